What follows belongs to an exercise in optimizing a design on an open flow for small area and a short achievable clock period; a production flow would make more cautious choices. The RTL was checked by simulation tests, not by an equivalence proof against the original design. Runs are listed by start time; runs that overlapped did not see each other's results, and the first one shown may already differ from the original design. Not every run is shown, and edits may drop behaviour that the tests do not exercise. Power is estimated from default activity; no workload was simulated.

### design.v
`timescale 1ns / 1ps
module iq (
 input clk,
 input reset,
 input logic [3:0] inserted,
 input logic [6:0] robIdx0,
 input logic [7:0] srcReg0_1,
 input logic [7:0] srcReg0_2,
 input logic [6:0] robIdx1,
 input logic [7:0] srcReg1_1,
 input logic [7:0] srcReg1_2,
 input logic [6:0] robIdx2,
 input logic [7:0] srcReg2_1,
 input logic [7:0] srcReg2_2,
 input logic [6:0] robIdx3,
 input logic [7:0] srcReg3_1,
 input logic [7:0] srcReg3_2,
 input logic executed,
 input logic [7:0] executedReg,
 output logic [2:0] numIssued,
 output logic [6:0] issued0,
 output logic [6:0] issued1,
 output logic [6:0] issued2,
 output logic [6:0] issued3,
 output logic full
);
localparam int N = 32;
logic [N-1:0] vld_q;
logic [N-1:0] r1_q;
logic [N-1:0] r2_q;
logic [6:0]   rob_q [N];
logic [7:0]   t1_q  [N];
logic [7:0]   t2_q  [N];
logic [4:0]   cnt_q;
function automatic logic [3:0] tadd(input logic [3:0] a, input logic [3:0] b);
    tadd[0] = a[0] | b[0];
    tadd[1] = a[1] | b[1] | (a[0] & b[0]);
    tadd[2] = a[2] | b[2] | (a[1] & b[0]) | (a[0] & b[1]);
    tadd[3] = a[3] | b[3] | (a[2] & b[0]) | (a[1] & b[1]) | (a[0] & b[2]);
endfunction
logic [N-1:0] rdy, fre;
always_comb begin
    rdy = vld_q & r1_q & r2_q;
    fre = ~vld_q;
end
logic [3:0] pr [6][N];
logic [3:0] pf [6][N];
always_comb begin
    for (int i = 0; i < N; i++) begin
        pr[0][i] = {3'b0, rdy[i]};
        pf[0][i] = {3'b0, fre[i]};
    end
    for (int l = 0; l < 5; l++) begin
        for (int i = 0; i < N; i++) begin
            if (((i >> l) & 1) == 1) begin
                pr[l+1][i] = tadd(pr[l][((i >> l) << l) - 1], pr[l][i]);
                pf[l+1][i] = tadd(pf[l][((i >> l) << l) - 1], pf[l][i]);
            end else begin
                pr[l+1][i] = pr[l][i];
                pf[l+1][i] = pf[l][i];
            end
        end
    end
end
logic [N-1:0] isel [4];    
logic [N-1:0] fsel [4];    
logic [N-1:0] iss;         
always_comb begin
    for (int i = 0; i < N; i++) begin
        logic [3:0] er, ef;
        er = (i == 0) ? 4'b0 : pr[5][(i == 0) ? 0 : i-1];
        ef = (i == 0) ? 4'b0 : pf[5][(i == 0) ? 0 : i-1];
        isel[0][i] = rdy[i] & ~er[0];
        isel[1][i] = rdy[i] & er[0] & ~er[1];
        isel[2][i] = rdy[i] & er[1] & ~er[2];
        isel[3][i] = rdy[i] & er[2] & ~er[3];
        iss[i]     = rdy[i] & ~er[3];
        fsel[0][i] = fre[i] & ~ef[0];
        fsel[1][i] = fre[i] & ef[0] & ~ef[1];
        fsel[2][i] = fre[i] & ef[1] & ~ef[2];
        fsel[3][i] = fre[i] & ef[2] & ~ef[3];
    end
end
logic [3:0] tot;
assign tot = pr[5][N-1];
assign numIssued = {tot[3], tot[1] & ~tot[3], (tot[0] & ~tot[1]) | (tot[2] & ~tot[3])};
assign full = (cnt_q > 5'd27);
always_comb begin
    issued0 = '0; issued1 = '0; issued2 = '0; issued3 = '0;
    for (int i = 0; i < N; i++) begin
        issued0 |= {7{isel[0][i]}} & rob_q[i];
        issued1 |= {7{isel[1][i]}} & rob_q[i];
        issued2 |= {7{isel[2][i]}} & rob_q[i];
        issued3 |= {7{isel[3][i]}} & rob_q[i];
    end
end
logic [3:0] ins;
assign ins = inserted & {4{~full}};
logic [2:0] ins_amt;
assign ins_amt = {2'b0, ins[0]} + {2'b0, ins[1]} + {2'b0, ins[2]} + {2'b0, ins[3]};
logic [6:0] p_rob [4];
logic [7:0] p_t1  [4];
logic [7:0] p_t2  [4];
assign p_rob[0] = robIdx0; assign p_t1[0] = srcReg0_1; assign p_t2[0] = srcReg0_2;
assign p_rob[1] = robIdx1; assign p_t1[1] = srcReg1_1; assign p_t2[1] = srcReg1_2;
assign p_rob[2] = robIdx2; assign p_t1[2] = srcReg2_1; assign p_t2[2] = srcReg2_2;
assign p_rob[3] = robIdx3; assign p_t1[3] = srcReg3_1; assign p_t2[3] = srcReg3_2;
logic [N-1:0] vld_n, r1_n, r2_n;
logic [6:0] rob_n [N];
logic [7:0] t1_n  [N];
logic [7:0] t2_n  [N];
always_comb begin
    for (int i = 0; i < N; i++) begin
        vld_n[i] = (vld_q[i] & ~iss[i]) |
                   (fsel[0][i] & ins[0]) | (fsel[1][i] & ins[1]) |
                   (fsel[2][i] & ins[2]) | (fsel[3][i] & ins[3]);
        r1_n[i] = vld_q[i] & (r1_q[i] | (executed && t1_q[i] == executedReg));
        r2_n[i] = vld_q[i] & (r2_q[i] | (executed && t2_q[i] == executedReg));
        rob_n[i] = ({7{vld_q[i]}} & rob_q[i]) |
                   ({7{fsel[0][i]}} & p_rob[0]) | ({7{fsel[1][i]}} & p_rob[1]) |
                   ({7{fsel[2][i]}} & p_rob[2]) | ({7{fsel[3][i]}} & p_rob[3]);
        t1_n[i]  = ({8{vld_q[i]}} & t1_q[i]) |
                   ({8{fsel[0][i]}} & p_t1[0]) | ({8{fsel[1][i]}} & p_t1[1]) |
                   ({8{fsel[2][i]}} & p_t1[2]) | ({8{fsel[3][i]}} & p_t1[3]);
        t2_n[i]  = ({8{vld_q[i]}} & t2_q[i]) |
                   ({8{fsel[0][i]}} & p_t2[0]) | ({8{fsel[1][i]}} & p_t2[1]) |
                   ({8{fsel[2][i]}} & p_t2[2]) | ({8{fsel[3][i]}} & p_t2[3]);
    end
end
always_ff @(posedge clk) begin
    if (~reset) begin
        vld_q <= '0;
        cnt_q <= '0;
    end else begin
        vld_q <= vld_n;
        cnt_q <= cnt_q + {2'b0, ins_amt} - {2'b0, numIssued};
    end
    r1_q <= r1_n;
    r2_q <= r2_n;
    for (int i = 0; i < N; i++) begin
        rob_q[i] <= rob_n[i];
        t1_q[i]  <= t1_n[i];
        t2_q[i]  <= t2_n[i];
    end
end
endmodule
### run.sh
#!/bin/bash
# synth_recipe.tcl (not shown) runs the flow's synth.tcl, then flattens the netlist and writes it again
# the make line also repeats each setting of config.mk as NAME=value (left out here)
make -C /OpenROAD-flow-scripts/flow DESIGN_CONFIG=/design/flow/config.mk WORK_HOME=/design/flow/orfs CLKGATE_MAP_FILE= SYNTH_SCRIPT=/design/flow/synth_recipe.tcl finish
### config.mk
export PLATFORM = sky130hd
export DESIGN_NAME = iq
export DESIGN_NICKNAME = iq
export VERILOG_FILES = /design/flow/design.v
export SDC_FILE = /design/flow/constraint.sdc
export NUM_CORES = 8
export LEC_CHECK = 0
export CAP_MARGIN = 40
export CORE_MARGIN = 2
export CORE_UTILIZATION = 40
export SETUP_SLACK_MARGIN = 0.5
export SLEW_MARGIN = 40
### constraint.sdc
create_clock -name core_clock -period 18.0 [get_ports {clk}]
set_input_delay 3.6000 -clock core_clock [delete_from_list [all_inputs] [get_ports {clk}]]
set_output_delay 3.6000 -clock core_clock [all_outputs]
set_load 0.01 [all_outputs]
==> impl.org, run 1 <==
** Die
- From bottom edge to top edge, the die measures 388 um.
- Std-Cell Core Area :: 147000 sq um
- Width of the die :: 388 um
- Once the floorplan was initialized, standard cells occupied 40.1% of the core.
- The die covers between 150000 and 200000 sq um.
- For this design the top-level I/O count stands at approximately 140.
- FP Rows :: around 140

** Global routing
- Global-route wire length before repair :: 491 mm
- Maximum number of pins on one net before global-route repair :: 83
- GRT Util Overall :: ~44%
- Antenna violations before repair :: 14
- Via count of the first global-routing pass :: 64100
- The total overflow left after global routing is 0.

** Detailed routing
- After detailed routing, the number of remaining DRC violations is 0.
- In the final routed layout, each cell accounts on average for 37.3 um.
- Once detail routing completed, the nets flagged for antenna violations numbered 0.
- For this run, the detailed router's first-pass iteration total came to 14.
- Total wirelength of the detailed-routed design :: 354 mm
- Count of vias placed by the detailed router :: 71000
- Per-cell via count in the routed design :: 7.48
- Drt initial violations :: 14100

** Logic synthesis
- Among all flip-flop cells after synthesis, the most frequent one is sky130_fd_sc_hd__dfxtp_1.
- Number of warnings issued by yosys :: 14
- In this run the mean area of a mapped cell was 7.52 sq um.
- Portion of the post-synthesis area used by sequential elements :: about 29%
- Count leader, synth :: sky130_fd_sc_hd__nand2_1
- By count the netlist is led by 1451 x sky130_fd_sc_hd__nand2_1, 814 x sky130_fd_sc_hd__dfxtp_1, 795 x sky130_fd_sc_hd__clkbuf_1.
- Summed instance area of the synthesized netlist :: 59100 sq um
- Cells after synthesis :: 7856
- Top cell type's share of synthesized area :: 27.6%
- Library cell with the largest summed area after synthesis :: sky130_fd_sc_hd__dfxtp_1
- Number of enable-type register cells in the synthesized netlist :: 23
- Sorting the synthesized cells by area gives the leading types as sky130_fd_sc_hd__dfxtp_1 28%, sky130_fd_sc_hd__nand2_1 9.2%, sky130_fd_sc_hd__a22oi_1 8.4%.
- Proportion of synthesized flip-flops having asynchronous set or reset :: 0%
- Number of library cell types mapped by synthesis :: 97
- Seq cells post-synth :: 837

** Clock network
- Once the clock tree was built, the setup fixing pass inserted 0 buffers.
- Post-cts gate resize count :: 0
- Post-CTS Hold Fix Bufs :: 0
- Clock slew seen by the registers of the worst setup and hold paths :: 0.06 ns
- CTS sink cnt :: about 840
- CTS built an H-tree with a depth of 3.
- Worst-Skew Late Latency :: approximately 0.75 ns
- Counting the buffers created by CTS gives 94.
- Buffers from clock root to sink, at most :: 3
- TritonCTS built the clock tree.
- Clock tree root driver cell :: sky130_fd_sc_hd__clkbuf_16

** Critical path
- The critical path contains buffers and inverters numbering 2 combined.
- Along the worst path, the maximum fanout reaches 39.
- Setup slack on the worst reg-to-reg path comes out at about 10 ns.
- Critical Path Source Type :: flop
- At the worst endpoint, the arrival time is 7.06 ns.
- The number of cells on the worst reg-to-reg path is 20.
- Type of destination of the critical path :: output port
- The setup path with the least slack is of type flop to output port.
- Among all stages on the critical path, the largest delay is contributed by sky130_fd_sc_hd__a2111o_1.
- Grouping stages by cell kind, the critical path spends the most delay in simple AND/OR/NAND/NOR gates.
- Critical path data required time :: 14.40 ns
- Delay contributed by the slowest stage of the critical path :: 0.73 ns
- Walking the worst path, the cells encountered are buf_4 -> and3_1 -> nor4_4 -> a211oi_1 -> a2111o_1 -> a221oi_2 -> nand3_1 -> a2111oi_0 -> nand2_1 -> nor2_1 -> a222oi_1 -> nand4_1 -> clkdlybuf4s50_1.
- The critical path crosses 13 cells after its start point.

** Placement
- Once detailed placement completed, the half-perimeter wirelength came to 220 mm.
- Routability-driven placement finished with a final weighted congestion of 1.04.
- Port buffer count :: between 100 and 150

** Layout
- Area growth, synth to finish :: 11.1%
- At the end of the flow, the number of nets in the layout was 7603.
- For this run, the share of the core covered by cells in the final layout is 44.6%.
- The post-route netlist has 10.5% of its cells at a drive strength greater than 1.
- The filler cells instantiated in the layout total 14700.
- Summing all flip-flop and latch instances after layout gives 17000 sq um.
- Footprint of the multi-input gates :: around 39000 sq um

** STA
- Final Max Slew Viols :: 0
- The worst pin sits at a relative slew slack of between 20% and 30%.
- Setup repair after global routing left no endpoint under its margin.
- The clock period could shrink to 10.66 ns.
- Worst clock skew on the final layout :: 0.0575 ns
- The total count of hold-check failures in the final report came to 0.
- Worst Tran Pin Value :: 1.09 ns
- Setup total negative slack on the finished layout was measured at 0 ns.
- Setup violations remaining at the end of the flow were counted as 0.
- Part of the cycle the worst path needs :: 59.2%
- FMAX :: ~0.094 GHz

** Worst hold path
- Worst min path class :: flop to flop
- Number of cells on the worst hold path :: 2

** Power and ir drop
- For this design the ratio of total power to cell area is 73.8 nW/um^2.
- IR analysis of the VDD net gives a maximum drop of 67.3 uV.
- Leak Pwr :: roughly 25 nW
- After layout, the design draws a total of 4.85 mW.

** Run
- Max-capacitance violation count :: 0

** Outcome
- The flow ran to the end and the layout has no timing, DRC or antenna violations.
## logic make-up after synthesis
family	count (synthesis)	synth area share, %
AOI/OAI and AO/OA	2697	34.4
and+or+nand+nor	2694	20.7
buffers and inverters	1002	6.56
DFF	837	28.8
xor gates and xnor gates	550	8.16
adders and majority gates	50	0.941
muxes	26	0.443
## through the flow
step | hold WS (ns) | cell area [sq um] | instances | setup slack, ns
3_5_place_dp | 0.467 | 62400 | 9315 | 8.36
6_report | 0.479 | 65600 | 9493 | 7.34
4_1_cts | 0.481 | 65400 | 9480 | 7.59
2_1_floorplan | 0.447 | 59100 | 7856 | 10.88
5_1_grt | 0.499 | 65600 | 9482 | 7.24
3_3_place_gp | 0.459 | 61900 | 9306 | 8.14
## worst reg2reg max path, stage by stage (launching register included)
cell and delay [ns]:
sky130_fd_sc_hd__dfxtp_2 0.35, sky130_fd_sc_hd__buf_4 0.30, sky130_fd_sc_hd__nand3_1 0.39, sky130_fd_sc_hd__nand2_1 0.25, sky130_fd_sc_hd__a21oi_1 0.61, sky130_fd_sc_hd__o221ai_1 0.44, sky130_fd_sc_hd__or3_1 0.61, sky130_fd_sc_hd__nor2_1 0.80
sky130_fd_sc_hd__nand3_1 0.32, sky130_fd_sc_hd__a21oi_1 0.28, sky130_fd_sc_hd__nand4_1 0.24, sky130_fd_sc_hd__o22ai_1 0.48, sky130_fd_sc_hd__ha_1 0.34, sky130_fd_sc_hd__fa_1 0.48, sky130_fd_sc_hd__inv_1 0.05, sky130_fd_sc_hd__fa_1 0.41
sky130_fd_sc_hd__fa_1 0.48, sky130_fd_sc_hd__a21o_1 0.17, sky130_fd_sc_hd__a21oi_1 0.18, sky130_fd_sc_hd__xnor2_1 0.14, sky130_fd_sc_hd__nor2_1 0.05
## path summary, 6_finish.rpt
check                  start         end
hold / removal    t1_q[4][1]  t1_q[4][1]
setup / recovery    vld_q[7]  issued3[4]
setup reg to reg    vld_q[2]    cnt_q[4]
hold reg to reg   t1_q[4][1]  t1_q[4][1]
## sequential cells by signal (all words and copies together), names as in the netlist, named ones only
register / count
t1_q: 248
r2_q: 32
vld_q: 32
r1_q: 32
rob_q: 217
t2_q: 248
cnt_q: 5
## layout by cell type (no fill, tap or decap), types with 32 or more instances in the layout
master                            count
sky130_fd_sc_hd__a211oi_1            43
sky130_fd_sc_hd__a21oi_1            405
sky130_fd_sc_hd__a221o_1            272
sky130_fd_sc_hd__a221oi_1           265
sky130_fd_sc_hd__a222oi_1           162
sky130_fd_sc_hd__a22o_1             226
sky130_fd_sc_hd__a22oi_1            664
sky130_fd_sc_hd__a31oi_1             42
sky130_fd_sc_hd__and3_1              60
sky130_fd_sc_hd__buf_2               55
sky130_fd_sc_hd__buf_4              354
sky130_fd_sc_hd__clkbuf_1            32
sky130_fd_sc_hd__clkbuf_16           97
sky130_fd_sc_hd__clkdlybuf4s50_1     65
sky130_fd_sc_hd__dfxtp_1            794
sky130_fd_sc_hd__inv_1               49
sky130_fd_sc_hd__maj3_1              37
sky130_fd_sc_hd__nand2_1           1451
sky130_fd_sc_hd__nand3_1            426
sky130_fd_sc_hd__nand4_1             77
sky130_fd_sc_hd__nor2_1             238
sky130_fd_sc_hd__nor3_1              53
sky130_fd_sc_hd__nor3_2              71
sky130_fd_sc_hd__nor4_1             112
sky130_fd_sc_hd__nor4_2              39
sky130_fd_sc_hd__o211ai_1            36
sky130_fd_sc_hd__o21a_1              60
sky130_fd_sc_hd__o21ai_0            294
sky130_fd_sc_hd__o22ai_1             37
sky130_fd_sc_hd__xnor2_1            154
sky130_fd_sc_hd__xor2_1             396
## cell type report
class	count	share of cell area, %
repair buffers	481	5.56
clock buffers	144	4.20
multi-input cells	6017	59.9
clock inverters	21	0.366
diodes	11	0.0419
flip-flops and latches	837	25.9
inverters	52	0.297
well taps	1930	3.68
## report_power, final
group,internal (mW),leakage [nW],total [mW],switching [mW]
Sequential,1.97,6.84,2.11,0.144
Clock,1.08,1.45,1.96,0.879
Combinational,0.226,16.4,0.770,0.544
Total,3.28,24.7,4.85,1.57
## metal layers
| layer | share of wire, % | vias up | global-route usage [%] |
|---|---|---|---|
| li1 | - | 29000 | - |
| met1 | 38 | 34000 | 58.8 |
| met2 | 40 | 6474 | 62.0 |
| met3 | 15 | 1537 | 14.4 |
| met4 | 7.2 | 6 | 27.0 |
| met5 | 0.011 | - | 0 |
==> inputs of run 2 (changes only) <==
==> design.v (replaced) <==
`timescale 1ns / 1ps
module iq (
 input clk,
 input reset,
 input logic [3:0] inserted,
 input logic [6:0] robIdx0,
 input logic [7:0] srcReg0_1,
 input logic [7:0] srcReg0_2,
 input logic [6:0] robIdx1,
 input logic [7:0] srcReg1_1,
 input logic [7:0] srcReg1_2,
 input logic [6:0] robIdx2,
 input logic [7:0] srcReg2_1,
 input logic [7:0] srcReg2_2,
 input logic [6:0] robIdx3,
 input logic [7:0] srcReg3_1,
 input logic [7:0] srcReg3_2,
 input logic executed,
 input logic [7:0] executedReg,
 output logic [2:0] numIssued,
 output logic [6:0] issued0,
 output logic [6:0] issued1,
 output logic [6:0] issued2,
 output logic [6:0] issued3,
 output logic full
);
localparam int N = 32;
localparam int NG = 8;
logic [N-1:0] vld_q;
logic [N-1:0] r1_q;
logic [N-1:0] r2_q;
logic [6:0]   rob_q [N];
logic [7:0]   t1_q  [N];
logic [7:0]   t2_q  [N];
logic [4:0]   cnt_q;
logic [3:0]   isel_q [N];
logic [2:0]   nis_q;       
function automatic logic [3:0] tadd(input logic [3:0] a, input logic [3:0] b);
    tadd[0] = a[0] | b[0];
    tadd[1] = a[1] | b[1] | (a[0] & b[0]);
    tadd[2] = a[2] | b[2] | (a[1] & b[0]) | (a[0] & b[1]);
    tadd[3] = a[3] | b[3] | (a[2] & b[0]) | (a[1] & b[1]) | (a[0] & b[2]);
endfunction
function automatic logic [3:0] tcnt4(input logic [3:0] x);
    tcnt4 = tadd({2'b0, x[1] & x[0], x[1] | x[0]}, {2'b0, x[3] & x[2], x[3] | x[2]});
endfunction
function automatic logic [3:0] t2oh(input logic [3:0] t);
    t2oh = {t[2] & ~t[3], t[1] & ~t[2], t[0] & ~t[1], ~t[0]};
endfunction
logic [N-1:0] iss;
always_comb for (int i = 0; i < N; i++) iss[i] = |isel_q[i];
logic [6:0] issued [4];
for (genvar k = 0; k < 4; k++) begin : g_out
    for (genvar b = 0; b < 7; b++) begin : g_bit
        logic [N-1:0] s, d;
        for (genvar i = 0; i < N; i++) begin : g_i
            assign s[i] = isel_q[i][k];
            assign d[i] = rob_q[i][b];
        end
        iq_ao32 u_mux (.s(s), .d(d), .o(issued[k][b]));
    end
end
assign issued0 = issued[0];
assign issued1 = issued[1];
assign issued2 = issued[2];
assign issued3 = issued[3];
assign numIssued = nis_q;
assign full = (cnt_q > 5'd27);
logic [N-1:0] fre;
assign fre = ~vld_q;
logic [3:0] fgo [NG];
always_comb begin
    logic [3:0] c;
    c = 4'b0;
    for (int g = 0; g < NG; g++) begin
        fgo[g] = t2oh(c);
        c = tadd(c, tcnt4(fre[4*g +: 4]));
    end
end
logic [3:0] fsel [N];      
for (genvar g = 0; g < NG; g++) begin : g_fsel
    iq_grpsel_c u_sel (.m(fre[4*g +: 4]), .go(fgo[g]),
                     .s0(fsel[4*g]), .s1(fsel[4*g+1]), .s2(fsel[4*g+2]), .s3(fsel[4*g+3]));
end
logic [3:0] ins;
assign ins = inserted & {4{~full}};
logic [2:0] ins_amt;
assign ins_amt = {2'b0, ins[0]} + {2'b0, ins[1]} + {2'b0, ins[2]} + {2'b0, ins[3]};
logic [6:0] p_rob [4];
logic [7:0] p_t1  [4];
logic [7:0] p_t2  [4];
assign p_rob[0] = robIdx0; assign p_t1[0] = srcReg0_1; assign p_t2[0] = srcReg0_2;
assign p_rob[1] = robIdx1; assign p_t1[1] = srcReg1_1; assign p_t2[1] = srcReg1_2;
assign p_rob[2] = robIdx2; assign p_t1[2] = srcReg2_1; assign p_t2[2] = srcReg2_2;
assign p_rob[3] = robIdx3; assign p_t1[3] = srcReg3_1; assign p_t2[3] = srcReg3_2;
logic [N-1:0] vld_n, r1_n, r2_n, keep;
logic [6:0] rob_n [N];
logic [7:0] t1_n  [N];
logic [7:0] t2_n  [N];
always_comb begin
    for (int i = 0; i < N; i++) begin
        keep[i]  = vld_q[i] & ~iss[i];
        vld_n[i] = keep[i] | (|(fsel[i] & ins));
    end
end
for (genvar i = 0; i < N; i++) begin : g_slot
    iq_rdy u_r1 (.keep(keep[i]), .r(r1_q[i]), .ex(executed), .t(t1_q[i]), .e(executedReg), .rn(r1_n[i]));
    iq_rdy u_r2 (.keep(keep[i]), .r(r2_q[i]), .ex(executed), .t(t2_q[i]), .e(executedReg), .rn(r2_n[i]));
    for (genvar b = 0; b < 7; b++) begin : g_rob
        iq_dbit u_d (.hold(vld_q[i]), .q(rob_q[i][b]), .sel(fsel[i]),
                     .p({p_rob[3][b], p_rob[2][b], p_rob[1][b], p_rob[0][b]}), .d(rob_n[i][b]));
    end
    for (genvar b = 0; b < 8; b++) begin : g_tag
        iq_dbit u_d1 (.hold(vld_q[i]), .q(t1_q[i][b]), .sel(fsel[i]),
                      .p({p_t1[3][b], p_t1[2][b], p_t1[1][b], p_t1[0][b]}), .d(t1_n[i][b]));
        iq_dbit u_d2 (.hold(vld_q[i]), .q(t2_q[i][b]), .sel(fsel[i]),
                      .p({p_t2[3][b], p_t2[2][b], p_t2[1][b], p_t2[0][b]}), .d(t2_n[i][b]));
    end
end
logic [N-1:0] rn;
assign rn = r1_n & r2_n;
logic [3:0] gp  [4][NG];    
logic [3:0] go_n [NG];
logic [3:0] isel_n [N];
logic [2:0] nis_n;
always_comb begin
    logic [3:0] t;
    for (int g = 0; g < NG; g++) gp[0][g] = tcnt4(rn[4*g +: 4]);
    for (int l = 0; l < 3; l++) begin
        for (int g = 0; g < NG; g++) begin
            if (((g >> l) & 1) == 1) gp[l+1][g] = tadd(gp[l][((g >> l) << l) - 1], gp[l][g]);
            else                     gp[l+1][g] = gp[l][g];
        end
    end
    go_n[0] = 4'b0001;
    for (int g = 1; g < NG; g++) go_n[g] = t2oh(gp[3][g-1]);
    t = gp[3][NG-1];
    nis_n = {t[3], t[1] & ~t[3], (t[0] & ~t[1]) | (t[2] & ~t[3])};
end
for (genvar g = 0; g < NG; g++) begin : g_isel
    iq_grpsel u_sel (.m(rn[4*g +: 4]), .go(go_n[g]),
                     .s0(isel_n[4*g]), .s1(isel_n[4*g+1]), .s2(isel_n[4*g+2]), .s3(isel_n[4*g+3]));
end
always_ff @(posedge clk) begin
    if (~reset) begin
        vld_q <= '0;
        cnt_q <= '0;
        nis_q <= '0;
        for (int i = 0; i < N; i++) isel_q[i] <= '0;
    end else begin
        vld_q <= vld_n;
        cnt_q <= cnt_q + {2'b0, ins_amt} - {2'b0, numIssued};
        nis_q <= nis_n;
        for (int i = 0; i < N; i++) isel_q[i] <= isel_n[i];
    end
    r1_q <= r1_n;
    r2_q <= r2_n;
    for (int i = 0; i < N; i++) begin
        rob_q[i] <= rob_n[i];
        t1_q[i]  <= t1_n[i];
        t2_q[i]  <= t2_n[i];
    end
end
endmodule
module iq_grpsel (
 input  logic [3:0] m,
 input  logic [3:0] go,
 output logic [3:0] s0,
 output logic [3:0] s1,
 output logic [3:0] s2,
 output logic [3:0] s3
);
logic [3:0] l1, l2, l3;    
assign l1 = {2'b0, m[0], ~m[0]};
assign l2 = {1'b0, m[0] & m[1], m[0] ^ m[1], ~m[0] & ~m[1]};
assign l3 = {m[0] & m[1] & m[2],
             (m[0] & m[1] & ~m[2]) | (m[0] & ~m[1] & m[2]) | (~m[0] & m[1] & m[2]),
             (m[0] & ~m[1] & ~m[2]) | (~m[0] & m[1] & ~m[2]) | (~m[0] & ~m[1] & m[2]),
             ~m[0] & ~m[1] & ~m[2]};
always_comb begin
    for (int k = 0; k < 4; k++) begin
        s0[k] = m[0] & go[k];
        s1[k] = 1'b0;
        s2[k] = 1'b0;
        s3[k] = 1'b0;
        for (int a = 0; a <= k; a++) begin
            s1[k] |= go[a] & l1[k-a];
            s2[k] |= go[a] & l2[k-a];
            s3[k] |= go[a] & l3[k-a];
        end
        s1[k] &= m[1];
        s2[k] &= m[2];
        s3[k] &= m[3];
    end
end
endmodule
module iq_grpsel_c (
 input  logic [3:0] m,
 input  logic [3:0] go,
 output logic [3:0] s0,
 output logic [3:0] s1,
 output logic [3:0] s2,
 output logic [3:0] s3
);
logic [3:0] v1, v2, v3;
assign v1 = m[0] ? {go[2:0], 1'b0} : go;
assign v2 = m[1] ? {v1[2:0], 1'b0} : v1;
assign v3 = m[2] ? {v2[2:0], 1'b0} : v2;
assign s0 = {4{m[0]}} & go;
assign s1 = {4{m[1]}} & v1;
assign s2 = {4{m[2]}} & v2;
assign s3 = {4{m[3]}} & v3;
endmodule
module iq_ao32 (
 input  logic [31:0] s,
 input  logic [31:0] d,
 output logic        o
);
assign o = |(s & d);
endmodule
module iq_dbit (
 input  logic       hold,
 input  logic       q,
 input  logic [3:0] sel,
 input  logic [3:0] p,
 output logic       d
);
assign d = (hold & q) | (sel[0] & p[0]) | (sel[1] & p[1]) | (sel[2] & p[2]) | (sel[3] & p[3]);
endmodule
module iq_rdy (
 input  logic       keep,
 input  logic       r,
 input  logic       ex,
 input  logic [7:0] t,
 input  logic [7:0] e,
 output logic       rn
);
assign rn = keep & (r | (ex & (t == e)));
endmodule
==> flow/run.sh (new file) <==
#!/bin/bash
# Standard ORFS layout (standard.sh, standard synthesis unchanged), with
# timing repair aimed at a tighter setup margin than the design's clock period needs.
set -euo pipefail
bash standard.sh SETUP_SLACK_MARGIN=12 finish > standard_flow.log 2>&1
==> standard.sh (new file) <==
#!/bin/bash
# synth_recipe.tcl (not shown) runs the flow's synth.tcl, then flattens the netlist and writes it again
# the make line also repeats each setting of config.mk as NAME=value (left out here)
make -C /OpenROAD-flow-scripts/flow DESIGN_CONFIG=/design/flow/config.mk WORK_HOME=/design/flow/orfs CLKGATE_MAP_FILE= SYNTH_SCRIPT=/design/flow/synth_recipe.tcl "${@:-finish}"
--- a/config.mk
+++ b/config.mk
@@ -7,6 +7,7 @@
 export LEC_CHECK = 0
 export CAP_MARGIN = 40
 export CORE_MARGIN = 2
-export CORE_UTILIZATION = 40
-export SETUP_SLACK_MARGIN = 0.5
+export CORE_UTILIZATION = 50
 export SLEW_MARGIN = 40
+export SYNTH_HIERARCHICAL = 1
+export SYNTH_MINIMUM_KEEP_SIZE = 0
removed: run.sh
==> impl.org, run 2 <==
** STA
- The maximum clock rate was 0.149 GHz (+59%).
- The actual transition at the worst max-transition pin came to 2.57 ns (+1.48 ns).
- The setup TNS was 0 ns (unchanged).
- Worst clock skew on the final layout :: 0.0394 ns (-0.0181 ns)
- Final-report setup violation count :: 0 (unchanged)
- The tightest hold margin was 0.463 ns (-0.0163 ns).
- The final period demand of the worst path is 6.70 ns (-3.96 ns).
- Setup repair after global routing could not meet its margin everywhere.
- The final number of max-transition violations is 76 (+76).
- Worst Setup Slack, final :: 11.30 ns (+3.96 ns)
- The total count of hold-check failures in the final report came to 0 (unchanged).
- The post-route fraction of the period consumed by the critical path is 37.2% (-22 points).
- Worst slew margin :: -72.0% (-99 points)

** Global routing
- The overall overflow remaining after global route is 0 (unchanged).
- Via count of the first global-routing pass :: 64900 (+1.3%)
- The largest net degree at the start of global routing is 99 (+19%).
- The number of antenna violations at the first check in global routing was 22 (+8).
- The overall fraction of global-route tracks in use is 57.8% (+13 points).
- The global-route wire length before repair was 485 mm (-1.3%).

** Detailed routing
- The number of vias after detailed routing was 70500 (-0.63%).
- Number of design rule violations left after detail routing :: 0 (unchanged)
- The count of routing violations after the opening detailed-route iteration was 17000 (+21%).
- The remaining number of nets flagged by the antenna check after routing came to 0 (unchanged).
- Per-cell via count in the routed design :: 8.29 (+11%)
- The detailed-router iteration count before antenna repair is 17 (+3).
- Wire length per cell :: 41.8 um (+12%)
- The aggregate routed wire length was 356 mm (+0.36%).

** Critical path
- Maximum fanout encountered on the critical timing path :: 7 (-82%)
- By startpoint and endpoint, the worst setup path is classified as input port to flop.
- Reg-to-reg setup timing slack :: 12.17 ns (+1.68 ns)
- The worst setup path is captured at a flop.
- Critical Path Source Type :: input port
- Number of cells traversed by the worst register-to-register path :: 17 (-15%)
- The critical path arrival is 7.31 ns (+0.25 ns).
- The worst path required time was 18.61 ns (+4.21 ns).
- The endpoint identified for the worst register-to-register timing path is vld_q[30].
- The startpoint identified for the worst register-to-register timing path is vld_q[2].

** Power and ir drop
- Fraction of power consumed by sequential logic :: 40.7% (-2.9 points)
- Portion of total power attributed to the clock network :: 39.8% (-0.7 points)
- The reported leakage power was 26.8 nW (+8.4%).
- The power per cell area came to 85.6 nW/um^2 (+16%).
- The combinational fraction of design power came to 19.4% (+3.5 points).
- Design internal power :: 4.08 mW (+24%)
- The switching power as a share of total power was 32.8% (+0.50 points).
- Peak ir drop on the vdd network :: 109 uV (+63%)
- The overall power is 6.07 mW (+25%).
- The power spent charging and discharging nets is 1.99 mW (+27%).

** Die
- The chip height was 340 um (-12%).
- The row count came to 123 (-13%).
- Std-Cell Core Area :: 112000 sq um (-24%)
- The floorplan die area came to 116000 sq um (-23%).
- The die outline width was 340 um (-12%).
- IO Count :: 139 (unchanged)
- The initial standard-cell utilization of the core is 50.3% (+10 points).

** Logic synthesis
- Cells after synthesis :: 6245 (-21%)
- The number of register bits inferred by synthesis came to 968 (+16%).
- The proportion of netlist area held by the largest area contributor came to 34.3% (+6.7 points).
- Main area contributors after synthesis :: sky130_fd_sc_hd__dfxtp_1 34%, sky130_fd_sc_hd__a22oi_1 16%, sky130_fd_sc_hd__a222oi_1 14%
- Portion of the post-synthesis area used by sequential elements :: 34.3% (+5.6 points)
- Number of library cell types mapped by synthesis :: 94 (-3.1%)
- The average size of a mapped cell came to 9.04 sq um (+20%).
- The Yosys warning count came to 34 (+20).
- The biggest area contributor in the post-synthesis netlist is sky130_fd_sc_hd__dfxtp_1.
- Proportion of synthesized flip-flops having asynchronous set or reset :: 0% (unchanged)
- The most used flip-flop cell after synthesis is sky130_fd_sc_hd__dfxtp_1.
- Among all cell types in the netlist, the one instantiated most often is sky130_fd_sc_hd__a22oi_1.
- Number of enable-type register cells in the synthesized netlist :: 0 (-100%)
- Summed instance area of the synthesized netlist :: 56500 sq um (-4.4%)
- Leading post-synthesis cells by instance count :: 1181 x sky130_fd_sc_hd__a22oi_1, 968 x sky130_fd_sc_hd__dfxtp_1, 922 x sky130_fd_sc_hd__nand2_1

** Worst hold path
- For hold timing, the worst endpoint is r1_q[30].
- Number of cells on the worst hold path :: 2 (unchanged)
- The worst hold path begins at r1_q[30].
- The path class of the tightest hold or removal check is flop to flop.

** Placement
- The placement-stage worst setup slack came to 8.17 ns (-0.190 ns).
- Port buffer count :: 138 (unchanged)
- The sum of net half-perimeters after detailed placement came to 204 mm (-7.5%).
- The global placement routability congestion came to 1.07 (+2.0%).

** Layout
- Area growth, synth to finish :: 25.8%
- Leaving out fill and tap cells, the most frequent cell in the layout is sky130_fd_sc_hd__a22oi_1.
- Number of nets in the final layout :: 7066 (-7.1%)
- Total of fill cells in the finished design :: 9336 (-37%)
- The largest registers in the layout are t1_q (256), t2_q (256), rob_q (224).
- Share of layout cells above drive strength 1 :: 21.2% (+11 points)
- The top cell types in the final layout, fill and taps aside, are 1082 x sky130_fd_sc_hd__a22oi_1, 896 x sky130_fd_sc_hd__nand2_1, 850 x sky130_fd_sc_hd__dfxtp_1.

** Clock network
- The number of hold-repair buffers added at the cts stage is 0 (unchanged).
- TritonCTS Buffers :: 109 (+16%)
- The clock latency at the later pin of the worst-skew pair came to 0.76 ns (about the same).
- CTS tree :: built
- The clock-pin slew reported for the worst setup and hold paths after clock tree synthesis came to 0.06 ns (about the same).
- CTS sink cnt :: 968 (+16%)
- The maximum level of the CTS H-tree was 3 (unchanged).
- Buffers from clock root to sink, at most :: 3 (unchanged)
- Clock tree root driver cell :: sky130_fd_sc_hd__clkbuf_16

** Outcome
- The flow ran to the end, but the layout failed its checks.
- Checks that blocked a clean result :: slew limit

** Run
- Max-capacitance violation count :: 0 (unchanged)
==> run 2: layer usage <==
metal  GRT usage, %  vias to the layer above  routed length (um)
met5           2.33                        -                 916
met4           41.6                       20               34100
met3           33.7                     2291               70500
met2           76.6                     7616              133000
met1           68.3                    33200              117000
li1               -                    27400                   -
==> run 2: Yosys stat by module (local to each module, per instance) <==
module	flip-flops and latches	cell area (sq um)
iq	968	25200
iq_ao32	0	158
iq_dbit	0	21.3
iq_grpsel	0	325
iq_grpsel_c	0	251
iq_rdy	0	103
==> run 2: area by class of cell <==
class	instances	area (sq um)	area share (%)
clock buffers	163	3270	4.61
diodes	9	22.5	0.0317
inverters	107	449	0.633
multi-input cells	5090	38700	54.5
flip-flops and latches	968	19600	27.6
repair inverters	1	7.51	0.0106
well taps	1500	1880	2.64
clock inverters	37	526	0.740
repair buffers	637	6530	9.20
==> run 2: power by group through the flow <==
stage | registers [mW] | logic [mW] | clock network [mW]
6_report | 2.48 | 1.18 | 2.42
5_1_grt | 2.48 | 1.18 | 2.47
3_3_place_gp | 2.50 | 0.967 | 0
3_5_place_dp | 2.50 | 0.989 | 0
4_1_cts | 2.46 | 1.07 | 2.39
2_1_floorplan | 2.45 | 0.520 | 0
==> run 2: how the worst max path moves through the flow <==
stage                               from            end
after floorplan           executedReg[6]  isel_q[31][2]
after global placement    executedReg[3]  isel_q[31][2]
after detailed placement  executedReg[5]  isel_q[31][2]
after CTS                 executedReg[4]  isel_q[27][3]
after global routing      executedReg[4]  isel_q[31][3]
final                     executedReg[4]  isel_q[31][3]
==> run 2: timing repair <==
item / CTS / global route
gates resized for setup: 712 / 170
cloned: 31 / 1
buffers inserted: 207 / 74
setup endpoints to repair: 150 / 133
pin swaps: 218 / 170
==> run 2: worst max-delay path, cell delays in order <==
cell,delay (ns)
sky130_fd_sc_hd__buf_16,0.16
sky130_fd_sc_hd__buf_16,0.18
sky130_fd_sc_hd__xnor2_2,0.17
sky130_fd_sc_hd__nand4_1,0.23
sky130_fd_sc_hd__o31ai_4,0.37
sky130_fd_sc_hd__nand2_2,0.17
sky130_fd_sc_hd__maj3_2,0.36
sky130_fd_sc_hd__and2_4,0.20
sky130_fd_sc_hd__o2111ai_4,0.32
sky130_fd_sc_hd__a2111o_2,0.41
sky130_fd_sc_hd__nand2_2,0.11
sky130_fd_sc_hd__a21oi_2,0.16
sky130_fd_sc_hd__nor2_2,0.06
sky130_fd_sc_hd__and3_4,0.16
sky130_fd_sc_hd__a21oi_1,0.15
sky130_fd_sc_hd__a21oi_1,0.06
sky130_fd_sc_hd__o31a_1,0.24
sky130_fd_sc_hd__and2_1,0.17
==> run 2: logic make-up after synthesis <==
family,share of synthesized area (%)
XOR/XNOR,8.13
buffers and inverters,1.93
other,0.0133
flip-flops,34.3
AO/OA/AOI/OAI,37.4
adder cells (fa/ha/maj),1.21
AND/OR/NAND/NOR,16.2
multiplexers,0.816
==> run 2: per-stage QoR <==
| stage | instance area (sq um) | utilization, % | cells |
|---|---|---|---|
| 3_5_place_dp | 60700 | 54.1 | 7988 |
| 3_3_place_gp | 60400 | 53.8 | 7981 |
| 4_1_cts | 69600 | 62.0 | 8426 |
| 6_report | 71000 | 63.3 | 8512 |
| 5_1_grt | 71000 | 63.3 | 8508 |
| 2_1_floorplan | 56800 | - | 6273 |
==> inputs of run 3 (changes only) <==
==> design.v (replaced) <==
`timescale 1ns / 1ps
module iq (
 input clk,
 input reset,
 input logic [3:0] inserted,
 input logic [6:0] robIdx0,
 input logic [7:0] srcReg0_1,
 input logic [7:0] srcReg0_2,
 input logic [6:0] robIdx1,
 input logic [7:0] srcReg1_1,
 input logic [7:0] srcReg1_2,
 input logic [6:0] robIdx2,
 input logic [7:0] srcReg2_1,
 input logic [7:0] srcReg2_2,
 input logic [6:0] robIdx3,
 input logic [7:0] srcReg3_1,
 input logic [7:0] srcReg3_2,
 input logic executed,
 input logic [7:0] executedReg,
 output logic [2:0] numIssued,
 output logic [6:0] issued0,
 output logic [6:0] issued1,
 output logic [6:0] issued2,
 output logic [6:0] issued3,
 output logic full
);
localparam int N = 32;
logic [N-1:0] vld_q;
logic [N-1:0] r1_q;
logic [N-1:0] r2_q;
logic [6:0]   rob_q [N];
logic [7:0]   t1_q  [N];
logic [7:0]   t2_q  [N];
logic [4:0]   cnt_q;       
logic [3:0]   isel_q [N];
logic [2:0]   nis_q;       
logic [6:0] issued [4];
for (genvar k = 0; k < 4; k++) begin : g_out
    for (genvar b = 0; b < 7; b++) begin : g_bit
        logic [N-1:0] s, d;
        logic [3:0] o8;
        logic [1:0] n16;
        for (genvar i = 0; i < N; i++) begin : g_i
            assign s[i] = isel_q[i][k];
            assign d[i] = rob_q[i][b];
        end
        for (genvar q = 0; q < 4; q++) begin : g_q
            iq_ao8 u_ao (.s(s[8*q +: 8]), .d(d[8*q +: 8]), .o(o8[q]));
        end
        iq_nor2  u_n0 (.a(o8[0]), .b(o8[1]), .y(n16[0]));
        iq_nor2  u_n1 (.a(o8[2]), .b(o8[3]), .y(n16[1]));
        iq_nand2 u_o  (.a(n16[0]), .b(n16[1]), .y(issued[k][b]));
    end
end
assign issued0 = issued[0];
assign issued1 = issued[1];
assign issued2 = issued[2];
assign issued3 = issued[3];
assign numIssued = nis_q;
assign full = (cnt_q > 5'd27);
logic [N-1:0] fre;
assign fre = ~vld_q;
logic [3:0] fsel [N];      
logic [4*N-1:0] fsel_w;
iq_pick u_fpick (.m(fre), .sel(fsel_w), .tot());
always_comb for (int i = 0; i < N; i++) fsel[i] = fsel_w[4*i +: 4];
logic [3:0] ins;
assign ins = inserted & {4{~full}};
logic [2:0] ins_amt;
assign ins_amt = {2'b0, ins[0]} + {2'b0, ins[1]} + {2'b0, ins[2]} + {2'b0, ins[3]};
logic [6:0] p_rob [4];
logic [7:0] p_t1  [4];
logic [7:0] p_t2  [4];
assign p_rob[0] = robIdx0; assign p_t1[0] = srcReg0_1; assign p_t2[0] = srcReg0_2;
assign p_rob[1] = robIdx1; assign p_t1[1] = srcReg1_1; assign p_t2[1] = srcReg1_2;
assign p_rob[2] = robIdx2; assign p_t1[2] = srcReg2_1; assign p_t2[2] = srcReg2_2;
assign p_rob[3] = robIdx3; assign p_t1[3] = srcReg3_1; assign p_t2[3] = srcReg3_2;
logic [N-1:0] iss, keep, vld_n, r1_n, r2_n;
logic [6:0] rob_n [N];
logic [7:0] t1_n  [N];
logic [7:0] t2_n  [N];
always_comb begin
    for (int i = 0; i < N; i++) begin
        iss[i]   = |isel_q[i];
        keep[i]  = vld_q[i] & ~iss[i] & reset;
        vld_n[i] = keep[i] | (|(fsel[i] & ins));
    end
end
logic exn;
assign exn = ~executed;
for (genvar i = 0; i < N; i++) begin : g_slot
    iq_rdy u_r1 (.keep(keep[i]), .r(r1_q[i]), .exn(exn), .t(t1_q[i]), .e(executedReg), .rn(r1_n[i]));
    iq_rdy u_r2 (.keep(keep[i]), .r(r2_q[i]), .exn(exn), .t(t2_q[i]), .e(executedReg), .rn(r2_n[i]));
    for (genvar b = 0; b < 7; b++) begin : g_rob
        iq_dbit u_d (.hold(vld_q[i]), .q(rob_q[i][b]), .sel(fsel[i]),
                     .p({p_rob[3][b], p_rob[2][b], p_rob[1][b], p_rob[0][b]}), .d(rob_n[i][b]));
    end
    for (genvar b = 0; b < 8; b++) begin : g_tag
        iq_dbit u_d1 (.hold(vld_q[i]), .q(t1_q[i][b]), .sel(fsel[i]),
                      .p({p_t1[3][b], p_t1[2][b], p_t1[1][b], p_t1[0][b]}), .d(t1_n[i][b]));
        iq_dbit u_d2 (.hold(vld_q[i]), .q(t2_q[i][b]), .sel(fsel[i]),
                      .p({p_t2[3][b], p_t2[2][b], p_t2[1][b], p_t2[0][b]}), .d(t2_n[i][b]));
    end
end
logic [N-1:0] rn;
assign rn = r1_n & r2_n;
logic [3:0] isel_n [N];
logic [3:0] tot;
logic [2:0] nis_n;
logic [4*N-1:0] isel_w;
iq_pick u_ipick (.m(rn), .sel(isel_w), .tot(tot));
always_comb for (int i = 0; i < N; i++) isel_n[i] = isel_w[4*i +: 4];
assign nis_n = {~(|tot), tot[3] | tot[2], tot[3] | tot[1]};
always_ff @(posedge clk) begin
    if (~reset) begin
        vld_q <= '0;
        cnt_q <= '0;
    end else begin
        vld_q <= vld_n;
        cnt_q <= cnt_q + {2'b0, ins_amt} - {2'b0, numIssued};
    end
    nis_q <= nis_n;
    for (int i = 0; i < N; i++) isel_q[i] <= isel_n[i];
    r1_q <= r1_n;
    r2_q <= r2_n;
    for (int i = 0; i < N; i++) begin
        rob_q[i] <= rob_n[i];
        t1_q[i]  <= t1_n[i];
        t2_q[i]  <= t2_n[i];
    end
end
endmodule
module iq_pick (
 input  logic [31:0]  m,
 output logic [127:0] sel,
 output logic [3:0]   tot
);
logic [3:0] gc [8];         
logic [3:0] go [8];         
logic [3:0] c01, c23, c45, c46, c67, c47;
logic [1:0] l1  [8];        
logic [2:0] l2  [8];
logic [3:0] l3  [8];
iq_grp u_g0 (.m(m[3:0]), .c(gc[0]), .l1(sel[5:4]), .l2(sel[10:8]), .l3(sel[15:12]));
iq_buf u_g0s (.a(m[0]), .y(sel[0]));
assign sel[3:1] = 3'b0;
assign sel[7:6] = 2'b0;
assign sel[11]  = 1'b0;
for (genvar g = 1; g < 8; g++) begin : g_grp
    iq_grp u_g (.m(m[4*g +: 4]), .c(gc[g]), .l1(l1[g]), .l2(l2[g]), .l3(l3[g]));
end
iq_cadd u_p01 (.a(gc[0]), .b(gc[1]), .c(c01));
iq_cadd u_p23 (.a(gc[2]), .b(gc[3]), .c(c23));
iq_cadd u_p45 (.a(gc[4]), .b(gc[5]), .c(c45));
iq_cadd u_p46 (.a(c45),   .b(gc[6]), .c(c46));
iq_cadd u_p02 (.a(c01),   .b(gc[2]), .c(go[3]));
iq_cadd u_p03 (.a(c01),   .b(c23),   .c(go[4]));
iq_cadd u_p04 (.a(go[4]), .b(gc[4]), .c(go[5]));
iq_cadd u_p05 (.a(go[4]), .b(c45),   .c(go[6]));
iq_cadd u_p06 (.a(go[4]), .b(c46),   .c(go[7]));
iq_cadd u_p67 (.a(gc[6]), .b(gc[7]), .c(c67));
iq_cadd u_p47 (.a(c45),   .b(c67),   .c(c47));
iq_cadd u_p07 (.a(go[4]), .b(c47),   .c(tot));
assign go[0] = 4'b0001;
assign go[1] = gc[0];
assign go[2] = c01;
for (genvar g = 1; g < 8; g++) begin : g_sel
    iq_sel0 u_s0 (.go(go[g]), .l(m[4*g]), .s(sel[16*g    +: 4]));
    iq_sel1 u_s1 (.go(go[g]), .l(l1[g]), .s(sel[16*g+4  +: 4]));
    iq_sel2 u_s2 (.go(go[g]), .l(l2[g]), .s(sel[16*g+8  +: 4]));
    iq_cadd u_s3 (.a(go[g]),  .b(l3[g]), .c(sel[16*g+12 +: 4]));
end
endmodule
module iq_grp (
 input  logic [3:0] m,
 output logic [3:0] c,
 output logic [1:0] l1,
 output logic [2:0] l2,
 output logic [3:0] l3
);
logic [2:0] h01, h23;       
logic [3:0] c3;             
logic       m0n;
iq_ha3   u_h01 (.a(m[0]), .b(m[1]), .h(h01));
iq_ha3   u_h23 (.a(m[2]), .b(m[3]), .h(h23));
iq_cadd3 u_c   (.a(h01), .b(h23), .c(c));
iq_cinc  u_c3  (.a(h01), .b(m[2]), .c(c3));
iq_inv  u_m0n (.a(m[0]), .y(m0n));
iq_and2 u_l10 (.a(m0n), .b(m[1]), .y(l1[0]));
iq_and2 u_l11 (.a(m[0]), .b(m[1]), .y(l1[1]));
for (genvar k = 0; k < 3; k++) begin : g_l2
    iq_and2 u_l2 (.a(h01[k]), .b(m[2]), .y(l2[k]));
end
for (genvar k = 0; k < 4; k++) begin : g_l3
    iq_and2 u_l3 (.a(c3[k]), .b(m[3]), .y(l3[k]));
end
endmodule
module iq_ha3 (
 input  logic       a,
 input  logic       b,
 output logic [2:0] h
);
iq_nor2 u_0 (.a(a), .b(b), .y(h[0]));
iq_xor2 u_1 (.a(a), .b(b), .y(h[1]));
iq_and2 u_2 (.a(a), .b(b), .y(h[2]));
endmodule
module iq_cinc (
 input  logic [2:0] a,
 input  logic       b,
 output logic [3:0] c
);
logic bn;
iq_inv   u_bn (.a(b), .y(bn));
iq_and2  u_0  (.a(bn), .b(a[0]), .y(c[0]));
iq_ao2   u_1  (.a(b), .b(a[0]), .c(bn), .d(a[1]), .y(c[1]));
iq_ao2   u_2  (.a(b), .b(a[1]), .c(bn), .d(a[2]), .y(c[2]));
iq_and2  u_3  (.a(b), .b(a[2]), .y(c[3]));
endmodule
module iq_cadd3 (
 input  logic [2:0] a,
 input  logic [2:0] b,
 output logic [3:0] c
);
iq_and2 u_0 (.a(a[0]), .b(b[0]), .y(c[0]));
iq_ao2  u_1 (.a(a[0]), .b(b[1]), .c(a[1]), .d(b[0]), .y(c[1]));
iq_ao3  u_2 (.a(a[0]), .b(b[2]), .c(a[1]), .d(b[1]), .e(a[2]), .f(b[0]), .y(c[2]));
iq_ao2  u_3 (.a(a[1]), .b(b[2]), .c(a[2]), .d(b[1]), .y(c[3]));
endmodule
module iq_cadd (
 input  logic [3:0] a,
 input  logic [3:0] b,
 output logic [3:0] c
);
iq_and2 u_0 (.a(a[0]), .b(b[0]), .y(c[0]));
iq_ao2  u_1 (.a(a[0]), .b(b[1]), .c(a[1]), .d(b[0]), .y(c[1]));
iq_ao3  u_2 (.a(a[0]), .b(b[2]), .c(a[1]), .d(b[1]), .e(a[2]), .f(b[0]), .y(c[2]));
iq_ao4  u_3 (.a(a[0]), .b(b[3]), .c(a[1]), .d(b[2]), .e(a[2]), .f(b[1]), .g(a[3]), .h(b[0]), .y(c[3]));
endmodule
module iq_sel0 (
 input  logic [3:0] go,
 input  logic       l,
 output logic [3:0] s
);
for (genvar k = 0; k < 4; k++) begin : g_k
    iq_and2 u_s (.a(go[k]), .b(l), .y(s[k]));
end
endmodule
module iq_sel1 (
 input  logic [3:0] go,
 input  logic [1:0] l,
 output logic [3:0] s
);
iq_and2 u_0 (.a(go[0]), .b(l[0]), .y(s[0]));
iq_ao2  u_1 (.a(go[0]), .b(l[1]), .c(go[1]), .d(l[0]), .y(s[1]));
iq_ao2  u_2 (.a(go[1]), .b(l[1]), .c(go[2]), .d(l[0]), .y(s[2]));
iq_ao2  u_3 (.a(go[2]), .b(l[1]), .c(go[3]), .d(l[0]), .y(s[3]));
endmodule
module iq_sel2 (
 input  logic [3:0] go,
 input  logic [2:0] l,
 output logic [3:0] s
);
iq_and2 u_0 (.a(go[0]), .b(l[0]), .y(s[0]));
iq_ao2  u_1 (.a(go[0]), .b(l[1]), .c(go[1]), .d(l[0]), .y(s[1]));
iq_ao3  u_2 (.a(go[0]), .b(l[2]), .c(go[1]), .d(l[1]), .e(go[2]), .f(l[0]), .y(s[2]));
iq_ao3  u_3 (.a(go[1]), .b(l[2]), .c(go[2]), .d(l[1]), .e(go[3]), .f(l[0]), .y(s[3]));
endmodule
module iq_ao2 (input logic a, input logic b, input logic c, input logic d, output logic y);
logic x0, x1;
iq_nand2 u_0 (.a(a), .b(b), .y(x0));
iq_nand2 u_1 (.a(c), .b(d), .y(x1));
iq_nand2 u_y (.a(x0), .b(x1), .y(y));
endmodule
module iq_ao3 (input logic a, input logic b, input logic c, input logic d,
               input logic e, input logic f, output logic y);
logic x0, x1, x2;
iq_nand2 u_0 (.a(a), .b(b), .y(x0));
iq_nand2 u_1 (.a(c), .b(d), .y(x1));
iq_nand2 u_2 (.a(e), .b(f), .y(x2));
iq_nand3 u_y (.a(x0), .b(x1), .c(x2), .y(y));
endmodule
module iq_ao4 (input logic a, input logic b, input logic c, input logic d,
               input logic e, input logic f, input logic g, input logic h, output logic y);
logic x0, x1, x2, x3;
iq_nand2 u_0 (.a(a), .b(b), .y(x0));
iq_nand2 u_1 (.a(c), .b(d), .y(x1));
iq_nand2 u_2 (.a(e), .b(f), .y(x2));
iq_nand2 u_3 (.a(g), .b(h), .y(x3));
iq_nand4 u_y (.a(x0), .b(x1), .c(x2), .d(x3), .y(y));
endmodule
module iq_buf (input logic a, output logic y);
assign y = a;
endmodule
module iq_inv (input logic a, output logic y);
assign y = ~a;
endmodule
module iq_and2 (input logic a, input logic b, output logic y);
assign y = a & b;
endmodule
module iq_xor2 (input logic a, input logic b, output logic y);
assign y = a ^ b;
endmodule
module iq_nand3 (input logic a, input logic b, input logic c, output logic y);
assign y = ~(a & b & c);
endmodule
module iq_nand4 (input logic a, input logic b, input logic c, input logic d, output logic y);
assign y = ~(a & b & c & d);
endmodule
module iq_ao8 (
 input  logic [7:0] s,
 input  logic [7:0] d,
 output logic       o
);
assign o = |(s & d);
endmodule
module iq_nor2 (input logic a, input logic b, output logic y);
assign y = ~(a | b);
endmodule
module iq_nand2 (input logic a, input logic b, output logic y);
assign y = ~(a & b);
endmodule
module iq_dbit (
 input  logic       hold,
 input  logic       q,
 input  logic [3:0] sel,
 input  logic [3:0] p,
 output logic       d
);
assign d = (hold & q) | (sel[0] & p[0]) | (sel[1] & p[1]) | (sel[2] & p[2]) | (sel[3] & p[3]);
endmodule
module iq_rdy (
 input  logic       keep,
 input  logic       r,
 input  logic       exn,
 input  logic [7:0] t,
 input  logic [7:0] e,
 output logic       rn
);
assign rn = keep & (r | ~(exn | (|(t ^ e))));
endmodule
==> flow/run.sh (replaced) <==
#!/bin/bash
# The standard layout (standard.sh, standard synthesis unchanged), with
# timing repair aimed at a setup margin of 12 ns (a period near 6 ns) instead
# of the design's 18 ns, and a repair_design pass after global route's timing
# repair (post_grt.tcl) so that no max-slew or max-cap violation is left.
set -euo pipefail
F="$(pwd)/flow"
bash standard.sh SETUP_SLACK_MARGIN=12 POST_GLOBAL_ROUTE_TCL="$F/post_grt.tcl" finish > standard_flow.log 2>&1
==> flow/post_grt.tcl (new file) <==
# Timing repair in global_route.tcl can leave max-slew or max-capacitance
# violations behind it; repair them and re-route the nets that changed.
global_route -start_incremental
repair_design_helper
detailed_placement
global_route -end_incremental
estimate_parasitics -global_routing
write_guides $::env(RESULTS_DIR)/route.guide
==> impl.org, run 3 <==
** Outcome
- The run finished with no timing, DRC or antenna violations.

** Layout
- The largest registers in the layout are t1_q (256), t2_q (256), rob_q (224).
- From synthesis to final layout, the design area changed by 19.3%.
- Most frequent cells in the layout :: 1525 x sky130_fd_sc_hd__nand2_1, 1204 x sky130_fd_sc_hd__a22oi_1, 878 x sky130_fd_sc_hd__dfxtp_1
- The share of post-route cells with drive strength above 1 was 13.4% (-7.8 points).
- The library cell used most frequently in the layout, excluding fill and tap cells, is sky130_fd_sc_hd__nand2_1.
- Number of nets in the final layout :: 6949 (-1.7%)
- Final non-filler cell total :: 8340 (-2.0%)

** Detailed routing
- Number of design rule violations left after detail routing :: 0 (unchanged)
- Met1 layer wirelength in the final routing :: 104 mm (-11%)
- Pre-Repair DR Iteration Count :: 14 (-3)
- The remaining number of nets flagged by the antenna check after routing came to 0 (unchanged).
- The met3 layer wire length in the routed design came to 51.0 mm (-28%).
- The via density per instance was 7.88 (-4.9%).
- The detail-routed net length per standard cell was 36.8 um (-12%).
- The aggregate routed wire length is 307 mm (-14%).
- The number of vias after detailed routing was 65700 (-6.8%).
- In this run the top signal layer used is met5.
- The count of routing violations after the opening detailed-route iteration came to 14800 (-13%).
- The total length of routed met2 wires was 123 mm (-7.7%).

** Die
- Initial standard-cell utilization of the core :: 50.4% (+0.11 points)
- The chip height is 335 um (-1.4%).
- FP Rows :: 121 (-1.6%)
- Std-Cell Core Area :: 109000 sq um (-3.0%)
- Width of the die :: 335 um (-1.4%)
- IO Count :: 139 (unchanged)
- Area of the die :: 112000 sq um (-2.7%)

** Clock network
- Number of buffers inserted by post-CTS setup repair :: 37 (-82%)
- Worst-Skew Late Latency :: 0.74 ns (-0.02 ns)
- The clock-pin slew reported for the worst setup and hold paths after clock tree synthesis came to 0.06 ns (about the same).
- Post-cts gate resize count :: 346 (-51%)
- The number of hold-repair buffers added at the cts stage came to 0 (unchanged).
- CTS placed an instance of sky130_fd_sc_hd__clkbuf_16 at the clock tree root.
- TritonCTS Buffers :: 111 (+1.8%)
- TritonCTS built the clock tree.
- Buffers from clock root to sink, at most :: 3 (unchanged)
- CTS sink cnt :: 968 (unchanged)
- The maximum level of the CTS H-tree was 3 (unchanged).

** STA
- The final period demand of the worst path was 6.19 ns (-0.504 ns).
- Worst Tran Pin Value :: 0.898 ns (-1.67 ns)
- The relative max-transition margin came to 40.1% (+110 points).
- FMAX :: 0.161 GHz (+8.1%)
- The final count of negative-setup-slack endpoints came to 0 (unchanged).
- The final setup slack of the worst path came to 11.81 ns (+0.504 ns).
- The setup TNS was 0 ns (unchanged).
- The worst-case clock skew was 0.0254 ns (-0.0140 ns).
- The post-route fraction of the period consumed by the critical path is 34.4% (-2.8 points).
- Final Max Slew Viols :: 0 (-100%)
- The total count of hold-check failures in the final report was 0 (unchanged).

** Placement
- The global placement routability congestion is 1.05 (-1.7%).
- The sum of net half-perimeters after detailed placement came to 175 mm (-14%).
- Port buffer count :: 138 (unchanged)
- # placed instances :: 8044 (+0.70%)
- The placement-stage worst setup slack was 9.73 ns (+1.55 ns).

** Power and ir drop
- Design internal power :: 4.04 mW (-0.98%)
- Reported net switching power :: 1.94 mW (-2.9%)
- Fraction of power consumed by sequential logic :: 40.8% (about the same)
- Leak Pwr :: 27.3 nW (+1.8%)
- Power density over the cells :: 91.2 nW/um^2 (+6.6%)
- Portion of total power attributed to the clock network :: 40.3% (+0.5 points)
- The switching power as a share of total power was 32.4% (-0.43 points).
- The combinational fraction of design power is 18.8% (-0.6 points).
- The overall power came to 5.98 mW (-1.6%).
- The maximum vdd drop is 128 uV (+17%).

** Critical path
- Type of destination of the critical path :: flop
- Type of the worst setup path :: input port to flop
- The maximum fanout along the worst path came to 29 (+22).
- The worst path required time came to 18.65 ns (+0.04 ns).
- Arrival @ worst endpoint :: 6.85 ns (-0.46 ns)
- Critical Path Source Type :: input port

** Logic synthesis
- Cells after synthesis :: 6364 (+1.9%)
- The cell area after technology mapping was 54900 sq um (-2.8%).
- Mean Syn Cell Area :: 8.63 sq um (-4.6%)
- Number of warnings issued by yosys :: 36 (+5.9%)

** Global routing
- Global-route wire length before repair :: 430 mm (-11%)
- The number of antenna violations at the first check in global routing came to 8 (-64%).
- Via count of the first global-routing pass :: 61400 (-5.5%)
- GRT Util Overall :: 51.6% (-6.2 points)
- The overall overflow remaining after global route was 0 (unchanged).
- Maximum number of pins on one net before global-route repair :: 35 (-65%)

** Run
- Max-capacitance violation count :: 0 (unchanged)

** Worst hold path
- Worst min path class :: flop to flop
-- run 3: through the flow --
stage / cell area (sq um) / hold WS [ns] / util (%)
after floorplan: 55200 / 0.435 / -
after global placement: 58900 / 0.441 / 54.1
after detailed placement: 59200 / 0.447 / 54.4
after CTS: 64700 / 0.464 / 59.4
final: 65500 / 0.466 / 60.2
-- run 3: path summary, 6_finish.rpt --
kind	start	to	slack (ns)	cells past startpoint
worst min register to register	r1_q[23]	r1_q[23]	0.47	1
worst min-delay path	r1_q[23]	r1_q[23]	0.47	1
worst max-delay path	executedReg[7]	nis_q[2]	11.81	19
worst max register to register	vld_q[2]	vld_q[30]	12.62	17
-- run 3: area by class of cell --
class	instances	area (sq um)
diodes	3	7.51
clock inverters	46	553
fillers	9714	43300
clock buffers	161	3290
multi-input cells	5292	36500
repair buffers	382	3580
flip-flops and latches	968	19500
well taps	1414	1770
inverters	74	294
-- run 3: critical path, stage by stage --
cell and delay (ns):
sky130_fd_sc_hd__buf_6 0.25, sky130_fd_sc_hd__buf_16 0.30, sky130_fd_sc_hd__xor2_1 0.13, sky130_fd_sc_hd__nor3_2 0.48
sky130_fd_sc_hd__a32o_1 0.27, sky130_fd_sc_hd__and2_4 0.23, sky130_fd_sc_hd__xor2_4 0.11, sky130_fd_sc_hd__nand2_2 0.10
sky130_fd_sc_hd__nand3_4 0.10, sky130_fd_sc_hd__nand2_2 0.07, sky130_fd_sc_hd__nand4_1 0.11, sky130_fd_sc_hd__buf_6 0.15
sky130_fd_sc_hd__nand2_2 0.06, sky130_fd_sc_hd__nand4_1 0.11, sky130_fd_sc_hd__buf_6 0.18, sky130_fd_sc_hd__nand2_2 0.06
sky130_fd_sc_hd__nand4_1 0.11, sky130_fd_sc_hd__or2_4 0.25, sky130_fd_sc_hd__nor3_2 0.09
-- run 3: power by group through the flow --
stage / clock, mW / combinational (mW) / sequential (mW)
6_report: 2.41 / 1.13 / 2.44
4_1_cts: 2.40 / 1.05 / 2.43
3_5_place_dp: 0 / 0.999 / 2.47
3_3_place_gp: 0 / 0.983 / 2.47
2_1_floorplan: 0 / 0.516 / 2.44
-- run 3: metal layers --
layer  vias up  track usage (%)
met5         -            0.478
li1      26700                -
met1     31000             63.1
met2      6298             72.6
met4        12             39.1
met3      1650             20.1
==> inputs of run 4 (changes only) <==
--- a/design.v
+++ b/design.v
@@ -62,7 +62,7 @@
 assign fre = ~vld_q;
 logic [3:0] fsel [N];      
 logic [4*N-1:0] fsel_w;
-iq_pick u_fpick (.m(fre), .sel(fsel_w), .tot());
+iq_pick #(.TOT(0)) u_fpick (.m(fre), .sel(fsel_w), .tot());
 always_comb for (int i = 0; i < N; i++) fsel[i] = fsel_w[4*i +: 4];
 logic [3:0] ins;
 assign ins = inserted & {4{~full}};
@@ -120,7 +120,8 @@
         cnt_q <= cnt_q + {2'b0, ins_amt} - {2'b0, numIssued};
     end
     nis_q <= nis_n;
-    for (int i = 0; i < N; i++) isel_q[i] <= isel_n[i];
+    for (int i = 0; i < N; i++)
+        for (int k = 0; k < 4; k++) isel_q[i][k] <= (k <= i) ? isel_n[i][k] : 1'b0;
     r1_q <= r1_n;
     r2_q <= r2_n;
     for (int i = 0; i < N; i++) begin
@@ -130,7 +131,9 @@
     end
 end
 endmodule
-module iq_pick (
+module iq_pick #(
+ parameter bit TOT = 1      
+) (
  input  logic [31:0]  m,
  output logic [127:0] sel,
  output logic [3:0]   tot
@@ -158,9 +161,13 @@
 iq_cadd u_p04 (.a(go[4]), .b(gc[4]), .c(go[5]));
 iq_cadd u_p05 (.a(go[4]), .b(c45),   .c(go[6]));
 iq_cadd u_p06 (.a(go[4]), .b(c46),   .c(go[7]));
-iq_cadd u_p67 (.a(gc[6]), .b(gc[7]), .c(c67));
-iq_cadd u_p47 (.a(c45),   .b(c67),   .c(c47));
-iq_cadd u_p07 (.a(go[4]), .b(c47),   .c(tot));
+if (TOT) begin : g_tot
+    iq_cadd u_p67 (.a(gc[6]), .b(gc[7]), .c(c67));
+    iq_cadd u_p47 (.a(c45),   .b(c67),   .c(c47));
+    iq_cadd u_p07 (.a(go[4]), .b(c47),   .c(tot));
+end else begin : g_nt
+    assign tot = 4'b0;
+end
 assign go[0] = 4'b0001;
 assign go[1] = gc[0];
 assign go[2] = c01;
==> flow/run.sh (replaced) <==
#!/bin/bash
# The standard layout (standard.sh, standard synthesis unchanged) with:
#  - timing repair aimed at a setup margin of 12 ns (a period near 6 ns)
#    instead of the design's 18 ns;
#  - a repair_design pass after global route's timing repair (post_grt.tcl),
#    so that no max-slew or max-cap violation is left;
#  - CTS sink clusters of up to 20 flip-flops within 80 um and no dummy loads,
#    which needs about half the clock buffers.
set -euo pipefail
F="$(pwd)/flow"
bash standard.sh \
  SETUP_SLACK_MARGIN=12 \
  POST_GLOBAL_ROUTE_TCL="$F/post_grt.tcl" \
  "CTS_ARGS=-sink_clustering_enable -repair_clock_nets -dont_use_dummy_load -sink_clustering_size 20 -sink_clustering_max_diameter 80" \
  finish > standard_flow.log 2>&1
--- a/config.mk
+++ b/config.mk
@@ -7,7 +7,7 @@
 export LEC_CHECK = 0
 export CAP_MARGIN = 40
 export CORE_MARGIN = 2
-export CORE_UTILIZATION = 50
+export CORE_UTILIZATION = 56
 export SLEW_MARGIN = 40
 export SYNTH_HIERARCHICAL = 1
 export SYNTH_MINIMUM_KEEP_SIZE = 0
==> impl.org, run 4 <==
** Worst hold path
- Hold Startpoint :: r2_q[8]
- Worst min path class :: flop to flop

** Layout
- Number of nets in the final layout :: 6859 (-1.3%)
- Final non-filler cell total :: 8016 (-3.9%)
- Area growth, synth to finish :: 16.1%
- Final standard cell area without fillers :: 63100 sq um (-3.7%)
- Most frequent cells in the layout :: 1551 x sky130_fd_sc_hd__nand2_1, 1162 x sky130_fd_sc_hd__a22oi_1, 849 x sky130_fd_sc_hd__dfxtp_1
- Most common library cell in the layout ignoring fill and taps :: sky130_fd_sc_hd__nand2_1
- Total of fill cells in the finished design :: 8306 (-14%)
- The largest registers in the layout are t1_q (256), t2_q (256), rob_q (224).
- Final core utilization :: 65.4% (+5.2 points)
- The share of post-route cells with drive strength above 1 came to 12.6% (-0.77 points).

** Detailed routing
- The aggregate routed wire length was 303 mm (-1.2%).
- Wire length per cell :: 37.8 um (+2.8%)
- The count of routing violations after the opening detailed-route iteration came to 17600 (+19%).
- The detailed-router iteration count before antenna repair is 15 (+1).
- The via density per instance is 8.25 (+4.7%).
- The remaining routing DRC violations was 0 (unchanged).
- Count of vias placed by the detailed router :: 66100 (+0.61%)
- Number of nets with antenna violations after detailed routing :: 0 (unchanged)

** STA
- The final period demand of the worst path is 6.12 ns (-0.0761 ns).
- Worst clock skew on the final layout :: 0.147 ns (+0.122 ns)
- The setup TNS was 0 ns (unchanged).
- The post-route fraction of the period consumed by the critical path came to 34.0% (-0.42 points).
- Worst slew margin :: 31.5% (-8.6 points)
- The final number of max-transition violations was 0 (unchanged).
- The total count of hold-check failures in the final report is 0 (unchanged).
- The tightest hold margin was 0.478 ns (+0.0124 ns).
- FMAX :: 0.163 GHz (+1.2%)
- Worst Tran Pin Value :: 1.02 ns (+0.120 ns)
- Final-report setup violation count :: 0 (unchanged)

** Die
- Initial standard-cell utilization of the core :: 56.3% (+5.9 points)
- Area of the die :: 99500 sq um (-12%)
- The die outline width was 315 um (-5.9%).
- The chip height is 315 um (-5.9%).
- The I/O pin total came to 139 (unchanged).
- The core box area is 96400 sq um (-11%).
- FP Rows :: 114 (-5.8%)

** Placement
- Routability cong. :: 1.07 (+1.9%)
- # placed instances :: 7859 (-2.3%)
- The quantity of I/O buffers inserted on ports was 138 (unchanged).
- Final HPWL from detailed placement :: 171 mm (-2.6%)
- Area of placed instances :: 58600 sq um (-1.0%)

** Clock network
- The maximum level of the CTS H-tree came to 2 (-1).
- The number of buffers between clock root and the deepest sink is 3 (unchanged).
- CTS sink cnt :: 962 (-0.62%)
- Clock tree root driver cell :: sky130_fd_sc_hd__clkbuf_16
- TritonCTS Buffers :: 57 (-49%)
- The number of hold-repair buffers added at the cts stage was 0 (unchanged).
- Clock slew seen by the registers of the worst setup and hold paths :: 0.09 ns (+0.03 ns)
- TritonCTS built the clock tree.
- The number of post-CTS setup repair buffers is 37 (unchanged).
- The number of gates resized after cts is 355 (+2.6%).
- The clock latency at the later pin of the worst-skew pair was 0.78 ns (+0.04 ns).

** Run
- The count of max-cap constraint violations came to 0 (unchanged).

** Global routing
- Via count of the first global-routing pass :: 60500 (-1.4%)
- The global-route wire length before repair is 419 mm (-2.7%).
- The largest net degree at the start of global routing was 39 (+11%).
- Antenna violations before repair :: 5 (-3)
- Residual overflow from global routing :: 0 (unchanged)
- GRT Util Overall :: 56.9% (+5.3 points)

** Critical path
- The most critical setup path has its endpoint at nis_q[2].
- The critical path arrival is 6.70 ns (-0.15 ns).
- Startpoint of the most critical register-to-register path :: vld_q[0]
- Critical path data required time :: 18.59 ns (-0.06 ns)
- Type of the worst setup path :: input port to flop
- The worst setup path is launched from an input port.
- Reg-to-reg setup timing slack :: 12.35 ns (-0.27 ns)
- Critical Path Source :: executedReg[5]
- STA classifies the critical path endpoint as a flop.
- The number of cells on the worst reg-to-reg path came to 16 (-1).
- Maximum fanout encountered on the critical timing path :: 34 (+17%)
- The endpoint identified for the worst register-to-register timing path is t2_q[27][1].

** Logic synthesis
- The instance count of the mapped netlist came to 6297 (-1.1%).
- The average size of a mapped cell came to 8.63 sq um (about the same).
- The Yosys warning count came to 43 (+19%).
- Summed instance area of the synthesized netlist :: 54300 sq um (-1.0%)

** Power and ir drop
- The maximum vdd drop was 90.8 uV (-29%).
- The power per cell area came to 76.1 nW/um^2 (-17%).
- Leak Pwr :: 26.2 nW (-3.9%)

** Outcome
- Run status :: timing/DRC/antenna clean
[run 4: layout make-up]
cell class / instances / area [sq um] / area share (%)
Multi-Input combinational cell: 5278 / 36500 / 57.9
Sequential cell: 962 / 19400 / 30.8
Timing Repair Buffer: 364 / 3750 / 5.95
Tap cell: 1276 / 1600 / 2.53
Clock buffer: 57 / 1430 / 2.26
Inverter: 73 / 304 / 0.482
Timing Repair inverter: 3 / 42.5 / 0.0674
Antenna cell: 3 / 7.51 / 0.0119
[run 4: metal layers]
layer | up-vias | wire length (um) | GRT usage, %
met5 | - | 147 | 0.852
met2 | 7098 | 115000 | 76.8
met4 | 8 | 31900 | 45.8
met1 | 30700 | 97700 | 68.2
met3 | 1997 | 58300 | 27.1
li1 | 26300 | - | -
[run 4: how the worst min path moves through the flow]
stage | slack, ns | to | cells after the start
finish | 0.48 | r2_q[8] | 1
CTS | 0.47 | r1_q[10] | 1
detailed placement | 0.45 | r2_q[12] | 1
global placement | 0.44 | r1_q[21] | 1
floorplan | 0.44 | r2_q[10] | 1
[run 4: through the flow]
stage,setup WS (ns),power (mW)
after floorplan,11.54,2.86
after global placement,9.88,3.31
after detailed placement,9.78,3.34
after CTS,11.95,4.63
final,11.88,4.80
[run 4: critical path: stages]
cell                        delay [ns]
sky130_fd_sc_hd__buf_12           0.27
sky130_fd_sc_hd__clkbuf_16        0.33
sky130_fd_sc_hd__xor2_1           0.10
sky130_fd_sc_hd__nor3_1           0.31
sky130_fd_sc_hd__a32o_1           0.26
sky130_fd_sc_hd__and2_4           0.25
sky130_fd_sc_hd__xor2_2           0.14
sky130_fd_sc_hd__nand2_1          0.09
sky130_fd_sc_hd__nand3_1          0.09
sky130_fd_sc_hd__nand2_1          0.09
sky130_fd_sc_hd__nand3_2          0.12
sky130_fd_sc_hd__nand2_4          0.15
sky130_fd_sc_hd__nand3_4          0.17
sky130_fd_sc_hd__nand2_1          0.12
sky130_fd_sc_hd__nand4_1          0.14
sky130_fd_sc_hd__or2_4            0.27
sky130_fd_sc_hd__nor3_1           0.12
[run 4: report_power, final]
part           switching [mW]  internal (mW)  total (mW)
clock network           0.784          0.559        1.34
registers               0.134           2.25        2.39
logic                   0.733          0.336        1.07
==> inputs of run 5 (changes only) <==
--- a/design.v
+++ b/design.v
@@ -33,7 +33,7 @@
 logic [7:0]   t2_q  [N];
 logic [4:0]   cnt_q;       
 logic [3:0]   isel_q [N];
-logic [2:0]   nis_q;       
+logic [3:0]   tot_q;       
 logic [6:0] issued [4];
 for (genvar k = 0; k < 4; k++) begin : g_out
     for (genvar b = 0; b < 7; b++) begin : g_bit
@@ -56,7 +56,7 @@
 assign issued1 = issued[1];
 assign issued2 = issued[2];
 assign issued3 = issued[3];
-assign numIssued = nis_q;
+assign numIssued = {~(|tot_q), tot_q[3] | tot_q[2], tot_q[3] | tot_q[1]};
 assign full = (cnt_q > 5'd27);
 logic [N-1:0] fre;
 assign fre = ~vld_q;
@@ -106,11 +106,9 @@
 assign rn = r1_n & r2_n;
 logic [3:0] isel_n [N];
 logic [3:0] tot;
-logic [2:0] nis_n;
 logic [4*N-1:0] isel_w;
 iq_pick u_ipick (.m(rn), .sel(isel_w), .tot(tot));
 always_comb for (int i = 0; i < N; i++) isel_n[i] = isel_w[4*i +: 4];
-assign nis_n = {~(|tot), tot[3] | tot[2], tot[3] | tot[1]};
 always_ff @(posedge clk) begin
     if (~reset) begin
         vld_q <= '0;
@@ -119,7 +117,7 @@
         vld_q <= vld_n;
         cnt_q <= cnt_q + {2'b0, ins_amt} - {2'b0, numIssued};
     end
-    nis_q <= nis_n;
+    tot_q <= tot;
     for (int i = 0; i < N; i++)
         for (int k = 0; k < 4; k++) isel_q[i][k] <= (k <= i) ? isel_n[i][k] : 1'b0;
     r1_q <= r1_n;
--- a/flow/run.sh
+++ b/flow/run.sh
@@ -5,11 +5,16 @@
 #  - a repair_design pass after global route's timing repair (post_grt.tcl),
 #    so that no max-slew or max-cap violation is left;
 #  - CTS sink clusters of up to 20 flip-flops within 80 um and no dummy loads,
-#    which needs about half the clock buffers.
+#    which needs about half the clock buffers;
+#  - buf_4 as the port buffer (the default pick is a slow delay cell, which
+#    timing repair cannot swap as it keeps cell footprints).
+# The whole make output goes to standard_flow.log; ORFS keeps each step's log
+# under orfs/logs.
 set -euo pipefail
 F="$(pwd)/flow"
 bash standard.sh \
   SETUP_SLACK_MARGIN=12 \
   POST_GLOBAL_ROUTE_TCL="$F/post_grt.tcl" \
   "CTS_ARGS=-sink_clustering_enable -repair_clock_nets -dont_use_dummy_load -sink_clustering_size 20 -sink_clustering_max_diameter 80" \
+  "BUFFER_PORTS_ARGS=-buffer_cell sky130_fd_sc_hd__buf_4" \
   finish > standard_flow.log 2>&1
==> impl.org, run 5 <==
** Clock network
- The number of gates resized after cts is 121 (-66%).
- Post-CTS Hold Fix Bufs :: 0 (unchanged)
- CTS tree :: built
- Clock tree root driver cell :: sky130_fd_sc_hd__clkbuf_16
- The CTS sink count came to 963 (+0.10%).
- Worst-Skew Late Latency :: 0.75 ns (-0.03 ns)
- Buffers from clock root to sink, at most :: 3 (unchanged)
- The total clock buffers created by CTS is 58 (+1.8%).
- Number of buffers inserted by post-CTS setup repair :: 8 (-78%)
- H-Tree Depth :: 2 (unchanged)
- Clock slew seen by the registers of the worst setup and hold paths :: 0.09 ns (about the same)

** Critical path
- Critical path data required time :: 18.57 ns (-0.02 ns)
- The critical path arrival came to 6.67 ns (-0.03 ns).
- Endpoint of the worst register-to-register path :: vld_q[27]
- Reg-to-reg setup timing slack :: 12.84 ns (+0.49 ns)
- Maximum fanout encountered on the critical timing path :: 26 (-24%)
- The setup path with the least slack is of type input port to flop.
- Number of cells traversed by the worst register-to-register path :: 18 (+2)
- Startpoint of the most critical register-to-register path :: vld_q[2]
- STA classifies the critical path endpoint as a flop.
- Critical Path Source Type :: input port

** Detailed routing
- Number of design rule violations left after detail routing :: 0 (unchanged)
- Pre-Repair DR Iteration Count :: 17 (+2)
- Per-cell via count in the routed design :: 8.20 (-0.56%)
- The aggregate routed wire length came to 295 mm (-2.7%).
- The remaining number of nets flagged by the antenna check after routing came to 0 (unchanged).
- Drt initial violations :: 16500 (-6.3%)
- The number of vias after detailed routing is 65800 (-0.43%).
- The detail-routed net length per standard cell was 36.7 um (-2.8%).

** Layout
- The share of post-route cells with drive strength above 1 came to 9.31% (-3.3 points).
- The top cell types in the final layout, fill and taps aside, are 1573 x sky130_fd_sc_hd__nand2_1, 1213 x sky130_fd_sc_hd__a22oi_1, 947 x sky130_fd_sc_hd__dfxtp_1.
- Registers with the most flip-flops :: t1_q (256), t2_q (256), rob_q (224)
- The number of standard cells in the final layout excluding fillers came to 8027 (+0.14%).
- The area growth from synthesis to layout is 12.6%.
- The utilization after layout was 63.8% (-1.6 points).
- The final layout net count came to 6869 (+0.15%).
- Leaving out fill and tap cells, the most frequent cell in the layout is sky130_fd_sc_hd__nand2_1.

** Power and ir drop
- Combinational share of power :: 22.6% (+0.3 points)
- Power density over the cells :: 78.5 nW/um^2 (+3.2%)
- The maximum vdd drop was 113 uV (+24%).
- Leak Pwr :: 25.5 nW (-2.6%)
- Design internal power :: 3.17 mW (+0.72%)
- Net switching fraction of the power :: 34.8% (+0.36 points)
- Fraction of power consumed by sequential logic :: 49.4% (-0.4 points)
- The overall power was 4.86 mW (+1.3%).
- Portion of total power attributed to the clock network :: 27.9% (about the same)
- The power spent charging and discharging nets is 1.69 mW (+2.3%).

** STA
- The relative max-transition margin was 35.1% (+3.6 points).
- Worst Tran Pin Value :: 0.973 ns (-0.0449 ns)
- The final number of max-transition violations came to 0 (unchanged).
- FMAX :: 0.164 GHz (+0.21%)
- Part of the cycle the worst path needs :: 33.9% (-0.071 points)
- Hold Fails Final Rpt :: 0 (unchanged)
- The setup TNS was 0 ns (unchanged).
- The final count of negative-setup-slack endpoints came to 0 (unchanged).
- Minimum period implied by the final worst setup slack :: 6.10 ns (-0.0127 ns)
- Worst clock skew on the final layout :: 0.0968 ns (-0.0505 ns)
- The final setup slack of the worst path came to 11.90 ns (+0.0127 ns).

** Placement
- Final HPWL from detailed placement :: 168 mm (-1.5%)
- The global placement routability congestion came to 1.06 (-0.84%).
- Placement-stage worst setup slack :: 9.94 ns (+0.168 ns)
- The quantity of I/O buffers inserted on ports was 138 (unchanged).
- The number of placed cells counting well taps is 7896 (+0.47%).

** Die
- IO Count :: 139 (unchanged)
- Width of the die :: 317 um (+0.60%)
- The initial standard-cell utilization of the core came to 56.7% (+0.35 points).
- Vert. Die Dim :: 317 um (+0.60%)
- Area of the die :: 101000 sq um (+1.2%)
- The row count was 114 (unchanged).
- The core box area was 97000 sq um (+0.59%).

** Global routing
- The number of antenna violations at the first check in global routing was 10 (+5).
- GRT Util Overall :: 54.7% (-2.2 points)
- The overall overflow remaining after global route came to 0 (unchanged).
- The global-route wire length before repair is 408 mm (-2.6%).
- The via count of the first global-routing pass is 59600 (-1.4%).
- The largest net degree at the start of global routing is 47 (+21%).

** Logic synthesis
- Number of warnings issued by yosys :: 43 (unchanged)
- The cell area after technology mapping came to 55000 sq um (+1.2%).
- Cells after synthesis :: 6392 (+1.5%)
- The average size of a mapped cell is 8.60 sq um (-0.29%).

** Worst hold path
- Hold Startpoint :: r1_q[30]
- The path with the worst hold slack has its endpoint at r1_q[30].
- Worst min path class :: flop to flop
- Number of cells on the worst hold path :: 1 (unchanged)

** Outcome
- Run status :: timing/DRC/antenna clean

** Run
- Max-capacitance violation count :: 0 (unchanged)
[run 5: cell types whose count changed in the layout (fill, tap and decap cells not counted), moves of 17 or more]
cell / previous run / this run
sky130_fd_sc_hd__a222oi_1: 756 / 736
sky130_fd_sc_hd__a22oi_1: 1162 / 1213
sky130_fd_sc_hd__a22oi_2: 22 / 0
sky130_fd_sc_hd__clkdlybuf4s50_1: 39 / 0
sky130_fd_sc_hd__dfxtp_1: 849 / 947
sky130_fd_sc_hd__dfxtp_2: 98 / 16
sky130_fd_sc_hd__inv_1: 70 / 87
sky130_fd_sc_hd__nand2_1: 1551 / 1573
sky130_fd_sc_hd__nor2_1: 31 / 76
sky130_fd_sc_hd__nor2_2: 40 / 14
sky130_fd_sc_hd__nor2_4: 19 / 0
sky130_fd_sc_hd__nor3b_1: 26 / 44
sky130_fd_sc_hd__nor4_2: 39 / 21
sky130_fd_sc_hd__o21ai_0: 0 / 17
[run 5: stage by stage]
step	cell area [sq um]	hold slack, ns
3_3_place_gp	58500	0.440
6_report	61900	0.469
2_1_floorplan	55400	0.435
4_1_cts	60800	0.468
3_5_place_dp	58600	0.448
[run 5: area by class of cell]
| type | instances | area [sq um] |
|---|---|---|
| well taps | 1276 | 1600 |
| fillers | 8429 | 35100 |
| repair inverters | 2 | 22.5 |
| inverters | 89 | 364 |
| diodes | 4 | 10.0 |
| repair buffers | 290 | 2890 |
| clock buffers | 58 | 1450 |
| multi-input cells | 5345 | 36300 |
| flip-flops and latches | 963 | 19300 |
[run 5: layer usage]
layer,global-route usage (%),share of wire (%)
met1,64.6,32
met2,76.1,39
met3,23.9,18
met4,45.3,11
met5,0.568,0.040
[run 5: power by group through the flow]
stage	combinational (mW)	sequential, mW	clock, mW
6_report	1.10	2.40	1.36
4_1_cts	0.975	2.39	1.34
3_5_place_dp	0.951	2.44	0
3_3_place_gp	0.936	2.44	0
2_1_floorplan	0.494	2.42	0
[run 5: worst max-delay path by stage]
stage / from / end / slack (ns) / cells after the start
2_1_floorplan: executed / isel_q[20][2] / 11.64 / 12
6_report: executedReg[4] / isel_q[31][3] / 11.90 / 13
3_5_place_dp: executedReg[1] / isel_q[31][3] / 9.94 / 17
4_1_cts: executedReg[6] / isel_q[31][3] / 11.97 / 15
3_3_place_gp: executedReg[6] / isel_q[31][3] / 9.98 / 17
[run 5: critical path, stage by stage]
cell                        delay, ns
sky130_fd_sc_hd__buf_12          0.24
sky130_fd_sc_hd__bufbuf_16       0.41
sky130_fd_sc_hd__xor2_1          0.09
sky130_fd_sc_hd__nor4_1          0.41
sky130_fd_sc_hd__a32o_1          0.26
sky130_fd_sc_hd__and2_2          0.43
sky130_fd_sc_hd__nor2_1          0.19
sky130_fd_sc_hd__and2_1          0.29
sky130_fd_sc_hd__and2_1          0.20
sky130_fd_sc_hd__nand2_1         0.07
sky130_fd_sc_hd__nand4_1         0.20
sky130_fd_sc_hd__nand2_1         0.13
sky130_fd_sc_hd__nand4_1         0.09
==> inputs of run 6 (changes only) <==
--- a/design.v
+++ b/design.v
@@ -24,7 +24,7 @@
  output logic [6:0] issued3,
  output logic full
 );
-localparam int N = 32;
+localparam int N = 31;      
 logic [N-1:0] vld_q;
 logic [N-1:0] r1_q;
 logic [N-1:0] r2_q;
@@ -37,13 +37,15 @@
 logic [6:0] issued [4];
 for (genvar k = 0; k < 4; k++) begin : g_out
     for (genvar b = 0; b < 7; b++) begin : g_bit
-        logic [N-1:0] s, d;
+        logic [31:0] s, d;
         logic [3:0] o8;
         logic [1:0] n16;
         for (genvar i = 0; i < N; i++) begin : g_i
             assign s[i] = isel_q[i][k];
             assign d[i] = rob_q[i][b];
         end
+        assign s[31] = 1'b0;
+        assign d[31] = 1'b0;
         for (genvar q = 0; q < 4; q++) begin : g_q
             iq_ao8 u_ao (.s(s[8*q +: 8]), .d(d[8*q +: 8]), .o(o8[q]));
         end
@@ -61,9 +63,11 @@
 logic [N-1:0] fre;
 assign fre = ~vld_q;
 logic [3:0] fsel [N];      
-logic [4*N-1:0] fsel_w;
-iq_pick #(.TOT(0)) u_fpick (.m(fre), .sel(fsel_w), .tot());
-always_comb for (int i = 0; i < N; i++) fsel[i] = fsel_w[4*i +: 4];
+logic [127:0] fsel_w;
+iq_pick #(.TOT(0)) u_fpick (.m({1'b0, fre}), .sel(fsel_w), .tot());
+always_comb
+    for (int i = 0; i < N; i++)
+        for (int k = 0; k < 4; k++) fsel[i][k] = (k >= i - 27) ? fsel_w[4*i + k] : 1'b0;
 logic [3:0] ins;
 assign ins = inserted & {4{~full}};
 logic [2:0] ins_amt;
@@ -89,16 +93,17 @@
 logic exn;
 assign exn = ~executed;
 for (genvar i = 0; i < N; i++) begin : g_slot
+    localparam int KMIN = (i > 27) ? i - 27 : 0;    
     iq_rdy u_r1 (.keep(keep[i]), .r(r1_q[i]), .exn(exn), .t(t1_q[i]), .e(executedReg), .rn(r1_n[i]));
     iq_rdy u_r2 (.keep(keep[i]), .r(r2_q[i]), .exn(exn), .t(t2_q[i]), .e(executedReg), .rn(r2_n[i]));
     for (genvar b = 0; b < 7; b++) begin : g_rob
-        iq_dbit u_d (.hold(vld_q[i]), .q(rob_q[i][b]), .sel(fsel[i]),
+        iq_dbit #(.KMIN(KMIN)) u_d (.hold(vld_q[i]), .q(rob_q[i][b]), .sel(fsel[i]),
                      .p({p_rob[3][b], p_rob[2][b], p_rob[1][b], p_rob[0][b]}), .d(rob_n[i][b]));
     end
     for (genvar b = 0; b < 8; b++) begin : g_tag
-        iq_dbit u_d1 (.hold(vld_q[i]), .q(t1_q[i][b]), .sel(fsel[i]),
+        iq_dbit #(.KMIN(KMIN)) u_d1 (.hold(vld_q[i]), .q(t1_q[i][b]), .sel(fsel[i]),
                       .p({p_t1[3][b], p_t1[2][b], p_t1[1][b], p_t1[0][b]}), .d(t1_n[i][b]));
-        iq_dbit u_d2 (.hold(vld_q[i]), .q(t2_q[i][b]), .sel(fsel[i]),
+        iq_dbit #(.KMIN(KMIN)) u_d2 (.hold(vld_q[i]), .q(t2_q[i][b]), .sel(fsel[i]),
                       .p({p_t2[3][b], p_t2[2][b], p_t2[1][b], p_t2[0][b]}), .d(t2_n[i][b]));
     end
 end
@@ -106,8 +111,8 @@
 assign rn = r1_n & r2_n;
 logic [3:0] isel_n [N];
 logic [3:0] tot;
-logic [4*N-1:0] isel_w;
-iq_pick u_ipick (.m(rn), .sel(isel_w), .tot(tot));
+logic [127:0] isel_w;
+iq_pick u_ipick (.m({1'b0, rn}), .sel(isel_w), .tot(tot));
 always_comb for (int i = 0; i < N; i++) isel_n[i] = isel_w[4*i +: 4];
 always_ff @(posedge clk) begin
     if (~reset) begin
@@ -324,14 +329,19 @@
 module iq_nand2 (input logic a, input logic b, output logic y);
 assign y = ~(a & b);
 endmodule
-module iq_dbit (
+module iq_dbit #(
+ parameter int KMIN = 0
+) (
  input  logic       hold,
  input  logic       q,
  input  logic [3:0] sel,
  input  logic [3:0] p,
  output logic       d
 );
-assign d = (hold & q) | (sel[0] & p[0]) | (sel[1] & p[1]) | (sel[2] & p[2]) | (sel[3] & p[3]);
+always_comb begin
+    d = hold & q;
+    for (int k = KMIN; k < 4; k++) d |= sel[k] & p[k];
+end
 endmodule
 module iq_rdy (
  input  logic       keep,
==> impl.org, run 6 <==
** Die
- The die outline width is 311 um (-2.1%).
- The I/O pin total is 139 (unchanged).
- FP Rows :: 112 (-1.8%)
- The chip height was 311 um (-2.1%).
- Area of the die :: 96600 sq um (-4.1%)
- Initial standard-cell utilization of the core :: 56.5% (-0.21 points)
- The core box area is 93300 sq um (-3.8%).

** Placement
- The placed cell area was 56500 sq um (-3.7%).
- Routability cong. :: 1.03 (-2.5%)
- Final HPWL from detailed placement :: 161 mm (-4.2%)
- Placement-stage worst setup slack :: 9.92 ns (-0.0202 ns)
- The quantity of I/O buffers inserted on ports was 138 (unchanged).
- The number of placed cells counting well taps was 7662 (-3.0%).

** Critical path
- The setup path with the least slack is of type flop to output port.
- STA classifies the critical path startpoint as a flop.
- The slowest stage of the critical path belongs to the cell sky130_fd_sc_hd__dfxtp_1.
- The number of cells on the worst reg-to-reg path is 17 (-1).
- In this run the critical register-to-register path is captured at vld_q[23].
- The delay contributed by the slowest stage of the critical path was 0.49 ns (+0.06 ns).
- Sum of buffers and inverters on the critical path :: 1 (-1)
- The critical path arrival was 2.53 ns (-4.14 ns).
- Maximum fanout encountered on the critical timing path :: 8 (-69%)
- The worst setup slack for register-to-register paths is 12.68 ns (-0.16 ns).
- STA classifies the critical path endpoint as an output port.
- The startpoint identified for the worst register-to-register timing path is vld_q[0].
- Broken down by cell family, the worst path's largest delay share belongs to simple AND/OR/NAND/NOR gates.
- Critical path data required time :: 14.40 ns (-4.17 ns)
- The signal on the critical path passes through a22oi_1 -> nand4_1 -> nor2_1 -> nand2_1 -> buf_4.

** Logic synthesis
- The Yosys warning count was 47 (+9.3%).
- The instance count of the mapped netlist is 6123 (-4.2%).
- Mean Syn Cell Area :: 8.61 sq um (about the same)
- The cell area after technology mapping came to 52700 sq um (-4.1%).

** Clock network
- The total clock buffers created by CTS came to 57 (-1.7%).
- The CTS sink count came to 933 (-3.1%).
- The number of gates resized after cts came to 132 (+9.1%).
- Worst-Skew Late Latency :: 0.74 ns (about the same)
- The number of post-CTS setup repair buffers came to 14 (+6).
- TritonCTS built the clock tree.
- Buffers from clock root to sink, at most :: 3 (unchanged)
- Post-CTS Hold Fix Bufs :: 0 (unchanged)
- Clock slew seen by the registers of the worst setup and hold paths :: 0.09 ns (about the same)
- The maximum level of the CTS H-tree came to 2 (unchanged).
- CTS placed an instance of sky130_fd_sc_hd__clkbuf_16 at the clock tree root.

** Power and ir drop
- Net switching fraction of the power :: 35.1% (+0.37 points)
- The maximum vdd drop was 143 uV (+27%).
- The part of the total power dissipated in the clock network came to 27.2% (-0.7 points).
- The combinational fraction of design power came to 24.0% (+1.4 points).
- The share of power burned in registers came to 48.8% (-0.6 points).
- The power per cell area was 81.1 nW/um^2 (+3.3%).
- Leak Pwr :: 24.7 nW (-3.3%)
- Design internal power :: 3.13 mW (-1.3%)
- Reported net switching power :: 1.70 mW (+0.36%)

** Global routing
- The via count of the first global-routing pass was 56500 (-5.2%).
- The largest net degree at the start of global routing was 40 (-15%).
- The number of antenna violations at the first check in global routing was 4 (-6).
- GRT Util Overall :: 53.0% (-1.7 points)
- Global-route wire length before repair :: 384 mm (-5.8%)
- The overall overflow remaining after global route came to 0 (unchanged).

** Detailed routing
- Drt initial violations :: 15500 (-6.4%)
- Number of design rule violations left after detail routing :: 0 (unchanged)
- Number of nets with antenna violations after detailed routing :: 0 (unchanged)
- Per-cell via count in the routed design :: 7.95 (-3.0%)
- Count of vias placed by the detailed router :: 61900 (-6.0%)
- Total wirelength of the detailed-routed design :: 273 mm (-7.3%)
- The detail-routed net length per standard cell is 35.1 um (-4.4%).
- Pre-Repair DR Iteration Count :: 14 (-3)

** STA
- Hold Fails Final Rpt :: 0 (unchanged)
- Worst clock skew on the final layout :: 0.0785 ns (-0.0183 ns)
- Total negative slack for setup checks :: 0 ns (unchanged)
- The maximum clock rate came to 0.163 GHz (-0.36%).
- Worst Setup Slack, final :: 11.87 ns (-0.0219 ns)
- Final-report setup violation count :: 0 (unchanged)
- Final Max Slew Viols :: 0 (unchanged)
- Worst Tran Pin Value :: 0.822 ns (-0.151 ns)
- The relative max-transition margin came to 45.2% (+10 points).
- Minimum period implied by the final worst setup slack :: 6.13 ns (+0.0219 ns)
- Part of the cycle the worst path needs :: 34.0% (+0.12 points)

** Layout
- In the final layout, the registers with the most flip-flops are t1_q (248), t2_q (248), rob_q (217).
- Leaving out fill and tap cells, the most frequent cells in the layout are 1470 x sky130_fd_sc_hd__nand2_1, 1164 x sky130_fd_sc_hd__a22oi_1, 913 x sky130_fd_sc_hd__dfxtp_1.
- Most common library cell in the layout ignoring fill and taps :: sky130_fd_sc_hd__nand2_1
- Share of layout cells above drive strength 1 :: 9.21% (-0.10 points)
- The final layout net count is 6651 (-3.2%).
- Relative to the synthesized area, the layout overhead comes to 12.9%.
- Final standard cell area without fillers :: 59500 sq um (-3.9%)
- The number of standard cells in the final layout excluding fillers came to 7785 (-3.0%).

** Worst hold path
- Hold Startpoint :: r2_q[28]
- The worst hold path terminates at r2_q[28].
- The path class of the tightest hold or removal check is flop to flop.
- Number of cells on the worst hold path :: 1 (unchanged)

** Run
- Max-capacitance violation count :: 0 (unchanged)

** Outcome
- Run status :: timing/DRC/antenna clean
[run 6: cell type report]
type                    instances  area [sq um]
flip-flops and latches        933         18700
multi-input cells            5162         34800
clock buffers                  57          1430
inverters                      96           390
fillers                      8136         33800
repair inverters                3          30.0
diodes                          2          5.00
repair buffers                278          2620
well taps                    1254          1570
[run 6: how the worst max path moves through the flow]
stage | from | to | slack, ns | cells after the start
3_3_place_gp | executedReg[6] | isel_q[24][3] | 10.02 | 16
3_5_place_dp | executedReg[6] | isel_q[27][3] | 9.92 | 16
2_1_floorplan | executed | isel_q[30][2] | 11.68 | 15
4_1_cts | reset | isel_q[24][3] | 11.98 | 19
6_report | isel_q[27][2] | issued2[6] | 11.87 | 5
[run 6: layer usage]
| metal | track usage [%] | part of all wire (%) | up-vias |
|---|---|---|---|
| met3 | 21.8 | 18 | 1605 |
| li1 | - | - | 25300 |
| met5 | 1.19 | 0.011 | - |
| met4 | 40.2 | 9.4 | 6 |
| met1 | 64.3 | 33 | 28800 |
| met2 | 74.3 | 40 | 6259 |
[run 6: power groups by stage]
stage               logic [mW]  clock network [mW]  registers, mW
finish                    1.16                1.31           2.36
floorplan                0.558                   0           2.36
global placement          1.01                   0           2.39
CTS                       1.06                1.29           2.34
detailed placement        1.03                   0           2.39
[run 6: stage by stage]
stage                     total power, mW  hold slack, ns  utilization, %
after floorplan                      2.92           0.435               -
after global placement               3.40           0.439            60.3
after detailed placement             3.42           0.447            60.5
after CTS                            4.70           0.469            63.0
final                                4.83           0.474            63.8
==> inputs of run 7 (changes only) <==
--- a/design.v
+++ b/design.v
@@ -94,16 +94,17 @@
 assign exn = ~executed;
 for (genvar i = 0; i < N; i++) begin : g_slot
     localparam int KMIN = (i > 27) ? i - 27 : 0;    
+    localparam int KMAX = (i < 3) ? i : 3;           
     iq_rdy u_r1 (.keep(keep[i]), .r(r1_q[i]), .exn(exn), .t(t1_q[i]), .e(executedReg), .rn(r1_n[i]));
     iq_rdy u_r2 (.keep(keep[i]), .r(r2_q[i]), .exn(exn), .t(t2_q[i]), .e(executedReg), .rn(r2_n[i]));
     for (genvar b = 0; b < 7; b++) begin : g_rob
-        iq_dbit #(.KMIN(KMIN)) u_d (.hold(vld_q[i]), .q(rob_q[i][b]), .sel(fsel[i]),
+        iq_dbit #(.KMIN(KMIN), .KMAX(KMAX)) u_d (.hold(vld_q[i]), .q(rob_q[i][b]), .sel(fsel[i]),
                      .p({p_rob[3][b], p_rob[2][b], p_rob[1][b], p_rob[0][b]}), .d(rob_n[i][b]));
     end
     for (genvar b = 0; b < 8; b++) begin : g_tag
-        iq_dbit #(.KMIN(KMIN)) u_d1 (.hold(vld_q[i]), .q(t1_q[i][b]), .sel(fsel[i]),
+        iq_dbit #(.KMIN(KMIN), .KMAX(KMAX)) u_d1 (.hold(vld_q[i]), .q(t1_q[i][b]), .sel(fsel[i]),
                       .p({p_t1[3][b], p_t1[2][b], p_t1[1][b], p_t1[0][b]}), .d(t1_n[i][b]));
-        iq_dbit #(.KMIN(KMIN)) u_d2 (.hold(vld_q[i]), .q(t2_q[i][b]), .sel(fsel[i]),
+        iq_dbit #(.KMIN(KMIN), .KMAX(KMAX)) u_d2 (.hold(vld_q[i]), .q(t2_q[i][b]), .sel(fsel[i]),
                       .p({p_t2[3][b], p_t2[2][b], p_t2[1][b], p_t2[0][b]}), .d(t2_n[i][b]));
     end
 end
@@ -330,7 +331,8 @@
 assign y = ~(a & b);
 endmodule
 module iq_dbit #(
- parameter int KMIN = 0
+ parameter int KMIN = 0,
+ parameter int KMAX = 3
 ) (
  input  logic       hold,
  input  logic       q,
@@ -340,7 +342,7 @@
 );
 always_comb begin
     d = hold & q;
-    for (int k = KMIN; k < 4; k++) d |= sel[k] & p[k];
+    for (int k = KMIN; k <= KMAX; k++) d |= sel[k] & p[k];
 end
 endmodule
 module iq_rdy (
==> impl.org, run 7 <==
** Outcome
- Run status :: timing/DRC/antenna clean

** Critical path
- The worst setup path is launched from a flop.
- The endpoint identified for the worst register-to-register timing path is vld_q[22].
- The maximum fanout along the worst path came to 8 (unchanged).
- Startpoint of the most critical register-to-register path :: vld_q[0]
- The number of cells on the worst reg-to-reg path is 18 (+1).
- The worst path required time came to 14.40 ns (about the same).
- The worst setup path is captured at an output port.
- For this design, the slowest cell found on the critical path is sky130_fd_sc_hd__dfxtp_1.
- Worst-path cell chain :: a22oi_1 -> nand4_1 -> nor2_1 -> nand2_1 -> buf_4
- Delay contributed by the slowest stage of the critical path :: 0.41 ns (-0.08 ns)
- The critical path arrival is 2.47 ns (-0.06 ns).
- The worst setup path is of the flop to output port kind.
- Reg-to-reg setup timing slack :: 12.38 ns (-0.30 ns)
- In this run the worst setup path terminates at issued1[2].
- Tracing the worst setup path back leads to its startpoint at isel_q[16][1].

** STA
- The final period demand of the worst path came to 6.07 ns (-0.0516 ns).
- The relative max-transition margin came to 34.8% (-10 points).
- Worst Setup Slack, final :: 11.93 ns (+0.0516 ns)
- The post-route fraction of the period consumed by the critical path was 33.7% (-0.29 points).
- Hold Fails Final Rpt :: 0 (unchanged)
- The tightest hold margin is 0.468 ns (-0.00597 ns).
- Worst clock skew on the final layout :: 0.105 ns (+0.0261 ns)
- The final count of negative-setup-slack endpoints came to 0 (unchanged).
- FMAX :: 0.165 GHz (+0.85%)
- Final Max Slew Viols :: 0 (unchanged)
- The actual transition at the worst max-transition pin came to 0.978 ns (+0.156 ns).
- The setup TNS was 0 ns (unchanged).

** Clock network
- CTS sink cnt :: 933 (unchanged)
- The number of buffers between clock root and the deepest sink is 3 (unchanged).
- The number of gates resized after cts was 156 (+18%).
- H-Tree Depth :: 2 (unchanged)
- Worst-Skew Late Latency :: 0.76 ns (+0.02 ns)
- TritonCTS Buffers :: 57 (unchanged)
- CTS tree :: built
- The number of post-CTS setup repair buffers came to 23 (+9).
- CTS placed an instance of sky130_fd_sc_hd__clkbuf_16 at the clock tree root.
- The clock-pin slew reported for the worst setup and hold paths after clock tree synthesis is 0.09 ns (about the same).
- The number of hold-repair buffers added at the cts stage is 0 (unchanged).

** Global routing
- The overall overflow remaining after global route came to 0 (unchanged).
- Global-route wire length before repair :: 380 mm (-1.0%)
- The overall fraction of global-route tracks in use is 53.7% (+0.74 points).
- The largest net degree at the start of global routing came to 40 (unchanged).
- Via count of the first global-routing pass :: 55500 (-1.7%)
- The number of antenna violations at the first check in global routing was 8 (+4).

** Placement
- # placed instances :: 7568 (-1.2%)
- Placement-stage worst setup slack :: 9.87 ns (-0.0582 ns)
- The quantity of I/O buffers inserted on ports is 138 (unchanged).
- The sum of net half-perimeters after detailed placement is 156 mm (-3.0%).
- Area of placed instances :: 55900 sq um (-1.1%)
- The global placement routability congestion was 1.05 (+1.9%).

** Layout
- The footprint of the flip-flops and latches was 18700 sq um (about the same).
- The library cells used most frequently in the layout, excluding fill and tap cells, are 1426 x sky130_fd_sc_hd__nand2_1, 1144 x sky130_fd_sc_hd__a22oi_1, 911 x sky130_fd_sc_hd__dfxtp_1.
- The final layout net count is 6622 (-0.44%).
- The layout filler cell count was 8004 (-1.6%).
- Relative to the synthesized area, the layout overhead comes to 14.7%.
- Final core utilization :: 65.1% (+1.3 points)
- In the final layout, the registers with the most flip-flops are t1_q (248), t2_q (248), rob_q (217).
- Final non-filler cell total :: 7749 (-0.46%)
- The share of post-route cells with drive strength above 1 came to 10.5% (+1.3 points).
- Final standard cell area without fillers :: 59800 sq um (+0.56%)
- The area taken by multi-input logic gates came to 34400 sq um (-0.93%).
- Most common library cell in the layout ignoring fill and taps :: sky130_fd_sc_hd__nand2_1

** Die
- The initial standard-cell utilization of the core is 56.8% (+0.29 points).
- IO Count :: 139 (unchanged)
- The core box area is 91900 sq um (-1.5%).
- Width of the die :: 309 um (-0.49%)
- The row count is 111 (-0.89%).
- The floorplan die area was 95700 sq um (-0.97%).
- The chip height was 309 um (-0.49%).

** Power and ir drop
- Power density over the cells :: 81.8 nW/um^2 (+0.80%)
- Peak ir drop on the vdd network :: 136 uV (-5.1%)
- Leak Pwr :: 25.2 nW (+2.0%)
- The overall power came to 4.89 mW (+1.4%).

** Detailed routing
- The via density per instance was 7.94 (-0.23%).
- Total wirelength of the detailed-routed design :: 276 mm (+0.97%)
- Count of vias placed by the detailed router :: 61500 (-0.69%)
- The remaining number of nets flagged by the antenna check after routing came to 0 (unchanged).
- The detailed-router iteration count before antenna repair is 14 (unchanged).
- The remaining routing DRC violations came to 0 (unchanged).
- Drt initial violations :: 16000 (+3.8%)
- Wire length per cell :: 35.6 um (+1.4%)

** Logic synthesis
- Summed instance area of the synthesized netlist :: 52200 sq um (-0.98%)
- Number of warnings issued by yosys :: 50 (+6.4%)
- The instance count of the mapped netlist came to 6054 (-1.1%).
- The average size of a mapped cell came to 8.62 sq um (+0.15%).

** Worst hold path
- The tightest min-delay check is of the flop to flop type.
- The worst hold path depth came to 1 (unchanged).

** Run
- Max-capacitance violation count :: 0 (unchanged)
-- run 7: report_power, final --
part           total, mW  internal, mW  switching, mW
combinational       1.19         0.378          0.815
clock               1.32         0.558          0.759
sequential          2.38          2.22          0.163
total               4.89          3.16           1.74
-- run 7: worst min path at each step --
stage	startpoint	slack, ns	to
CTS	r1_q[25]	0.47	r1_q[25]
global placement	r2_q[10]	0.44	r2_q[10]
finish	r1_q[25]	0.47	r1_q[25]
floorplan	r2_q[4]	0.44	r2_q[4]
detailed placement	r2_q[11]	0.45	r2_q[11]
-- run 7: routing by layer --
layer | routed length (um) | GRT usage [%] | part of all wire, %
met1 | 91000 | 65.4 | 33
met2 | 107000 | 75.2 | 39
met3 | 50200 | 22.7 | 18
met4 | 27700 | 39.9 | 10
met5 | 209 | 0.152 | 0.076
-- run 7: worst max-delay path, delay by kind of cell (launching register included) --
kind	cells	cell delay, ns
and+or+nand+nor	3	0.76
DFF	1	0.41
AOI/OAI and AO/OA	1	0.40
buffers and inverters	1	0.22
-- run 7: layout make-up --
class | instances | area share, %
Multi-Input combinational cell | 5070 | 57.6
Timing Repair inverter | 1 | 0.0125
Antenna cell | 6 | 0.0251
Tap cell | 1243 | 2.60
Clock buffer | 57 | 2.38
Sequential cell | 933 | 31.3
Inverter | 119 | 0.774
Timing Repair Buffer | 320 | 5.40

-- what the ideal ports hide --
In the flow no input, the clock included, has a driving cell. The finished layouts below were timed again as built, in two steps.
Step 1 assumes that a clkbuf_16 drives the clock port and a buf_2 every other input.
Step 2 also shifts input and output timing later by t, the mid clock arrival at the registers, as if the neighbouring blocks saw the same clock.
Slacks: no drivers / after step 1 / after step 2; pairs: no drivers / after step 1.
run | shift t [ns] | setup slack, ns | pins driven straight from the clock port
run 1 | 0.806 | 7.341 / 7.259 / 8.065 | 1
run 2 | 0.824 | 11.303 / 11.029 / 10.205 | 1
run 3 | 0.816 | 11.807 / 11.791 / 10.976 | 1
run 4 | 0.789 | 11.883 / 11.764 / 10.975 | 1
run 5 | 0.788 | 11.896 / 11.842 / 11.064 | 1
run 6 | 0.778 | 11.874 / 11.792 / 11.133 | 1
run 7 | 0.785 | 11.925 / 11.851 / 11.082 | 1
For run 2, which loses most, drivers alone change the setup slack by -0.274 ns; drivers and shift together by -1.098 ns.
